This design comes from an exercise in tuning for small area on the open sky130 flow, not from production work. Where RTL was checked, it was by simulation tests only, not by an equivalence proof against the original. The runs stand in the order in which they began. Some may have run side by side, so a run need not build on the results above it, and the first need not be the original design. Not every run is shown, and edits may drop behaviour that the tests do not exercise. No functional check of the RTL was part of run 2. In runs 3 to 9 the design's own scripts or RTL, not TritonCTS, make the clock network. The clock input has no modelled driver; a real chip could not lean on it and would need a root buffer or a full tree. No activity file was given, so power comes from the tool's default toggle rates.

[flow/config.mk]
export PLATFORM = sky130hd
export DESIGN_NAME = clock_divider
export DESIGN_NICKNAME = clock_divider
export VERILOG_FILES = /design/flow/design.v
export SDC_FILE = /design/flow/constraint.sdc
export NUM_CORES = 4
export LEC_CHECK = 0
export CAP_MARGIN = 20
export CORE_MARGIN = 2
export CORE_UTILIZATION = 40
export PLACE_DENSITY = 0.6
export SLEW_MARGIN = 20
[flow/constraint.sdc]
create_clock -name core_clock -period 10.0 [get_ports {clk_in}]
set_input_delay 2.0000 -clock core_clock [delete_from_list [all_inputs] [get_ports {clk_in}]]
set_output_delay 2.0000 -clock core_clock [all_outputs]
set_load 0.01 [all_outputs]
[flow/design.v]
module clock_divider
  #(parameter WIDTH = 8)
(
  input clk_in, nrst,
  input [WIDTH-1:0] scale,
  output clk_out 
);
  integer count;  
  localparam integer CONST = 258830;  
  reg [31:0] true_scale;  
  reg signal_clk_out;  
  always @(posedge clk_in) begin 
    if (!nrst) begin
      signal_clk_out <= 0;
      count <= 0;
      true_scale <= scale * CONST;  
    end
    else begin
        if (count == (true_scale / 2 - 1)) begin
          signal_clk_out <= ~signal_clk_out;  
          count <= 0;
        end else begin 
          count <= count + 1;
        end
    end 
  end
  assign clk_out = (true_scale == 0) ? 1'b0 : signal_clk_out;
endmodule
[flow/run.sh]
#!/bin/bash
# synth_recipe.tcl (not shown) runs the flow's synth.tcl, then flattens the netlist and writes it again
# the make line also repeats each setting of config.mk as NAME=value (left out here)
make -C /OpenROAD-flow-scripts/flow DESIGN_CONFIG=/design/flow/config.mk WORK_HOME=/design/flow/orfs CLKGATE_MAP_FILE= SYNTH_SCRIPT=/design/flow/synth_recipe.tcl finish
==> notes.md, run 1 <==
* Run status: timing/DRC/antenna clean
* Reg2reg setup slack at 6290 ps
* Routed via count at 3810
* Post-route antenna net violation count at 0
* Cell with the most instances after synthesis: nor2_1
* Finished Cell Area at 0.00589 sq mm
* Core Footprint at 0.0131 sq mm
* First-pass GRT wire length at 18.6 mm
* Largest net degree at the start of global routing at 32
* I/O Buffers at 10
* Endpoints failing setup at 0
* Antenna Cells at 0
* Worst Hold Margin at 502 ps
* Share of flip-flops with an asynchronous set or reset at 0%
* Distinct cells, synth at 58
* Worst hold path depth at 2
* GRT overflow at 0
* Worst hold path class: flop to flop
* Post-cts sizing count at 0
* Vias in the first global route at 3908
* Net Count, Synth at 674
* Layout cells sized above 1 at 4.30%
* CP Launch Type: input pin
* Yosys top cell by area: ha_1
* Routed wire per std cell at 14.2 microns
* Min cycle time layout at 6730 ps
* CP max stage cell: o41ai_1
* CTS buffer count at 9
* Ys Warns at 1
* Crit end category: flop
* Fin crit share at 67.3%
* Setup TNS at 0 ps
* Slew HR at 36.7%
* CTS Sinks at 58
* Skew final at 8.40 ps
* FP Rows at 42
* Crit path kind: input pin to flop
* Synth top area share at 15.2%
* Layout area overhead at 10.0%
* Dpl hpwl at 8.79 mm
* Cell Area, Synth at 0.00536 sq mm
* Syn avg cell area at 9.46 sq um
* Synth top area cells: ha_1 15%, edfxtp_1 14%, dfxtp_1 12%
* Max incr delay on CP at 680 ps
* Slew Limit Fails at 0
* Vias per inst at 5.03
* CTS HTree Levels at 3
* Post-CTS setup buffer count at 0
* WP depth at 16
* Post-layout nets at 685
* Post-synth EDFFs at 25
* Hold_buf cts at 0
* Synth Instances at 566
* Antenna violations before repair at 0
* Synth Register Bits at 58
* Final GP Congestion at 0.914
* Net Sw Frac at 38.1%
* Crit-path cells: clkdlybuf4s50_1 -> fa_1 -> ha_1 -> inv_1 -> fa_1 -> inv_1 -> ha_1 -> ha_1 -> o21ai_0 -> a21oi_1 -> nor2b_1 -> o41ai_1 -> a311oi_1 -> nor3b_1 -> a21oi_1 -> xnor2_1
* Drt initial violations at 294
* Leakage Power at 2.46 nW
* Fillcell total at 1267
* Register area share after synthesis at 26.3%
* Worst-Margin Slew at 948 ps
* Fmax at 149 MHz
* RSZ-0062 raised after global routing: no
* Max-cap violations at 0
* Ys flop type: dfxtp_1
* Clock Power Share at 22.0%
* Final hold vios at 0
* Die height at 120 microns
* Die span in x at 120 microns
* Clock Tree Buf Depth at 2
* Area after DPL at 0.00561 sq mm
* Initial core utilization at 40.8%
* Critical path arrival at 6800 ps
* Max Fanout on Critical Path at 7
* Power density over the cells at 222 mW/mm^2
* Worst R2R Path Depth at 9
* Clk root buf: clkbuf_16
* Comb power frac at 48.4%
* CP bufs+invs at 3
* Crit path max-delay family: adder cells
* Drt pass-1 iters at 6
* Final WL at 10.8 mm
* Io pins at 11
* DR DRC count at 0
* Worst-path clk slew at 50 ps
* Worst EP required at 10070 ps
* Tot GR Track Use at 16.2%
* CTS tree: yes
* Skew-Pair Late Insertion Delay at 330 ps
* Crit path top cell by count: ha_1
* DIE AREA at 0.0143 sq mm
* P_sw at 497 uW
* Post-synth top cells: 70 x nor2_1, 69 x inv_1, 65 x ha_1
* Sequential Power Share at 29.6%
* Int Pwr at 808 uW
* VDD IR max at 76.0 uV
[worst paths after layout]
| kind | to | from |
|---|---|---|
| max | true_scale[25] | scale[5] |
| min | signal_clk_out | signal_clk_out |
| max reg2reg | count[18] | true_scale[4] |
| min reg2reg | signal_clk_out | signal_clk_out |
[power groups by stage]
stage	clock network, mW	logic (mW)	registers (mW)
after floorplan	0	0.508	0.369
after global placement	0	0.610	0.390
after detailed placement	0	0.626	0.391
after CTS	0.292	0.634	0.386
after global routing	0.301	0.722	0.393
final	0.287	0.631	0.387
[logic make-up after synthesis]
family,count (synthesis),share of synthesized area [%]
AND/OR/NAND/NOR,182,17.5
adder cells (fa/ha/maj),98,27.5
XOR/XNOR,83,13.6
buffers and inverters,79,6.12
AO/OA/AOI/OAI,61,7.97
flip-flops,58,26.3
multiplexers,5,0.958
[layer usage]
metal / track usage (%) / vias to the layer above / wire length [microns]
met5: 0 / - / 0
met3: 1.90 / 21 / 293
li1: - / 1947 / -
met4: 6.99 / 0 / 238
met1: 21.3 / 1777 / 5110
met2: 27.1 / 65 / 5110
[cell type report]
| type | instances | area, sq um | share of cell area, % |
|---|---|---|---|
| timing repair buffer | 10 | 100 | 1.70 |
| clock buffer | 14 | 274 | 4.65 |
| multi-input combinational | 429 | 3620 | 61.4 |
| tap | 176 | 220 | 3.74 |
| clock inverter | 2 | 10.0 | 0.170 |
| sequential | 58 | 1410 | 24.0 |
| inverter | 69 | 259 | 4.40 |
[per-stage QoR]
step | util [%] | setup slack [ps] | cells | total power [mW]
after global routing | 44.8 | 2890 | 758 | 1.42
after floorplan | - | 4110 | 566 | 0.877
after detailed placement | 42.7 | 3000 | 742 | 1.02
after global placement | 42.7 | 3200 | 742 | 1.00
final | 44.8 | 3270 | 758 | 1.31
after CTS | 44.8 | 3340 | 758 | 1.31
[cell usage in the layout (no fill, tap or decap), types with 8 or more instances in the layout]
cell and n:
nand2_1 14, or3_1 8, xor2_1 33, edfxtp_1 25, o21ai_0 10, xnor2_1 50
inv_1 69, dfxtp_1 33, clkdlybuf4s50_1 10, nor4_1 10, fa_1 33, clkbuf_16 9
ha_1 65, nand3_1 24, nor2_1 70, and3_1 9, nand2b_1 8, a21oi_1 21
[registers in the layout (all words and copies together), names as in the netlist]
signal          count
signal_clk_out      1
true_scale         25
count              32
[worst reg2reg max path, cell delays in order (launching register included)]
cell and delay (ps):
edfxtp_1 500, or4_4 620, or3_1 540, nor4_1 280, xnor2_1 160, o2111ai_1 180, a2111oi_4 390, o2111ai_2 260
nand2_2 510, nor2_1 130
==> inputs of run 2 (changes only) <==
==> flow/design.v (replaced) <==
module clock_divider
  #(parameter WIDTH = 8)
(
  input clk_in, nrst,
  input [WIDTH-1:0] scale,
  output clk_out
);
  localparam [16:0] P_FIRST = 17'b01010111000000010;
  localparam [16:0] P_LAST  = 17'b00101011100000001;
  reg  [16:0] p;
  wire        tick = (p[15:0] == P_LAST[15:0]);
  wire        fb   = ~(p[16] ^ p[11]) ^ tick;
  reg  [7:0] s;     
  reg  [7:0] k;     
  reg        out;
  always @(posedge clk_in) begin
    if (!nrst) begin
      p   <= P_FIRST;
      s   <= scale;
      k   <= 8'd1;
      out <= 1'b0;
    end else begin
      p <= {p[15:0], fb};
      if (tick) begin
        if (k == s) begin
          k   <= 8'd1;
          out <= out ^ (|s);
        end else begin
          k <= k + 8'd1;
        end
      end
    end
  end
  assign clk_out = out;
endmodule
==> run 2 against run 1 <==
Cell count down 76%. Sequential share of layout area is 23 points higher. Synthesized cell count down 78%. First-iteration DRC count decreased by 86%. Via count fell by 75%. Hold slack worse by 57 ps. Highest routed layer unchanged. Critical path depth down 13. Largest cell class is now sequential cells.
==> notes.md, run 2 <==
* Worst-path clk slew at 110 ps (+60 ps)
* Max-cap violations at 0 (unchanged)
* Layout cells sized above 1 at 9.42% (+5.1 points)
* Final WL at 2.29 mm (-79%)
* Worst-Margin Slew at 797 ps (-151 ps)
* Run status: timing/DRC/antenna clean
* Antenna Cells at 0 (unchanged)
* Endpoints failing setup at 0 (unchanged)
* Cell Area, Synth at 0.00139 sq mm (-74%)
* Grt met3 use at 4.86% (+3.0 points)
* Syn avg cell area at 11.1 sq um (+17%)
* Slew HR at 46.7% (+10 points)
* Initial core utilization at 41.6% (+0.81 points)
* Post-synth top cells: 26 x dfxtp_1, 10 x and2_1, 10 x nand2b_1, 10 x xnor2_1, 8 x edfxtp_1
* CTS buffer count at 5 (-4)
* Cell with the most instances after synthesis: dfxtp_1
* Power density over the cells at 185 mW/mm^2 (-17%)
* GRT busiest layer: met2
* Synth Register Bits at 34 (-41%)
* Max Fanout on Critical Path at 27 (+20)
* Crit path kind: input pin to flop
* Reg2reg setup slack at 7870 ps (+1580 ps)
* Layout area overhead at 17.0%
* Post-CTS setup buffer count at 0 (unchanged)
* Skew final at 12.6 ps (+4.24 ps)
* Critical path arrival at 3750 ps (-3050 ps)
* Critical Path Start: nrst
* Register area share after synthesis at 54.8% (+28 points)
* Yosys top cell by area: dfxtp_1
* Final GP Congestion at 0.801 (-12%)
* Post-cts sizing count at 0 (unchanged)
* Fin crit share at 35.0% (-32 points)
* Net Count, Synth at 136 (-80%)
* Clock Tree Buf Depth at 2 (unchanged)
* Slew Limit Fails at 0 (unchanged)
* Ys flop type: dfxtp_1
* DR DRC count at 0 (unchanged)
* Synth Instances at 125 (-78%)
* Worst R2R End: out
* Post-synth EDFFs at 8 (-68%)
* Worst Hold Margin at 446 ps (-56.8 ps)
* Synth top area share at 37.5% (+22 points)
* Sequential Area at 761 sq um (-46%)
* Most flops, register: p
* Antenna violations before repair at 0 (unchanged)
* Routed wire per std cell at 12.4 microns (-12%)
* Vias per inst at 5.10 (+1.4%)
* Most frequent cells in the layout: 26 x dfxtp_1, 10 x nand2b_1, 10 x xnor2_1, 10 x and2_1, 10 x clkdlybuf4s50_1
* Io pins at 11 (unchanged)
* Worst R2R Path Depth at 4 (-5)
* Hold path start: p[0]
* Vias in the first global route at 944 (-76%)
* Reg2reg start: p[3]
* I/O Buffers at 10 (unchanged)
* First-pass GRT wire length at 4.04 mm (-78%)
* Routed via count at 938 (-75%)
* Largest net degree at the start of global routing at 28 (-13%)
* Distinct cells, synth at 32 (-45%)
* Ys Warns at 1 (unchanged)
* Biggest regs: p: 17 flops, k: 8 flops, s: 8 flops
* Core Footprint at 0.00334 sq mm (-75%)
* Worst EP required at 10240 ps (+170 ps)
* Final hold vios at 0 (unchanged)
* Fmax at 285 MHz (+92%)
* Min cycle time layout at 3500 ps (-3220 ps)
* FP Rows at 21 (-50%)
* Drt pass-1 iters at 4 (-2)
* Post-layout nets at 148 (-78%)
* Met2 global-route usage at 20.9% (-6.2 points)
* GRT overflow at 0 (unchanged)
* Tot GR Track Use at 13.2% (-3.0 points)
* DIE AREA at 0.00396 sq mm (-72%)
* Crit end category: flop
* Share of flip-flops with an asynchronous set or reset at 0% (unchanged)
* Drt initial violations at 41 (-86%)
* Largest register FFs at 17 (-47%)
* CTS tree: yes
* RSZ-0062 raised after global routing: no
* Die span in x at 62.9 microns (-47%)
* M1 GR Usage at 15.8% (-5.5 points)
* CTS HTree Levels at 2 (-1)
* Fillcell total at 319 (-75%)
* CP Launch Type: input pin
* Post-route antenna net violation count at 0 (unchanged)
* Commonest non-fill, non-tap cell in the layout: dfxtp_1
* Final Power at 300 uW (-77%)
* Multi-input logic area at 577 sq um (-84%)
* Leakage Power at 0.564 nW (-77%)
* Skew-Pair Late Insertion Delay at 320 ps (about the same)
* CP Capture Point: k[4]
* Synth top area cells: dfxtp_1 38%, edfxtp_1 17%, xnor2_1 6.3%
* Setup TNS at 0 ps (unchanged)
* Worst hold path class: flop to flop
* CTS Sinks at 34 (-41%)
* VDD IR max at 106 uV (+40%)
* Die height at 62.9 microns (-47%)
* Dpl hpwl at 1.58 mm (-82%)
* Clk root buf: clkbuf_4
* Hold_buf cts at 0 (unchanged)
[run 2: per-stage QoR]
stage	instances	cell area [sq um]	util, %	worst slack, ps
floorplan	125	1390	-	7260
global placement	176	1520	45.6	6260
detailed placement	176	1520	45.6	6150
CTS	184	1620	48.6	6510
global route	184	1620	48.6	6340
finish	184	1620	48.6	6500
[run 2: critical path, stage by stage]
cell and delay [ps]:
clkdlybuf4s50_1 990, o21ai_0 470, o221ai_1 290
[run 2: worst min-delay path by stage]
stage,end,depth (start not counted)
floorplan,p[1],1
global placement,p[3],1
detailed placement,p[13],1
CTS,p[1],1
global route,p[1],1
finish,p[1],1
[run 2: cell families after synthesis]
kind of cell	synth area share, %
adder cells (fa/ha/maj)	0.902
XOR/XNOR	6.31
AO/OA/AOI/OAI	10.7
multiplexers	0.721
AND/OR/NAND/NOR	22.9
buffers and inverters	3.61
flip-flops	54.8
[run 2: cell type report]
cell class / count / area share, %
clock buffers: 8 / 6.25
repair buffers: 10 / 6.17
flip-flops and latches: 34 / 46.9
multi-input cells: 79 / 35.5
inverters: 7 / 1.62
well taps: 46 / 3.55
[run 2: where the power goes]
part | internal, mW | switching (mW)
registers | 0.151 | 0.0109
logic | 0.0150 | 0.0132
clock network | 0.0647 | 0.0450
[run 2: layer usage]
layer	share of wire, %	vias to the layer above
li1	-	470
met1	47	443
met2	47	23
met3	4.1	2
met4	1.3	0
met5	0	-
==> inputs of run 3 (changes only) <==
==> flow/design.v (replaced) <==
module clock_divider
  #(parameter WIDTH = 8)
(
  input clk_in, nrst,
  input [WIDTH-1:0] scale,
  output clk_out
);
  localparam [16:0] P_FIRST = 17'b01010111000000010;
  localparam [16:0] P_LAST  = 17'b00101011100000001;
  localparam [16:0] M       = 17'b01010101010101010;
  reg  [16:0] x;
  wire [16:0] p    = x ^ M;
  wire        tick = (p[15:0] == P_LAST[15:0]);
  wire        fb   = ~(p[16] ^ p[11]) ^ tick;
  reg  [7:0] s;
  reg  [7:0] kn;
  reg        out;
  wire       match = ~|(s & kn);
  always @(posedge clk_in) begin
    if (!nrst) begin
      x   <= P_FIRST ^ M;
      s   <= scale;
      kn  <= 8'hFE;
      out <= 1'b0;
    end else begin
      x <= {p[15:0] ^ M[16:1], fb ^ M[0]};
      if (tick) begin
        kn  <= match ? 8'hFE : kn - 8'd1;
        out <= out ^ (match & |s);    
      end
    end
  end
  assign clk_out = out;
endmodule
==> flow/flow/run.sh (new file) <==
#!/bin/bash
# Own layout flow: the standard flow (standard.sh) with three changes:
#  - synthesis is synth_recipe.tcl unchanged, except that ABC maps the logic with an
#    area script (flow/area.abc) instead of ORFS's speed script; registers are mapped
#    before ABC runs, so they are the standard synthesis's;
#  - ports get the smallest buffer (buf_1);
#  - the clock port drives two clkbuf_8 buffers, each driving half of the registers,
#    in place of TritonCTS's tree with dummy loads (flow/clock_buffers.tcl).
# Each tool's log is under orfs/logs/; make's own output is in flow_make.log.
set -euo pipefail
W=$(pwd)
F=$W/flow
{
  echo "proc abc {args} { set i [lsearch -exact \$args -script]; if {\$i >= 0} { lset args [expr {\$i + 1}] $F/area.abc }; yosys abc {*}\$args }"
  cat synth_recipe.tcl
} > my_synth.tcl
sed "s#SYNTH_SCRIPT=[^ ]*#SYNTH_SCRIPT=$W/my_synth.tcl#" standard.sh > my_standard.sh
grep -q "SYNTH_SCRIPT=$W/my_synth.tcl" my_standard.sh
cat > pre_cts.tcl <<EOF
source $F/clock_buffers.tcl
rename clock_tree_synthesis my_tritoncts
proc clock_tree_synthesis {args} { my_clock_buffers sky130_fd_sc_hd__clkbuf_8 2 }
EOF
export PRE_CTS_TCL=$W/pre_cts.tcl
export BUFFER_PORTS_ARGS="-buffer_cell sky130_fd_sc_hd__buf_1"
bash my_standard.sh finish > flow_make.log 2>&1
==> flow/flow/area.abc (new file) <==
strash
&get -n
&fraig -x
&put
scorr
dc2
dretime
strash
&get -n
&dch -f
&nf -R 1000
&put
==> flow/flow/clock_buffers.tcl (new file) <==
# Clock distribution for a small design: the clock port drives NBUF clock buffers directly,
# each driving one group of registers (the groups split the registers by position).
proc my_clock_buffers { buf_master nbuf } {
  set block [ord::get_db_block]
  set master [[ord::get_db] findMaster $buf_master]
  set clk_net [$block findNet clk_in]
  $clk_net setSigType CLOCK
  set sinks {}
  foreach it [$clk_net getITerms] {
    set loc [[$it getInst] getLocation]
    lappend sinks [list $it [lindex $loc 0] [lindex $loc 1]]
  }
  # split by y into rows of groups, then by x
  set n [llength $sinks]
  set sinks [lsort -integer -index 2 $sinks]
  set groups {}
  set per [expr {int(ceil(double($n) / $nbuf))}]
  for {set g 0} {$g < $nbuf} {incr g} {
    lappend groups [lrange $sinks [expr {$g * $per}] [expr {min($n, ($g + 1) * $per) - 1}]]
  }
  set g 0
  foreach grp $groups {
    if { [llength $grp] == 0 } { continue }
    set net [odb::dbNet_create $block clknet_${g}_clk_in]
    $net setSigType CLOCK
    set inst [odb::dbInst_create $block $master clkbuf_${g}_clk_in]
    set sx 0; set sy 0
    foreach s $grp {
      set it [lindex $s 0]
      set sx [expr {$sx + [lindex $s 1]}]; set sy [expr {$sy + [lindex $s 2]}]
      $it disconnect
      $it connect $net
    }
    foreach it [$inst getITerms] {
      set m [[$it getMTerm] getName]
      if { $m == "A" } { $it connect $clk_net }
      if { $m == "X" } { $it connect $net }
    }
    $inst setLocation [expr {$sx / [llength $grp]}] [expr {$sy / [llength $grp]}]
    $inst setPlacementStatus PLACED
    puts "clock buffer $g ($buf_master) drives [llength $grp] registers"
    incr g
  }
}
==> flow/standard.sh (new file) <==
#!/bin/bash
# synth_recipe.tcl (not shown) runs the flow's synth.tcl, then flattens the netlist and writes it again
# the make line also repeats each setting of config.mk as NAME=value (left out here)
make -C /OpenROAD-flow-scripts/flow DESIGN_CONFIG=/design/flow/config.mk WORK_HOME=/design/flow/orfs CLKGATE_MAP_FILE= SYNTH_SCRIPT=/design/flow/synth_recipe.tcl "${@:-finish}"
removed: flow/run.sh
==> run 3 against run 2 <==
Global-route usage is 1.5 points lower. Largest power group unchanged. Critical endpoint is now kn[3]. Clock power is 55% lower. Utilization is 3.7 points lower. Still clean. Worst setup slack worse by 200 ps.
==> notes.md, run 3 <==
* Run status: timing/DRC/antenna clean
* CP Launch Type: input pin
* Crit path kind: input pin to flop
* Comb power frac at 3.3% (-6.1 points)
* Io pins at 11 (unchanged)
* DIE AREA at 0.00323 sq mm (-18%)
* Cell with the most instances after synthesis: dfxtp_1
* Layout area overhead at 9.32%
* Commonest non-fill, non-tap cell in the layout: dfxtp_1
* Distinct cells, synth at 22 (-31%)
* Routed wire per std cell at 12.5 microns (+0.58%)
* Core Footprint at 0.00271 sq mm (-19%)
* Post-synth top cells: 26 x dfxtp_1, 14 x nor2_1, 9 x nand2_1
* Worst EP required at 10040 ps (-200 ps)
* Post-cts sizing count at 0 (unchanged)
* GRT overflow at 0 (unchanged)
* I/O Buffers at 10 (unchanged)
* Layout cells sized above 1 at 1.82% (-7.6 points)
* Worst hold path class: flop to flop
* Hold_buf cts at 0 (unchanged)
* Register area share after synthesis at 68.2% (+13 points)
* Post-synth EDFFs at 8 (unchanged)
* Reg2reg start: x[2]
* Final Power at 207 uW (-31%)
* Routed via count at 722 (-23%)
* Vias per inst at 5.12 (+0.45%)
* Net Sw Frac at 18.7% (-4.3 points)
* Synth top area share at 46.7% (+9.2 points)
* Worst Hold Margin at 389 ps (-56.7 ps)
* Slew HR at 59.9% (+13 points)
* Skew-Pair Late Insertion Delay at 150 ps (-170 ps)
* Power density over the cells at 170 mW/mm^2 (-8.2%)
* Worst hold path depth at 1 (unchanged)
* FP Rows at 19 (-9.5%)
* Drt initial violations at 37 (-9.8%)
* Worst R2R End: kn[7]
* Hold path endpoint: x[7]
* Largest register FFs at 17 (unchanged)
* Synth top area cells: dfxtp_1 47%, edfxtp_1 22%, nor2_1 4.7%
* Die height at 56.8 microns (-9.7%)
* Critical path arrival at 3750 ps (about the same)
* Slew Limit Fails at 0 (unchanged)
* Synth Register Bits at 34 (unchanged)
* Int Pwr at 168 uW (-27%)
* Net Count, Synth at 109 (-20%)
* P_sw at 38.6 uW (-44%)
* Final GP Congestion at 0.803 (+0.17%)
* Final Non-Filler Cells at 141 (-23%)
* Biggest regs: x: 17 flops, kn: 8 flops, s: 8 flops
* Antenna Cells at 0 (unchanged)
* Post-place setup slack at 6090 ps (-66.5 ps)
* Yosys top cell by area: dfxtp_1
* Cell Area, Synth at 0.00111 sq mm (-20%)
* Hold path start: x[6]
* Fmax at 270 MHz (-5.4%)
* Tot GR Track Use at 11.7% (-1.5 points)
* Sequential Power Share at 72.5% (+18 points)
* Ys flop type: dfxtp_1
* Setup ws final at 6300 ps (-200 ps)
* Skew final at 1.48 ps (-11.2 ps)
* Min cycle time layout at 3700 ps (+200 ps)
* Post-CTS setup buffer count at 0 (unchanged)
* Final WL at 1.77 mm (-23%)
* Antenna violations before repair at 0 (unchanged)
* Worst-Margin Slew at 598 ps (-199 ps)
* Leakage Power at 0.415 nW (-26%)
* Dpl hpwl at 1.33 mm (-16%)
* Clock Power Share at 24.2% (-12 points)
* Worst-path clk slew at 100 ps (about the same)
* Die span in x at 56.8 microns (-9.7%)
* Most flops, register: x
* Most frequent cells in the layout: 26 x dfxtp_1, 14 x nor2_1, 10 x buf_1
* Worst R2R Path Depth at 7 (+3)
* Share of flip-flops with an asynchronous set or reset at 0% (unchanged)
* Final hold vios at 0 (unchanged)
* Synth Instances at 98 (-22%)
* Crit end category: flop
* Ys Warns at 1 (unchanged)
* Setup TNS at 0 ps (unchanged)
* First-pass GRT wire length at 3.10 mm (-23%)
* DR DRC count at 0 (unchanged)
* VDD IR max at 113 uV (+6.3%)
* Vias in the first global route at 706 (-25%)
* Initial core utilization at 41.1% (-0.45 points)
* Largest net degree at the start of global routing at 23 (-18%)
* Fin crit share at 37.0% (+2.0 points)
* Syn avg cell area at 11.4 sq um (+2.5%)
* Reg2reg setup slack at 7130 ps (-740 ps)
* RSZ-0062 raised after global routing: no
* Post-route antenna net violation count at 0 (unchanged)
* Drt pass-1 iters at 4 (unchanged)
* Cells after DPL at 139 (-21%)
* Post-layout nets at 123 (-17%)
* Endpoints failing setup at 0 (unchanged)
* Max Fanout on Critical Path at 22 (-19%)
* Max-cap violations at 0 (unchanged)
-- run 3: through the flow --
stage	util [%]	instance area (sq um)
3_3_place_gp	44.0	1190
6_report	45.0	1220
5_1_grt	45.0	1220
2_1_floorplan	-	1110
4_1_cts	45.0	1220
3_5_place_dp	44.0	1190
-- run 3: cell type report --
type	count	area (sq um)
repair buffers	10	37.5
well taps	31	38.8
inverters	4	15.0
plain buffers	2	27.5
flip-flops and latches	34	761
fillers	281	1490
multi-input cells	60	339
-- run 3: cells by family after synthesis --
group / synth area share [%]
fa+ha+maj: 1.12
simple gates: 17.4
xor+xnor: 3.14
compound gates: 8.75
buf+inv: 1.35
flops: 68.2
-- run 3: worst max-delay path by stage --
stage	from	to	slack (ps)	cells past startpoint
final	nrst	kn[3]	6300	5
after global routing	nrst	kn[3]	6070	5
after CTS	nrst	kn[3]	6070	5
after detailed placement	nrst	kn[3]	6090	5
after global placement	nrst	kn[3]	6220	5
after floorplan	nrst	kn[3]	6780	4
-- run 3: power by group through the flow --
stage / logic [mW] / clock network (mW) / registers (mW)
after detailed placement: 0.00703 / 0 / 0.153
after global routing: 0.00793 / 0.0569 / 0.151
after global placement: 0.00676 / 0 / 0.153
after CTS: 0.00705 / 0.0388 / 0.153
final: 0.00690 / 0.0500 / 0.150
after floorplan: 0.00440 / 0 / 0.152
-- run 3: metal layers --
layer | wire length (microns) | up-vias | track usage, %
li1 | - | 379 | -
met1 | 852 | 332 | 16.3
met2 | 836 | 7 | 20.4
met3 | 30 | 4 | 0.461
met4 | 45 | 0 | 2.33
met5 | 0 | - | 0
-- run 3: critical path, cell delays in order --
cell,delay [ps]
buf_1,200
clkinv_1,540
a21oi_1,680
a21boi_0,230
o21ai_0,90
==> inputs of run 4 (changes only) <==
--- a/flow/config.mk
+++ b/flow/config.mk
@@ -7,6 +7,6 @@
 export LEC_CHECK = 0
 export CAP_MARGIN = 20
 export CORE_MARGIN = 2
-export CORE_UTILIZATION = 40
+export CORE_UTILIZATION = 20
 export PLACE_DENSITY = 0.6
 export SLEW_MARGIN = 20
==> run 4 against run 3 <==
Synthesized cell count is the same. Combinational power rose by 2%. Flip-flop and latch count unchanged. Critical path type unchanged. Clock skew increased by 2.5 ps. Global-route usage fell by 5.4 points. Sequential power is essentially flat. Power rose by 0.71%. Clock power up 2%. Register-to-register slack barely moved.
==> notes.md, run 4 <==
* Vias per inst at 4.01 (-22%)
* Reg2reg start: x[2]
* Min cycle time layout at 3660 ps (-42.2 ps)
* Worst R2R Path Depth at 7 (unchanged)
* Cell Area, Synth at 0.00111 sq mm (unchanged)
* Layout area overhead at 13.9%
* Leakage Power at 0.415 nW (unchanged)
* Fmax at 273 MHz (+1.2%)
* Core Footprint at 0.00544 sq mm (+100%)
* Die span in x at 78.7 microns (+39%)
* Mux cell area share after synthesis at 0% (unchanged)
* VDD IR max at 72.8 uV (-36%)
* Hold path start: x[4]
* Crit end category: flop
* Post-layout nets at 123 (unchanged)
* Skew final at 3.99 ps (+2.52 ps)
* Die height at 78.7 microns (+39%)
* Ys flop type: dfxtp_1
* FP Rows at 27 (+8)
* Layout cells sized above 1 at 1.82% (unchanged)
* Worst-path clk slew at 100 ps (about the same)
* Register area share after synthesis at 68.2% (unchanged)
* Synth top area cells: dfxtp_1 47%, edfxtp_1 22%, nor2_1 4.7%
* Endpoints failing setup at 0 (unchanged)
* Skew-Pair Late Insertion Delay at 160 ps (about the same)
* Synth top area share at 46.7% (unchanged)
* Most flops, register: x
* DIE AREA at 0.00619 sq mm (+92%)
* Setup TNS at 0 ps (unchanged)
* Most frequent cells in the layout: 26 x dfxtp_1, 14 x nor2_1, 10 x buf_1
* Worst EP required at 10050 ps (about the same)
* Antenna Cells at 0 (unchanged)
* Crit path max-delay family: compound AO/OA/AOI/OAI gates
* GRT overflow at 0 (unchanged)
* Post-cts sizing count at 0 (unchanged)
* Drt initial violations at 48 (+30%)
* Syn avg cell area at 11.4 sq um (unchanged)
* Slew Limit Fails at 0 (unchanged)
* Synth Instances at 98 (unchanged)
* Post-synth EDFFs at 8 (unchanged)
* DR DRC count at 0 (unchanged)
* Worst-Margin Slew at 599 ps (+1.39 ps)
* Routed wire per std cell at 10.1 microns (-19%)
* Largest family of logic cells by synthesized area: simple AND/OR/NAND/NOR gates
* Net Count, Synth at 109 (unchanged)
* Fin crit share at 36.6% (-0.42 points)
* Final hold vios at 0 (unchanged)
* RSZ-0062 raised after global routing: no
* Tot GR Track Use at 6.36% (-5.4 points)
* Final Power at 208 uW (+0.71%)
* Fillcell total at 571 (+100%)
* Biggest regs: x: 17 flops, kn: 8 flops, s: 8 flops
* CP max stage cell: a21oi_1
* Max incr delay on CP at 650 ps (-30 ps)
* Distinct cells, synth at 22 (unchanged)
* Antenna violations before repair at 0 (unchanged)
* Critical Path Start: nrst
* I/O Buffers at 10 (unchanged)
* Slew HR at 59.8% (-0.093 points)
* Max-cap violations at 0 (unchanged)
* CP Launch Type: input pin
* Hold_buf cts at 0 (unchanged)
* Post-synthesis simple-gate area fraction at 17.4% (unchanged)
* Cell with the most instances after synthesis: dfxtp_1
* Dpl hpwl at 1.39 mm (+4.3%)
* Worst hold path depth at 1 (unchanged)
* Io pins at 11 (unchanged)
* Adder-cell share of the synthesized area at 1.12% (unchanged)
* Post-route antenna net violation count at 0 (unchanged)
* Initial core utilization at 20.5% (-21 points)
* Largest net degree at the start of global routing at 23 (unchanged)
* Post-CTS setup buffer count at 0 (unchanged)
* Power density over the cells at 164 mW/mm^2 (-3.4%)
* Ys Warns at 1 (unchanged)
* Run status: timing/DRC/antenna clean
* Crit-path cells: buf_1 -> clkinv_1 -> a21oi_1 -> a21boi_0 -> o21ai_0
* Largest register FFs at 17 (unchanged)
* Final WL at 1.84 mm (+4.1%)
* Final GP Congestion at 0.727 (-9.4%)
* Share of flip-flops with an asynchronous set or reset at 0% (unchanged)
* WP depth at 5 (unchanged)
* Worst hold path class: flop to flop
* Synth Area in Compound Gates at 8.75% (unchanged)
* Yosys top cell by area: dfxtp_1
* Max Fanout on Critical Path at 22 (unchanged)
* First-pass GRT wire length at 3.35 mm (+8.2%)
* Crit path kind: input pin to flop
* Synth Register Bits at 34 (unchanged)
* CP bufs+invs at 2 (unchanged)
* Commonest non-fill, non-tap cell in the layout: dfxtp_1
* XOR/XNOR Fraction of Synth Area at 3.14% (unchanged)
* Post-synth top cells: 26 x dfxtp_1, 14 x nor2_1, 9 x nand2_1
* Critical path arrival at 3710 ps (-40 ps)
* Reg2reg setup slack at 7140 ps (about the same)
* Drt pass-1 iters at 5 (+1)
* Routed via count at 730 (+1.1%)
* Vias in the first global route at 789 (+12%)
==> run 4: power breakdown <==
part	internal (mW)	switching, mW	total (mW)
sequential	0.147	0.00318	0.150
clock	0.0186	0.0327	0.0512
combinational	0.00285	0.00419	0.00705
==> run 4: cell type report <==
cell class | instances | area (sq um) | area share [%]
Buffer | 2 | 27.5 | 2.17
Tap cell | 72 | 90.1 | 7.09
Timing Repair Buffer | 10 | 37.5 | 2.96
Inverter | 4 | 15.0 | 1.18
Multi-Input combinational cell | 60 | 339 | 26.7
Sequential cell | 34 | 761 | 59.9
==> run 4: cells by family after synthesis <==
| logic type | count (synthesis) |
|---|---|
| AOI/OAI and AO/OA | 15 |
| xor gates and xnor gates | 4 |
| adders and majority gates | 1 |
| buffers and inverters | 4 |
| DFF | 34 |
| and+or+nand+nor | 40 |
==> run 4: path summary, 6_finish.rpt <==
kind,endpoint
worst min register to register,x[5]
worst max-delay path,kn[3]
worst min-delay path,x[5]
worst max register to register,kn[7]
==> run 4: through the flow <==
stage          utilization (%)  cells  area [sq um]  worst slack [ps]  hold slack, ps
6_report                  23.3    182          1270              6340             384
3_5_place_dp              22.8    180          1240              6120             363
2_1_floorplan                -     98          1110              6780             352
3_3_place_gp              22.8    180          1240              6160             365
4_1_cts                   23.3    182          1270              6120             363
5_1_grt                   23.3    182          1270              6040             404
==> run 4: routing by layer <==
metal  GRT usage, %  vias to the layer above  wire length (microns)  share of wire [%]
met4          0.526                        0                     14               0.76
met1           8.64                      341                    916                 50
met3          0.345                        4                     35                1.9
met5              0                        -                      0                  0
li1               -                      376                      -                  -
met2           11.5                        9                    871                 47
==> run 4: worst register-to-register path: stages, from the launching register on <==
cell	delay, ps
dfxtp_1	330
or4_1	550
or4_1	570
or4_1	510
or4_1	440
nor2_1	130
xnor2_1	130
nand2_1	70
==> inputs of run 5 (changes only) <==
==> flow/flow/run.sh (replaced) <==
#!/bin/bash
# Own layout flow: the standard flow (standard.sh) with these changes:
#  - synthesis is synth_recipe.tcl, except that ABC maps the logic with several scripts
#    (ORFS's speed script and flow/abc_*.script) and the smallest mapping is kept
#    (flow/abc_pick.tcl), and Yosys's adder extraction (ADDER_MAP_FILE) is off, so adders
#    go through ABC too; registers are mapped before ABC runs, so they are the standard
#    synthesis's;
#  - ports get the smallest buffer (buf_1);
#  - the clock port drives NBUF clock buffers, each driving one group of registers,
#    in place of TritonCTS's tree with dummy loads (flow/clock_buffers.tcl).
# Each tool's log is under orfs/logs/; make's own output is in flow_make.log.
set -euo pipefail
W=$(pwd)
F=$W/flow
CLKBUF=${CLKBUF:-sky130_fd_sc_hd__clkbuf_8}
NBUF=${NBUF:-2}
export FLOW_ABC_SCRIPTS="$(ls $F/abc_*.script | tr '\n' ' ')"
{
  echo "source $F/abc_pick.tcl"
  cat synth_recipe.tcl
} > my_synth.tcl
sed -e "s#SYNTH_SCRIPT=[^ ]*#SYNTH_SCRIPT=$W/my_synth.tcl ADDER_MAP_FILE=#" standard.sh > my_standard.sh
grep -q "SYNTH_SCRIPT=$W/my_synth.tcl ADDER_MAP_FILE=" my_standard.sh
cat > pre_cts.tcl <<EOF
source $F/clock_buffers.tcl
rename clock_tree_synthesis my_tritoncts
proc clock_tree_synthesis {args} { my_clock_buffers $CLKBUF $NBUF }
EOF
export PRE_CTS_TCL=$W/pre_cts.tcl
export BUFFER_PORTS_ARGS="-buffer_cell sky130_fd_sc_hd__buf_1"
bash my_standard.sh finish > flow_make.log 2>&1
==> flow/flow/abc_a.script (new file) <==
strash
&get -n
&fraig -x
&put
scorr
dc2
dretime
strash
&get -n
&dch -f
&nf -R 1000
&put
==> flow/flow/abc_b.script (new file) <==
strash
dc2
&get -n
&dch -f
&nf -R 1000
&put
==> flow/flow/abc_c.script (new file) <==
strash
&get -n
&fraig -x
&put
scorr
dc2
dretime
strash
&get -n
&dch -f
&nf -R 1000
&put
strash
&get -n
&dch -f
&nf -R 1000
&put
==> flow/flow/abc_d.script (new file) <==
strash
&get -n
&fraig -x
&put
scorr
dc2
dretime
strash
&get -n
&dch -f
&nf -R 1000 -p
&put
==> flow/flow/abc_pick.tcl (new file) <==
# Sourced by the synthesis script before ORFS's synth.tcl. Replaces the abc command: ABC maps
# the logic once with each script in FLOW_ABC_SCRIPTS (and ORFS's own), and the mapping with
# the smallest cell area is kept. Registers are mapped before abc runs and are not touched.
proc my_abc_area {} {
  set st [yosys tee -q -s result.string stat {*}$::my_lib_args]
  if {[regexp {Chip area for module[^:]*:\s*([0-9.]+)} $st -> a]} { return $a }
  return 1e18
}
proc abc {args} {
  set i [lsearch -exact $args -script]
  set ::my_lib_args {}
  foreach j [lsearch -all -exact $args -liberty] { lappend ::my_lib_args -liberty [lindex $args [expr {$j + 1}]] }
  yosys design -save my_pre_abc
  set best ""; set best_area 1e18
  foreach s [concat [list [lindex $args [expr {$i + 1}]]] $::env(FLOW_ABC_SCRIPTS)] {
    yosys design -load my_pre_abc
    set a $args; lset a [expr {$i + 1}] $s
    yosys abc {*}$a
    yosys opt_clean -purge
    set area [my_abc_area]
    puts "bench abc script $s: area $area"
    if {$area < $best_area} { set best_area $area; set best $s }
  }
  puts "bench abc: keeping $best (area $best_area)"
  yosys design -load my_pre_abc
  set a $args; lset a [expr {$i + 1}] $best
  yosys abc {*}$a
}
removed: flow/flow/area.abc
==> run 5 against run 4 <==
Largest power group unchanged. Final area down 4.0%. Hold slack better by 9.7 ps. Maximum frequency up 17%. Critical path type unchanged. Critical endpoint is now s[4]. Flip-flop and latch count unchanged. Wire length down 7.6%.
==> notes.md, run 5 <==
* Run status: timing/DRC/antenna clean
* Ys Warns at 1 (unchanged)
* FP Rows at 26 (-3.7%)
* RSZ-0062 raised after global routing: no
* Max Fanout on Critical Path at 20 (-9.1%)
* Max-cap violations at 0 (unchanged)
* Crit-path cells: buf_1 -> clkinv_1
* Final hold vios at 0 (unchanged)
* Largest net degree at the start of global routing at 21 (-8.7%)
* P_sw at 39.8 uW (-0.61%)
* Power density over the cells at 171 mW/mm^2 (+4.0%)
* Fillcell total at 589 (+3.2%)
* CP bufs+invs at 2 (unchanged)
* Final WL at 1.70 mm (-7.6%)
* Layout cells sized above 1 at 1.90% (+0.087 points)
* Share of flip-flops with an asynchronous set or reset at 0% (unchanged)
* Clock Power Share at 24.6% (about the same)
* Crit path kind: input pin to flop
* Post-layout nets at 117 (-4.9%)
* Synth Register Bits at 34 (unchanged)
* Fin crit share at 31.3% (-5.3 points)
* Drt pass-1 iters at 4 (-1)
* DIE AREA at 0.00593 sq mm (-4.2%)
* Synth Instances at 93 (-5.1%)
* Antenna violations before repair at 0 (unchanged)
* Hold_buf cts at 0 (unchanged)
* Biggest regs: x: 17 flops, kn: 8 flops, s: 8 flops
* Largest register FFs at 17 (unchanged)
* Die span in x at 77.0 microns (-2.1%)
* Crit path max-delay family: buffers and inverters
* Die height at 77.0 microns (-2.1%)
* Yosys top cell by area: dfxtp_1
* Cell with the most instances after synthesis: dfxtp_1
* Post-CTS setup buffer count at 0 (unchanged)
* Post-route antenna net violation count at 0 (unchanged)
* Slew Limit Fails at 0 (unchanged)
* Vias in the first global route at 649 (-18%)
* Fmax at 320 MHz (+17%)
* Register area share after synthesis at 71.4% (+3.1 points)
* Ys flop type: dfxtp_1
* Final Power at 208 uW (-0.16%)
* Comb power frac at 3.1% (-0.3 points)
* Commonest non-fill, non-tap cell in the layout: dfxtp_1
* Worst hold path class: flop to flop
* Endpoints failing setup at 0 (unchanged)
* Int Pwr at 168 uW (about the same)
* Worst-Margin Slew at 545 ps (-53.9 ps)
* CP Launch Type: input pin
* Skew final at 3.75 ps (-0.239 ps)
* Routed via count at 680 (-6.8%)
* Post-cts sizing count at 0 (unchanged)
* Most flops, register: x
* Final GP Congestion at 0.711 (-2.2%)
* Slew HR at 63.4% (+3.6 points)
* Most frequent cells in the layout: 26 x dfxtp_1, 15 x nor2_1, 10 x nand2_1, 10 x buf_1, 8 x edfxtp_1
* Net Sw Frac at 19.1% (-0.087 points)
* Cell Area, Synth at 0.00107 sq mm (-4.4%)
* Distinct cells, synth at 18 (-18%)
* Core Footprint at 0.00514 sq mm (-5.5%)
* Routed wire per std cell at 9.70 microns (-3.9%)
* Io pins at 11 (unchanged)
* Setup TNS at 0 ps (unchanged)
* Post-synth top cells: 26 x dfxtp_1, 15 x nor2_1, 10 x nand2_1
* Sequential Power Share at 72.3% (+0.3 points)
* Synth top area cells: dfxtp_1 49%, edfxtp_1 23%, nor2_1 5.3%
* Layout area overhead at 14.3%
* Min cycle time layout at 3130 ps (-534 ps)
* Skew-Pair Late Insertion Delay at 160 ps (about the same)
* Post-synth EDFFs at 8 (unchanged)
* Worst-path clk slew at 100 ps (about the same)
* DR DRC count at 0 (unchanged)
* VDD IR max at 81.2 uV (+11%)
* Final Core Density at 23.7% (+0.36 points)
* Worst EP required at 9750 ps (-300 ps)
* Antenna Cells at 0 (unchanged)
* Drt initial violations at 30 (-38%)
* Dpl hpwl at 1.29 mm (-7.1%)
* Net Count, Synth at 103 (-5.5%)
* Crit end category: flop
* CP max stage cell: clkinv_1
* Max incr delay on CP at 560 ps (-90 ps)
* Tot GR Track Use at 5.81% (-0.55 points)
* I/O Buffers at 10 (unchanged)
* Synth top area share at 48.8% (+2.1 points)
* First-pass GRT wire length at 2.96 mm (-12%)
* Syn avg cell area at 11.5 sq um (+0.76%)
* Final Non-Filler Cells at 175 (-3.8%)
* GRT overflow at 0 (unchanged)
* Critical path arrival at 2880 ps (-830 ps)
* Leakage Power at 0.394 nW (-4.9%)
* Initial core utilization at 20.7% (+0.24 points)
* Cells after DPL at 173 (-3.9%)
* Vias per inst at 3.89 (-3.1%)
[run 5: cell count changes after synthesis, sizes merged, moves of 2 or more]
cell / delta
a22oi: -2
or2: +2
clkinv: -3
nand3b: +2
o21ai: +2
o31ai: -2
a21oi: +2
or4: -5
[run 5: area by class of cell]
class / instances / area (sq um) / area share [%]
timing repair buffer: 10 / 37.5 / 3.08
inverter: 1 / 3.75 / 0.308
sequential: 34 / 761 / 62.4
multi-input combinational: 58 / 302 / 24.7
tap: 70 / 87.6 / 7.19
buffer: 2 / 27.5 / 2.26
[run 5: kinds of logic (layout without fill, tap and decap cells)]
logic type | after synthesis | after routing | share of synthesized area (%)
AND/OR/NAND/NOR | 41 | 41 | 18.0
flip-flops | 34 | 34 | 71.4
AO/OA/AOI/OAI | 14 | 14 | 7.86
XOR/XNOR | 3 | 3 | 2.47
buffers and inverters | 1 | 13 | 0.352
[run 5: power groups by stage]
| stage | sequential [mW] | clock, mW | combinational [mW] |
|---|---|---|---|
| after floorplan | 0.152 | 0 | 0.00404 |
| after global placement | 0.153 | 0 | 0.00660 |
| after detailed placement | 0.153 | 0 | 0.00670 |
| after CTS | 0.153 | 0.0388 | 0.00669 |
| after global routing | 0.151 | 0.0588 | 0.00761 |
| final | 0.150 | 0.0512 | 0.00648 |
[run 5: stage by stage]
stage                     area (sq um)  worst slack [ps]  hold WS [ps]
after CTS                         1220              6620           375
after detailed placement          1190              6630           371
after global placement            1190              6670           364
after global routing              1220              6740           429
after floorplan                   1070              7310           358
final                             1220              6870           394
[run 5: worst paths after layout]
| check | cells past startpoint | from | slack, ps | endpoint |
|---|---|---|---|---|
| worst max-delay path | 2 | nrst | 6870 | s[4] |
| worst min-delay path | 1 | x[9] | 390 | x[10] |
| worst max register to register | 10 | x[11] | 7340 | kn[7] |
| worst min register to register | 1 | x[9] | 390 | x[10] |
[run 5: routing by layer]
metal	up-vias	routed length, microns	global-route usage, %
met1	306	884	8.92
met3	3	60	0.118
met2	16	701	9.04
met4	0	51	1.43
met5	-	0	0
li1	355	-	-
==> inputs of run 6 (changes only) <==
--- a/flow/flow/run.sh
+++ b/flow/flow/run.sh
@@ -12,8 +12,8 @@
 set -euo pipefail
 W=$(pwd)
 F=$W/flow
-CLKBUF=${CLKBUF:-sky130_fd_sc_hd__clkbuf_8}
-NBUF=${NBUF:-2}
+CLKBUF=${CLKBUF:-sky130_fd_sc_hd__clkbuf_4}
+NBUF=${NBUF:-3}
 export FLOW_ABC_SCRIPTS="$(ls $F/abc_*.script | tr '\n' ' ')"
 {
   echo "source $F/abc_pick.tcl"
==> run 6 against run 5 <==
Area after synthesis did not move. First-iteration DRC count fell by 17%. Clock skew rose by 12 ps. Cell count rose by 0.57%. Final area fell by 0.41%. Sequential power barely moved. Largest cell class unchanged. Largest power group unchanged.
==> notes.md, run 6 <==
* Run status: timing/DRC/antenna clean
* Post-CTS setup buffer count at 0 (unchanged)
* Fillcell total at 590 (+0.17%)
* Die span in x at 77.0 microns (unchanged)
* Routed via count at 686 (+0.88%)
* Skew-Pair Late Insertion Delay at 170 ps (about the same)
* Ys flop type: dfxtp_1
* Slew HR at 63.5% (+0.13 points)
* Biggest regs: x: 17 flops, kn: 8 flops, s: 8 flops
* Synth Register Bits at 34 (unchanged)
* Post-route antenna net violation count at 0 (unchanged)
* Post-cts sizing count at 0 (unchanged)
* Worst Hold Margin at 395 ps (+1.65 ps)
* Initial core utilization at 20.7% (unchanged)
* Mux cell area share after synthesis at 0% (unchanged)
* Synth top area cells: dfxtp_1 49%, edfxtp_1 23%, nor2_1 5.3%
* XOR/XNOR Fraction of Synth Area at 2.46% (unchanged)
* Max incr delay on CP at 560 ps (about the same)
* Dpl hpwl at 1.29 mm (unchanged)
* Antenna Cells at 0 (unchanged)
* DR DRC count at 0 (unchanged)
* Net Sw Frac at 19.5% (+0.40 points)
* Post-layout nets at 118 (+0.85%)
* Fin crit share at 31.1% (-0.19 points)
* Synth top area share at 48.8% (unchanged)
* CP bufs+invs at 2 (unchanged)
* Hold_buf cts at 0 (unchanged)
* Post-synth top cells: 26 x dfxtp_1, 15 x nor2_1, 10 x nand2_1
* Tot GR Track Use at 5.76% (-0.050 points)
* Worst EP required at 9770 ps (+20 ps)
* Endpoints failing setup at 0 (unchanged)
* Reg2reg setup slack at 7330 ps (about the same)
* Max Fanout on Critical Path at 20 (unchanged)
* Largest register FFs at 17 (unchanged)
* I/O Buffers at 10 (unchanged)
* Layout cells sized above 1 at 2.83% (+0.93 points)
* Most flops, register: x
* Final WL at 1.72 mm (+1.1%)
* P_sw at 39.8 uW (about the same)
* Int Pwr at 164 uW (-2.4%)
* Crit path max-delay family: buffers and inverters
* Worst-path clk slew at 120 ps (+20 ps)
* Net Count, Synth at 103 (unchanged)
* Worst hold path class: flop to flop
* Io pins at 11 (unchanged)
* FP Rows at 26 (unchanged)
* Fmax at 322 MHz (+0.62%)
* Synth Area in Compound Gates at 7.86% (unchanged)
* Syn avg cell area at 11.5 sq um (unchanged)
* Vias per inst at 3.90 (+0.31%)
* Adder-cell share of the synthesized area at 0% (unchanged)
* Sequential Power Share at 73.8% (+1.5 points)
* Clock Power Share at 23.1% (-1.5 points)
* Cell Area, Synth at 0.00107 sq mm (unchanged)
* Most frequent cells in the layout: 26 x dfxtp_1, 15 x nor2_1, 10 x nand2_1, 10 x buf_1, 8 x edfxtp_1
* Commonest non-fill, non-tap cell in the layout: dfxtp_1
* Yosys top cell by area: dfxtp_1
* Final hold vios at 0 (unchanged)
* Largest net degree at the start of global routing at 21 (unchanged)
* Leakage Power at 0.394 nW (-0.15%)
* Largest family of logic cells by synthesized area: simple AND/OR/NAND/NOR gates
* DIE AREA at 0.00593 sq mm (unchanged)
* First-pass GRT wire length at 2.95 mm (-0.24%)
* Power density over the cells at 168 mW/mm^2 (-1.6%)
* Vias in the first global route at 647 (-0.31%)
* Final GP Congestion at 0.711 (unchanged)
* GRT overflow at 0 (unchanged)
* Antenna violations before repair at 0 (unchanged)
* Drt pass-1 iters at 4 (unchanged)
* Drt initial violations at 25 (-17%)
* Routed wire per std cell at 9.74 microns (+0.49%)
* Register area share after synthesis at 71.4% (unchanged)
* Critical path arrival at 2880 ps (about the same)
* Setup TNS at 0 ps (unchanged)
* Post-synthesis simple-gate area fraction at 18.0% (unchanged)
* VDD IR max at 45.8 uV (-44%)
* Max-cap violations at 0 (unchanged)
* Crit path kind: input pin to flop
* Distinct cells, synth at 18 (unchanged)
* RSZ-0062 raised after global routing: no
* Layout area overhead at 13.8%
* Synth Instances at 93 (unchanged)
* Ys Warns at 1 (unchanged)
* Min cycle time layout at 3110 ps (-19.2 ps)
* Crit end category: flop
* Skew final at 16.0 ps (+12.2 ps)
* Crit-path cells: buf_1 -> clkinv_1
* CP max stage cell: clkinv_1
* Post-synth EDFFs at 8 (unchanged)
* Cell with the most instances after synthesis: dfxtp_1
* Slew Limit Fails at 0 (unchanged)
* Comb power frac at 3.2% (about the same)
* Die height at 77.0 microns (unchanged)
* Core Footprint at 0.00514 sq mm (unchanged)
* Worst-Margin Slew at 543 ps (-1.91 ps)
* Share of flip-flops with an asynchronous set or reset at 0% (unchanged)
* CP Launch Type: input pin
==> run 6: power by group through the flow <==
stage          clock [mW]  sequential (mW)  combinational (mW)
4_1_cts            0.0349            0.153             0.00669
3_5_place_dp            0            0.153             0.00670
2_1_floorplan           0            0.152             0.00404
5_1_grt            0.0540            0.151             0.00761
6_report           0.0470            0.150             0.00647
3_3_place_gp            0            0.153             0.00660
==> run 6: cell families (layout without fill, tap and decap cells) <==
| family | count (synthesis) | after routing |
|---|---|---|
| AO/OA/AOI/OAI | 14 | 14 |
| XOR/XNOR | 3 | 3 |
| buffers and inverters | 1 | 14 |
| flip-flops | 34 | 34 |
| AND/OR/NAND/NOR | 41 | 41 |
==> run 6: routing by layer <==
layer	share of wire, %	vias to the layer above	global-route usage (%)
li1	-	358	-
met1	53	303	8.92
met2	41	22	8.86
met3	3.8	3	0.118
met4	2.5	0	1.43
met5	0	-	0
==> run 6: layout make-up <==
class	count	area (sq um)	area share, %
multi-input cells	58	302	24.8
well taps	70	87.6	7.22
repair buffers	10	37.5	3.09
inverters	1	3.75	0.309
plain buffers	3	22.5	1.86
flip-flops and latches	34	761	62.7
==> run 6: path summary, 6_finish.rpt <==
kind,endpoint,cells past startpoint,startpoint
min reg2reg,x[10],1,x[9]
max reg2reg,kn[7],10,x[11]
min,x[10],1,x[9]
max,s[4],2,nrst
==> run 6: through the flow <==
step / instances / setup slack (ps) / instance area, sq um / total power, mW / utilization [%]
after floorplan: 93 / 7310 / 1070 / 0.156 / -
after global placement: 173 / 6670 / 1190 / 0.160 / 23.2
after detailed placement: 173 / 6630 / 1190 / 0.160 / 23.2
after CTS: 176 / 6620 / 1210 / 0.195 / 23.6
after global routing: 176 / 6770 / 1210 / 0.213 / 23.6
final: 176 / 6890 / 1210 / 0.204 / 23.6
==> inputs of run 7 (changes only) <==
--- a/flow/config.mk
+++ b/flow/config.mk
@@ -8,5 +8,5 @@
 export CAP_MARGIN = 20
 export CORE_MARGIN = 2
 export CORE_UTILIZATION = 20
-export PLACE_DENSITY = 0.6
+export PLACE_DENSITY = 0.85
 export SLEW_MARGIN = 20
==> run 7 against run 6 <==
Combinational power grew 3.4%. Synthesized cell count is the same. Sequential power is essentially flat. Wire length shrank 0.82%. Register-to-register slack gained 20 ps. Sequential share of layout area is the same. Worst setup slack gained 11 ps. Hold slack lost 3.3 ps. Final area is the same. Largest power group unchanged.
==> notes.md, run 7 <==
* Run status: timing/DRC/antenna clean
* Endpoints failing setup at 0 (unchanged)
* I/O Buffers at 10 (unchanged)
* Post-place setup slack at 6700 ps (+75.2 ps)
* Setup ws final at 6900 ps (+11.0 ps)
* Biggest regs: x: 17 flops, kn: 8 flops, s: 8 flops
* Cell Area, Synth at 0.00107 sq mm (unchanged)
* Critical path arrival at 2860 ps (-20 ps)
* Synth top area share at 48.8% (unchanged)
* Worst hold path class: flop to flop
* Sequential Area at 761 sq um (unchanged)
* VDD IR max at 35.7 uV (-22%)
* Slew Limit Fails at 0 (unchanged)
* Io pins at 11 (unchanged)
* Routed via count at 697 (+1.6%)
* Grt met3 use at 0.706% (+0.59 points)
* Initial core utilization at 20.7% (unchanged)
* Finished Cell Area at 0.00121 sq mm (unchanged)
* Layout cells sized above 1 at 2.83% (unchanged)
* Layout area overhead at 13.8% (unchanged)
* Fin crit share at 31.0% (-0.11 points)
* Multi-input logic area at 302 sq um (unchanged)
* Setup TNS at 0 ps (unchanged)
* CP max stage cell: clkinv_1
* CP bufs+invs at 2 (unchanged)
* CP Launch Type: input pin
* Dpl hpwl at 1.32 mm (+2.9%)
* Slew HR at 64.9% (+1.4 points)
* DR DRC count at 0 (unchanged)
* Core Footprint at 0.00514 sq mm (unchanged)
* Worst-Margin Slew at 523 ps (-20.3 ps)
* Largest register FFs at 17 (unchanged)
* RSZ-0062 raised after global routing: no
* Register area share after synthesis at 71.4% (unchanged)
* Share of flip-flops with an asynchronous set or reset at 0% (unchanged)
* Worst EP required at 9760 ps (about the same)
* Post-synth EDFFs at 8 (unchanged)
* Post-synth top cells: 26 x dfxtp_1, 15 x nor2_1, 10 x nand2_1
* Largest net degree at the start of global routing at 21 (unchanged)
* Worst-path clk slew at 100 ps (-20 ps)
* Antenna violations before repair at 0 (unchanged)
* Post-cts sizing count at 0 (unchanged)
* Routed wire per std cell at 9.66 microns (-0.82%)
* GRT overflow at 0 (unchanged)
* Post-route antenna net violation count at 0 (unchanged)
* Ys Warns at 1 (unchanged)
* Min cycle time layout at 3100 ps (-11.0 ps)
* Die height at 77.0 microns (unchanged)
* Crit path max-delay family: buffers and inverters
* Synth Instances at 93 (unchanged)
* Most frequent cells in the layout: 26 x dfxtp_1, 15 x nor2_1, 10 x nand2_1, 10 x buf_1, 8 x edfxtp_1
* Net Count, Synth at 103 (unchanged)
* FP Rows at 26 (unchanged)
* Met2 global-route usage at 10.0% (+1.1 points)
* M1 GR Usage at 7.51% (-1.4 points)
* Post-layout nets at 118 (unchanged)
* Vias per inst at 3.96 (+1.6%)
* Die span in x at 77.0 microns (unchanged)
* Fmax at 323 MHz (+0.35%)
* Drt initial violations at 62 (+150%)
* Hold_buf cts at 0 (unchanged)
* Distinct cells, synth at 18 (unchanged)
* Crit path kind: input pin to flop
* Commonest non-fill, non-tap cell in the layout: dfxtp_1
* Drt pass-1 iters at 4 (unchanged)
* Post-CTS setup buffer count at 0 (unchanged)
* Syn avg cell area at 11.5 sq um (unchanged)
* Area after DPL at 0.00119 sq mm (unchanged)
* Cell with the most instances after synthesis: dfxtp_1
* Tot GR Track Use at 5.71% (-0.055 points)
* Crit-path cells: buf_1 -> clkinv_1
* Leakage Power at 0.394 nW (unchanged)
* Skew final at 14.9 ps (-1.07 ps)
* Antenna Cells at 0 (unchanged)
* Max Fanout on Critical Path at 20 (unchanged)
* Crit end category: flop
* DIE AREA at 0.00593 sq mm (unchanged)
* Power density over the cells at 167 mW/mm^2 (-0.86%)
* Skew-Pair Late Insertion Delay at 170 ps (about the same)
* GRT busiest layer: met2
* Final GP Congestion at 0.833 (+17%)
* Max incr delay on CP at 540 ps (-20 ps)
* Final Core Density at 23.6% (unchanged)
* Yosys top cell by area: dfxtp_1
* First-pass GRT wire length at 2.89 mm (-2.1%)
* Final WL at 1.70 mm (-0.82%)
* Fillcell total at 575 (-2.5%)
* Most flops, register: x
* Synth Register Bits at 34 (unchanged)
* Final hold vios at 0 (unchanged)
* Synth top area cells: dfxtp_1 49%, edfxtp_1 23%, nor2_1 5.3%
* Ys flop type: dfxtp_1
* Max-cap violations at 0 (unchanged)
* Vias in the first global route at 663 (+2.5%)
run 7: cell counts in the layout (fill, tap and decap cells not counted):
No cell type changed its count.
run 7: power breakdown:
part | switching [mW] | internal, mW | leakage [nW]
sequential | 0.00344 | 0.147 | 0.292
clock | 0.0307 | 0.0144 | 0.0138
combinational | 0.00394 | 0.00274 | 0.0880
run 7: metrics by stage:
| step | cells | power (mW) | hold WS (ps) |
|---|---|---|---|
| final | 176 | 0.202 | 392 |
| after global routing | 176 | 0.212 | 402 |
| after CTS | 176 | 0.195 | 370 |
| after detailed placement | 173 | 0.160 | 376 |
| after global placement | 173 | 0.160 | 363 |
| after floorplan | 93 | 0.156 | 358 |
run 7: final timing paths:
check / start / end / slack (ps) / cells past startpoint
min reg2reg: x[4] / x[5] / 390 / 1
max: nrst / s[4] / 6900 / 2
min: x[4] / x[5] / 390 / 1
max reg2reg: x[11] / kn[7] / 7350 / 10
run 7: logic make-up after synthesis:
kind of cell              after synthesis  share of synthesized area [%]
AOI/OAI and AO/OA                      14                           7.86
buffers and inverters                   1                          0.352
DFF                                    34                           71.4
xor gates and xnor gates                3                           2.47
and+or+nand+nor                        41                           18.0
run 7: metal layers:
layer / routed length [microns] / part of all wire [%]
met1: 823 / 48
met2: 817 / 48
met3: 42 / 2.5
met4: 17 / 1.0
met5: 0 / 0
run 7: area by class of cell:
cell class / count / area share (%)
buffer: 3 / 1.86
inverter: 1 / 0.309
multi-input combinational: 58 / 24.8
sequential: 34 / 62.7
tap: 70 / 7.22
timing repair buffer: 10 / 3.09
==> inputs of run 8 (changes only) <==
--- a/flow/design.v
+++ b/flow/design.v
@@ -11,7 +11,7 @@
   reg  [16:0] x;
   wire [16:0] p    = x ^ M;
   wire        tick = (p[15:0] == P_LAST[15:0]);
-  wire        fb   = ~(p[16] ^ p[11]) ^ tick;
+  wire        fb   = ~(p[16] ^ p[11]) & ~tick;
   reg  [7:0] s;
   reg  [7:0] kn;
   reg        out;
==> run 8 against run 7 <==
Hold slack lost 20 ps. Sequential share of layout area grew 0.19 points. Maximum frequency shrank 0.76%. Critical endpoint is now kn[7]. Area after synthesis shrank 0.35%.
==> notes.md, run 8 <==
* Run status: timing/DRC/antenna clean
* Yosys top cell by area: dfxtp_1
* Final Non-Filler Cells at 174 (-1.1%)
* Syn avg cell area at 11.7 sq um (+1.8%)
* Ys Warns at 1 (unchanged)
* Commonest non-fill, non-tap cell in the layout: dfxtp_1
* Routed wire per std cell at 9.70 microns (+0.38%)
* Distinct cells, synth at 20 (+2)
* Die height at 76.9 microns (-0.16%)
* Antenna Cells at 0 (unchanged)
* Vias per inst at 3.95 (-0.30%)
* Crit-path cells: or4_1 -> nor4_1 -> nand2b_1 -> or3_1 -> or2_0 -> or3_1 -> nor2_1 -> xnor2_1 -> nand3_1
* Synth Instances at 91 (-2.2%)
* Layout cells sized above 1 at 2.88% (+0.054 points)
* Post-CTS setup buffer count at 0 (unchanged)
* Core Footprint at 0.00511 sq mm (-0.63%)
* Most flops, register: x
* Min cycle time layout at 3120 ps (+23.6 ps)
* Slew HR at 59.8% (-5.1 points)
* Tot GR Track Use at 5.86% (+0.15 points)
* WL met1 at 787 microns (-4.4%)
* I/O Buffers at 10 (unchanged)
* Final hold vios at 0 (unchanged)
* Uppermost layer routed: met4
* Crit path top cell by count: or3_1
* Fillcell total at 559 (-2.8%)
* Synth top area share at 49.0% (+0.17 points)
* Critical Path Start: x[2]
* FP Rows at 26 (unchanged)
* Met3 WL post-DR at 84 microns (+100%)
* Largest net degree at the start of global routing at 22 (+4.8%)
* Post-synth top cells: 26 x dfxtp_1, 15 x nor2_1, 8 x edfxtp_1, 8 x nand2_1, 5 x a21oi_1
* Post-synth EDFFs at 8 (unchanged)
* Cell with the most instances after synthesis: dfxtp_1
* DIE AREA at 0.00591 sq mm (-0.32%)
* Most frequent cells in the layout: 26 x dfxtp_1, 15 x nor2_1, 10 x buf_1
* CP Launch Type: flop
* Reg2reg start: x[2]
* Max Fanout on Critical Path at 5 (-75%)
* Endpoints failing setup at 0 (unchanged)
* DR WL met2 at 796 microns (-2.6%)
* Drt initial violations at 35 (-44%)
* GRT overflow at 0 (unchanged)
* Biggest regs: x: 17 flops, kn: 8 flops, s: 8 flops
* Io pins at 11 (unchanged)
* Slew Limit Fails at 0 (unchanged)
* Hold path start: x[6]
* Net Count, Synth at 101 (-1.9%)
* Worst hold path class: flop to flop
* First-pass GRT wire length at 3.01 mm (+4.0%)
* Worst-path clk slew at 110 ps (about the same)
* Crit end category: flop
* Worst EP required at 10050 ps (+290 ps)
* Vias in the first global route at 694 (+4.7%)
* Max incr delay on CP at 530 ps (about the same)
* DR DRC count at 0 (unchanged)
* Final GP Congestion at 0.785 (-5.7%)
* Routed via count at 687 (-1.4%)
* Critical path arrival at 3170 ps (+310 ps)
* Post-cts sizing count at 0 (unchanged)
* Fmax at 320 MHz (-0.76%)
* Drt pass-1 iters at 4 (unchanged)
* Layout area overhead at 13.9% (about the same)
* Share of flip-flops with an asynchronous set or reset at 0% (unchanged)
* VDD IR max at 84.8 uV (+140%)
* Post-route antenna net violation count at 0 (unchanged)
* Synth Register Bits at 34 (unchanged)
* Setup TNS at 0 ps (unchanged)
* Final WL at 1.69 mm (-0.76%)
* Synth top area cells: dfxtp_1 49%, edfxtp_1 23%, nor2_1 5.3%
* Die span in x at 76.9 microns (-0.16%)
* Register area share after synthesis at 71.6% (+0.25 points)
* Initial core utilization at 20.8% (+0.059 points)
* Worst-Margin Slew at 597 ps (+73.8 ps)
* Cell Area, Synth at 0.00106 sq mm (-0.35%)
* Post-layout nets at 116 (-1.7%)
* Leakage Power at 0.394 nW (about the same)
* Power density over the cells at 167 mW/mm^2 (about the same)
* Cells after DPL at 171 (-1.2%)
* Largest register FFs at 17 (unchanged)
* Crit path kind: flop to flop
* Fin crit share at 31.2% (+0.24 points)
* Skew-Pair Late Insertion Delay at 170 ps (about the same)
* Worst Hold Margin at 372 ps (-20.2 ps)
* Antenna violations before repair at 0 (unchanged)
* Ys flop type: dfxtp_1
* Hold_buf cts at 0 (unchanged)
* Skew final at 20.0 ps (+5.08 ps)
* Dpl hpwl at 1.32 mm (-0.33%)
* Max-cap violations at 0 (unchanged)
* CP max stage cell: or4_1
* RSZ-0062 raised after global routing: no
* Final Power at 202 uW (-0.24%)
-- run 8: stage by stage --
| step | cell area, sq um | util, % | setup WS [ps] |
|---|---|---|---|
| after floorplan | 1060 | - | 7240 |
| after CTS | 1210 | 23.7 | 6670 |
| final | 1210 | 23.7 | 6880 |
| after global routing | 1210 | 23.7 | 6640 |
| after detailed placement | 1190 | 23.2 | 6670 |
| after global placement | 1190 | 23.2 | 6720 |
-- run 8: cell families after synthesis --
| group | after synthesis | share of synthesized area, % |
|---|---|---|
| compound gates | 12 | 6.83 |
| xor+xnor | 3 | 2.47 |
| buf+inv | 1 | 0.353 |
| flops | 34 | 71.6 |
| simple gates | 41 | 18.7 |
-- run 8: report_power, final --
group	leakage (nW)	total, mW	switching, mW	internal (mW)
Clock	0.0138	0.0449	0.0305	0.0144
Combinational	0.0880	0.00666	0.00372	0.00294
Sequential	0.292	0.150	0.00320	0.147
Total	0.394	0.202	0.0374	0.164
-- run 8: worst max-delay path: cells and delay by family (launching register included) --
kind,cells,cell delay (ps)
xor gates and xnor gates,1,140
DFF,1,330
and+or+nand+nor,8,2530
-- run 8: worst paths after layout --
check / to / slack, ps / depth (start not counted)
setup / recovery: kn[7] / 6880 / 9
setup reg to reg: kn[7] / 6880 / 9
hold / removal: x[7] / 370 / 1
hold reg to reg: x[7] / 370 / 1
-- run 8: per-layer routing --
| metal | GRT usage (%) | vias up |
|---|---|---|
| met5 | 0 | - |
| met4 | 0.727 | 0 |
| met3 | 0.235 | 3 |
| met2 | 11.1 | 22 |
| met1 | 7.49 | 311 |
| li1 | - | 351 |
-- run 8: layout make-up --
cell class | count | area, sq um | share of cell area (%)
inverter | 1 | 3.75 | 0.310
buffer | 3 | 22.5 | 1.86
timing repair buffer | 10 | 37.5 | 3.10
multi-input combinational | 56 | 298 | 24.6
tap | 70 | 87.6 | 7.24
sequential | 34 | 761 | 62.9
==> inputs of run 9 (changes only) <==
==> flow/flow/abc_e.script (new file) <==
strash
dc2
dc2
&get -n
&dch -f
&nf -R 1000
&put
strash
&get -n
&dch -f
&nf -R 1000
&put
==> flow/flow/abc_f.script (new file) <==
strash
&get -n
&fraig -x
&put
scorr
dc2
dretime
strash
&get -n
&dch -f
&nf -R 1000
&put
strash
&get -n
&dch -f
&nf -R 1000
&put
strash
&get -n
&dch -f
&nf -R 1000
&put
==> flow/flow/abc_pick.tcl (replaced) <==
# Sourced by the synthesis script before ORFS's synth.tcl. Replaces the abc command: ABC maps
# the logic once with ORFS's own script and once with each script in FLOW_ABC_SCRIPTS, and
# the mapping with the smallest cell area is kept. Registers are mapped before abc runs and
# are not touched.
proc my_abc_area {} {
  set st [yosys tee -q -s result.string stat {*}$::my_lib_args]
  if {[regexp {Chip area for module[^:]*:\s*([0-9.]+)} $st -> a]} { return $a }
  return 1e18
}
proc abc {args} {
  set i [lsearch -exact $args -script]
  set ::my_lib_args {}
  foreach j [lsearch -all -exact $args -liberty] { lappend ::my_lib_args -liberty [lindex $args [expr {$j + 1}]] }
  set orfs_script [lindex $args [expr {$i + 1}]]
  yosys design -save my_pre_abc
  set best $orfs_script; set best_area 1e18
  foreach s [concat [list $orfs_script] $::env(FLOW_ABC_SCRIPTS)] {
    yosys design -load my_pre_abc
    set a $args; lset a [expr {$i + 1}] $s
    if {[catch { yosys abc {*}$a } err]} { puts "bench abc script $s failed: $err"; continue }
    yosys opt_clean -purge
    set area [my_abc_area]
    puts "bench abc script $s: area $area"
    if {$area < $best_area} { set best_area $area; set best $s }
  }
  puts "bench abc: keeping $best (area $best_area)"
  yosys design -load my_pre_abc
  set a $args; lset a [expr {$i + 1}] $best
  yosys abc {*}$a
}
==> run 9 against run 8 <==
Cell count down 0.57%. Clock power up 1%. Register-to-register slack better by 90 ps. Wire length down 9.1%. Critical path type unchanged. Power up 0.12%. Sequential share of layout area up 0.33 points. Combinational power down 0.8%. Die area down 0.56%. Maximum frequency up 3.1%. Clock skew down 9.1 ps. Critical endpoint unchanged. Global-route usage down 0.48 points. Largest cell class unchanged. Critical path depth unchanged. Largest power group unchanged.
==> notes.md, run 9 <==
* Hold path endpoint: x[5]
* Slew Limit Fails at 0 (unchanged)
* Hold path start: x[4]
* Drt initial violations at 20 (-43%)
* Worst R2R Path Depth at 9 (unchanged)
* Biggest regs: x: 17 flops, kn: 8 flops, s: 8 flops
* Share of flip-flops with an asynchronous set or reset at 0% (unchanged)
* Worst-Margin Slew at 617 ps (+19.6 ps)
* First-pass GRT wire length at 2.82 mm (-6.4%)
* Vias per inst at 3.76 (-4.7%)
* Max-cap violations at 0 (unchanged)
* Crit-path cells: or4_1 -> nor4_1 -> nand2b_1 -> or3_1 -> or2_0 -> or3_1 -> nor2_1 -> xnor2_1 -> nand2_1
* Post-CTS setup buffer count at 0 (unchanged)
* Initial core utilization at 20.7% (-0.12 points)
* Crit path top cell by count: or3_1
* Ys flop type: dfxtp_1
* Final hold vios at 0 (unchanged)
* Skew final at 10.9 ps (-9.13 ps)
* Worst EP required at 10070 ps (+20 ps)
* Worst hold path depth at 1 (unchanged)
* Most flops, register: x
* Run status: timing/DRC/antenna clean
* Setup ws final at 6970 ps (+93.8 ps)
* I/O Buffers at 10 (unchanged)
* Max incr delay on CP at 530 ps (about the same)
* VDD IR max at 105 uV (+24%)
* Post-route antenna net violation count at 0 (unchanged)
* Final GP Congestion at 0.772 (-1.6%)
* Largest register FFs at 17 (unchanged)
* Die span in x at 76.7 microns (-0.28%)
* Fin crit share at 30.3% (-0.94 points)
* Largest net degree at the start of global routing at 22 (unchanged)
* Cell Area, Synth at 0.00106 sq mm (-0.59%)
* CP Launch Type: flop
* Antenna violations before repair at 0 (unchanged)
* Endpoints failing setup at 0 (unchanged)
* Synth top area share at 49.3% (+0.29 points)
* Register area share after synthesis at 72.0% (+0.42 points)
* Power density over the cells at 168 mW/mm^2 (+0.64%)
* Routed wire per std cell at 8.87 microns (-8.5%)
* Synth top area cells: dfxtp_1 49%, edfxtp_1 23%, nor2_1 4.6%
* Vias in the first global route at 656 (-5.5%)
* Worst hold path class: flop to flop
* GRT overflow at 0 (unchanged)
* Critical path arrival at 3090 ps (-80 ps)
* Tot GR Track Use at 5.38% (-0.48 points)
* Hold_buf cts at 0 (unchanged)
* Commonest non-fill, non-tap cell in the layout: dfxtp_1
* RSZ-0062 raised after global routing: no
* Synth Instances at 90 (-1.1%)
* Leakage Power at 0.391 nW (-0.61%)
* Most frequent cells in the layout: 26 x dfxtp_1, 13 x nor2_1, 10 x buf_1
* Max Fanout on Critical Path at 5 (unchanged)
* Drt pass-1 iters at 4 (unchanged)
* Post-synth EDFFs at 8 (unchanged)
* CP max stage cell: or4_1
* Post-place setup slack at 6730 ps (+61.1 ps)
* DR DRC count at 0 (unchanged)
* Crit end category: flop
* Reg2reg start: x[2]
* Post-cts sizing count at 0 (unchanged)
* Final Power at 202 uW (+0.12%)
* Antenna Cells at 0 (unchanged)
* Post-layout nets at 115 (-0.86%)
* Skew-Pair Late Insertion Delay at 170 ps (about the same)
* Worst R2R End: kn[7]
* Ys Warns at 1 (unchanged)
* Synth Register Bits at 34 (unchanged)
* Yosys top cell by area: dfxtp_1
* Core Footprint at 0.00511 sq mm (unchanged)
* Die height at 76.7 microns (-0.28%)
* Cell with the most instances after synthesis: dfxtp_1
* Post-synth top cells: 26 x dfxtp_1, 13 x nor2_1, 8 x edfxtp_1, 8 x nand2_1, 6 x a21oi_1
* Distinct cells, synth at 20 (unchanged)
* Layout area overhead at 14.0% (about the same)
* Dpl hpwl at 1.19 mm (-10%)
* Layout cells sized above 1 at 2.91% (+0.028 points)
* Fmax at 330 MHz (+3.1%)
* Cells after DPL at 170 (-0.58%)
* Net Count, Synth at 100 (-0.99%)
* Final WL at 1.54 mm (-9.1%)
* Syn avg cell area at 11.7 sq um (+0.52%)
* Io pins at 11 (unchanged)
* Setup TNS at 0 ps (unchanged)
* Slew HR at 58.5% (-1.3 points)
* FP Rows at 26 (unchanged)
* Final Non-Filler Cells at 173 (-0.57%)
* Routed via count at 651 (-5.2%)
* Crit path kind: flop to flop
* Worst Hold Margin at 390 ps (+18.7 ps)
* Min cycle time layout at 3030 ps (-93.8 ps)
* Reg2reg setup slack at 6970 ps (+90 ps)
* Worst-path clk slew at 110 ps (about the same)
* DIE AREA at 0.00588 sq mm (-0.56%)
[run 9: cell types whose count changed after synthesis]
| cell | delta |
|---|---|
| nand3b_1 | -2 |
| and2_0 | +1 |
| nor2_1 | -2 |
| o21ai_0 | +1 |
| a21oi_1 | +1 |
[run 9: critical path: cells and delay by family, from the launching register on]
kind          cells  cell delay [ps]
simple gates      8             2460
flops             1              330
xor+xnor          1              130
[run 9: cell families after synthesis]
| logic type | share of synthesized area (%) |
|---|---|
| and+or+nand+nor | 17.3 |
| buffers and inverters | 0.355 |
| AOI/OAI and AO/OA | 7.82 |
| xor gates and xnor gates | 2.49 |
| DFF | 72.0 |
[run 9: layout make-up]
cell class | instances | area (sq um)
tap | 70 | 87.6
sequential | 34 | 761
multi-input combinational | 55 | 292
inverter | 1 | 3.75
fill | 558 | 3900
timing repair buffer | 10 | 37.5
buffer | 3 | 22.5
[run 9: worst max-delay path by stage]
| stage | endpoint | slack [ps] | from | cells after the start |
|---|---|---|---|---|
| after floorplan | s[0] | 7290 | nrst | 1 |
| after global placement | s[6] | 6790 | nrst | 2 |
| after detailed placement | s[2] | 6730 | nrst | 2 |
| after CTS | s[4] | 6760 | nrst | 2 |
| after global routing | kn[7] | 6660 | x[2] | 9 |
| final | kn[7] | 6970 | x[2] | 9 |
[run 9: metrics by stage]
stage / util (%) / cell area (sq um)
final: 23.6 / 1200
after global routing: 23.6 / 1200
after CTS: 23.6 / 1200
after detailed placement: 23.1 / 1180
after global placement: 23.1 / 1180
after floorplan: - / 1060
[run 9: metal layers]
metal / wire length (microns) / global-route usage, %
met1: 744 / 7.85
met2: 727 / 8.95
met3: 49 / 0.235
met4: 14 / 0.909
met5: 0 / 0
[run 9: power breakdown]
part,switching (mW),leakage (nW),internal (mW)
Combinational,0.00373,0.0855,0.00288
Sequential,0.00307,0.292,0.147
Clock,0.0309,0.0138,0.0144

[afterwards: timing with drivers on the ports]
The results above use ideal ports. As a check the final layouts listed here were re-extracted and re-timed, cells and wires unchanged.
Step 1 (the two cells are an assumption about what drives the block):
set clk [get_ports {clk_in}]
set_driving_cell -lib_cell sky130_fd_sc_hd__clkbuf_16 $clk
set_driving_cell -lib_cell sky130_fd_sc_hd__buf_2 [delete_from_list [all_inputs] $clk]
Step 2 times the ports against the registers' clock, not the clock port: input delays grow and output delays shrink by t, the midpoint of the rising clock arrivals with the driver on.
Slacks: no drivers / after step 1 / after step 2; pairs: no drivers / after step 1.
| run | t, ns | setup WS [ns] | hold slack, ns | worst setup path at the end | worst data-port slew with drivers (ns) |
|---|---|---|---|---|---|
| run 1 | 0.359 | 3.274 / 3.289 / 2.929 | 0.502 / 0.502 / 0.502 | input to register | 0.03 |
| run 2 | 0.341 | 6.496 / 6.498 / 6.157 | 0.446 / 0.446 / 0.446 | input to register | 0.03 |
| run 3 | 0.181 | 6.296 / 6.305 / 6.123 | 0.389 / 0.389 / 0.389 | input to register | 0.03 |
| run 4 | 0.185 | 6.338 / 6.347 / 6.162 | 0.384 / 0.384 / 0.384 | input to register | 0.05 |
| run 5 | 0.187 | 6.873 / 6.877 / 6.690 | 0.394 / 0.394 / 0.394 | input to register | 0.04 |
| run 6 | 0.197 | 6.892 / 6.894 / 6.697 | 0.395 / 0.395 / 0.395 | input to register | 0.04 |
| run 7 | 0.196 | 6.903 / 6.905 / 6.710 | 0.392 / 0.392 / 0.392 | input to register | 0.03 |
| run 8 | 0.189 | 6.879 / 6.879 / 6.703 | 0.372 / 0.372 / 0.372 | input to register | 0.04 |
| run 9 | 0.191 | 6.973 / 6.973 / 6.795 | 0.390 / 0.390 / 0.390 | input to register | 0.03 |
After both steps every run listed still meets setup and hold. The setup slack of run 1, which loses most, moves by +0.015 ns with the drivers and by -0.345 ns with both steps.
